Source: an optimization exercise on an open RTL-to-GDS flow (aim: small area). Production flows keep margins and buffers that such runs may drop. At most, simulation tests tie the RTL to the original design; equivalence was not proved. Runs are listed by start time; runs that overlapped did not see each other's results, and the first one shown may already differ from the original design. The series may have gaps, and a smaller design here may also do less where the tests do not look. The RTL of run 3 was laid out without a check of its function. Power and IR drop assume default switching activity.

==> design.v <==
module num_to_svnseg(
    input [3:0] in,
    output [6:0] out);
    reg [6:0] hex_encoding;
    always @(*) begin
        case (in)
            4'h0: hex_encoding = 7'h7E;
            4'h1: hex_encoding = 7'h30;
            4'h2: hex_encoding = 7'h6D;
            4'h3: hex_encoding = 7'h79;
            4'h4: hex_encoding = 7'h33;
            4'h5: hex_encoding = 7'h5B;
            4'h6: hex_encoding = 7'h5F;
            4'h7: hex_encoding = 7'h70;
            4'h8: hex_encoding = 7'h7F;
            4'h9: hex_encoding = 7'h7B;
            4'hA: hex_encoding = 7'h77;
            4'hB: hex_encoding = 7'h1F;
            4'hC: hex_encoding = 7'h4E;
            4'hD: hex_encoding = 7'h3D;
            4'hE: hex_encoding = 7'h4F;
            4'hF: hex_encoding = 7'h47;
        endcase
    end
    assign out = ~hex_encoding;
endmodule
module svnseg_controller(
    input clk,
    input rst,
    input [3:0] num3,
    input [3:0] num2,
    input [3:0] num1,
    input [3:0] num0,
    output dig1,
    output dig2,
    output dig3,
    output dig4,
    output seg0,
    output seg1,
    output seg2,
    output seg3,
    output seg4,
    output seg5,
    output seg6,
    output seg7);
    reg [11:0] counter;
    reg edited_clk;
    wire scan_tick = counter == 0 && !edited_clk;
    always @(posedge clk) begin
        if (rst) begin
            counter <= 0;
            edited_clk <= 1'b0;
        end
        else begin
            if (counter == 0)
                edited_clk <= !edited_clk;
            counter <= counter + 1;
        end
    end
    reg [1:0] state;
    reg [3:0] digit_select;
    reg [6:0] curr_output;
    wire [6:0] svn3, svn2, svn1, svn0;
    num_to_svnseg decode3(
        .in(num3),
        .out(svn3));
    num_to_svnseg decode2(
        .in(num2),
        .out(svn2));
    num_to_svnseg decode1(
        .in(num1),
        .out(svn1));
    num_to_svnseg decode0(
        .in(num0),
        .out(svn0));
    always @(posedge clk) begin
        if (rst) begin
            state <= 2'b00;
            digit_select <= 4'b0000;
            curr_output <= 7'b0000000;
        end
        else if (scan_tick) begin
            case (state)
                2'b00: begin
                    digit_select <= 4'b1110;
                    curr_output <= svn0;
                    state <= 2'b01;
                end
                2'b01: begin
                    digit_select <= 4'b1101;
                    curr_output <= svn1;
                    state <= 2'b10;
                end
                2'b10: begin
                    digit_select <= 4'b1011;
                    curr_output <= svn2;
                    state <= 2'b11;
                end
                2'b11: begin
                    digit_select <= 4'b0111;
                    curr_output <= svn3;
                    state <= 2'b00;
                end
            endcase
        end
    end
    assign {dig4, dig3, dig2, dig1} = digit_select;
    assign {seg0, seg1, seg2, seg3, seg4, seg5, seg6, seg7} = {curr_output, digit_select != 4'b1011};
endmodule
module sync_pulse_gen
    #(
    parameter TOTAL_ROWS = 525, ACTIVE_ROWS = 480, V_FRONT_PORCH = 10, V_BACK_PORCH = 33,
    parameter TOTAL_COLS = 800, ACTIVE_COLS = 640, H_FRONT_PORCH = 16, H_BACK_PORCH = 48
    )
    (
    input clk,
    input rst,
    output HSync,
    output VSync,
    output reg [$clog2(TOTAL_ROWS)-1:0] row,
    output reg [$clog2(TOTAL_COLS)-1:0] col
    );
    always @(posedge clk) begin
        if (rst) begin
            row <= 0;
            col <= 0;
        end
        else if (col < TOTAL_COLS-1)
            col <= col + 1;
        else begin
            col <= 0;
            if (row < TOTAL_ROWS-1)
                row <= row + 1;
            else
                row <= 0;
        end
    end
    assign HSync = col < ACTIVE_COLS + H_FRONT_PORCH || col >= TOTAL_COLS - H_BACK_PORCH;
    assign VSync = row < ACTIVE_ROWS + V_FRONT_PORCH || row >= TOTAL_ROWS - V_BACK_PORCH;
endmodule
module paddle
#(
    parameter CLKS_PER_MOVE = 250_000,
    parameter ACTIVE_ROWS = 480, ACTIVE_COLS = 640,
    parameter WIDTH = 16, HEIGHT = 64,
    parameter IS_LEFT_PADDLE = 1'b1
)
(
    input clk,
    input rst,
    input up,
    input down,
    input [$clog2(ACTIVE_ROWS)-1:0] row,
    input [$clog2(ACTIVE_COLS)-1:0] col,
    output [$clog2(ACTIVE_COLS)-1:0] pos,
    output paddle_present
);
    reg [$clog2(CLKS_PER_MOVE)-1:0] counter;
    wire [$clog2(ACTIVE_COLS)-1:0] x_pos = IS_LEFT_PADDLE ? WIDTH * 1/2 : ACTIVE_COLS - 1 - (WIDTH * 3/2);
    reg [$clog2(ACTIVE_ROWS)-1:0] y_pos;
    always @(posedge clk) begin
        if (rst) begin
            counter <= 0;
            y_pos <= ACTIVE_ROWS/2 - HEIGHT/2;
        end
        else if (counter == CLKS_PER_MOVE) begin
            counter <= 0;
            if (up && !down && y_pos > 3)
                y_pos <= y_pos - 1;
            else if (down && !up && y_pos < ACTIVE_ROWS-HEIGHT-3)
                y_pos <= y_pos + 1;
        end
        else
            counter <= counter + 1;
    end
    assign paddle_present = row >= y_pos && row < y_pos+HEIGHT && col >= x_pos && col < x_pos+WIDTH;
    assign pos = y_pos;
endmodule
module ball
#(
    parameter CLKS_PER_MOVE = 250_000,
    parameter ACTIVE_ROWS = 480, ACTIVE_COLS = 640,
    parameter SIDE_LEN = 16,
    parameter PADDLE_WIDTH = 16, PADDLE_HEIGHT = 64,
    parameter PADDLE_OFFSET = PADDLE_WIDTH/2
)
(
    input clk,
    input rst,
    input start,
    input [$clog2(ACTIVE_ROWS)-1:0] row,
    input [$clog2(ACTIVE_COLS)-1:0] col,
    input [$clog2(ACTIVE_ROWS)-1:0] pos1,
    input [$clog2(ACTIVE_ROWS)-1:0] pos2,
    output ball_present,
    output reg [3:0] score1,
    output reg [3:0] score2
);
    localparam [2:0] NONE = 3'd0, UP_RIGHT = 3'd1, DOWN_RIGHT = 3'd2, DOWN_LEFT = 3'd3, UP_LEFT = 3'd4;
    reg [2:0] dir;
    reg [$clog2(CLKS_PER_MOVE)-1:0] counter;
    reg [$clog2(ACTIVE_COLS)-1:0] x_pos;
    reg [$clog2(ACTIVE_ROWS)-1:0] y_pos;
    reg [2:0] dir_n;
    reg [$clog2(CLKS_PER_MOVE)-1:0] counter_n;
    reg [$clog2(ACTIVE_COLS)-1:0] x_n;
    reg [$clog2(ACTIVE_ROWS)-1:0] y_n;
    reg [3:0] score1_n, score2_n;
    always @(*) begin
        dir_n = dir;
        counter_n = counter;
        x_n = x_pos;
        y_n = y_pos;
        score1_n = score1;
        score2_n = score2;
        if (dir == NONE) begin
            if (start)
                dir_n = UP_RIGHT;
        end
        else begin
            if (counter == CLKS_PER_MOVE) begin
                counter_n = 0;
                if (x_pos == {$clog2(ACTIVE_COLS){1'b1}} - (SIDE_LEN-2) || x_pos == ACTIVE_COLS-1) begin
                    dir_n = NONE;
                    if (x_pos == ACTIVE_COLS-1)
                        score1_n = score1 + 1;
                    else
                        score2_n = score2 + 1;
                    x_n = ACTIVE_COLS/2 - SIDE_LEN/2;
                    y_n = ACTIVE_ROWS/2 - SIDE_LEN/2;
                end
                else begin
                    if (y_pos == 3
                        || (y_pos == pos1 + PADDLE_HEIGHT && x_pos < PADDLE_WIDTH + PADDLE_OFFSET)
                        || (y_pos == pos2 + PADDLE_HEIGHT && x_pos > ACTIVE_COLS - 1 - SIDE_LEN - PADDLE_WIDTH - PADDLE_OFFSET))
                        dir_n = dir_n == UP_RIGHT ? DOWN_RIGHT : DOWN_LEFT;
                    else if (y_pos >= ACTIVE_ROWS-SIDE_LEN-3
                             || (y_pos + SIDE_LEN == pos1 && x_pos < PADDLE_WIDTH + PADDLE_OFFSET)
                             || (y_pos + SIDE_LEN == pos2 && x_pos > ACTIVE_COLS - 1 - SIDE_LEN - PADDLE_WIDTH - PADDLE_OFFSET))
                        dir_n = dir_n == DOWN_RIGHT ? UP_RIGHT : UP_LEFT;
                    if (x_pos == PADDLE_WIDTH + PADDLE_OFFSET
                        && y_pos >= pos1-SIDE_LEN && y_pos < pos1 + PADDLE_HEIGHT)
                        dir_n = dir_n == UP_LEFT ? UP_RIGHT : DOWN_RIGHT;
                    else if (x_pos == ACTIVE_COLS - 1 - SIDE_LEN - PADDLE_WIDTH - PADDLE_OFFSET
                             && y_pos >= pos2-SIDE_LEN && y_pos < pos2 + PADDLE_HEIGHT)
                        dir_n = dir_n == UP_RIGHT ? UP_LEFT : DOWN_LEFT;
                    x_n = (dir_n == UP_RIGHT || dir_n == DOWN_RIGHT) ? x_pos + 1 : x_pos - 1;
                    y_n = (dir_n == UP_LEFT || dir_n == UP_RIGHT) ? y_pos - 1: y_pos + 1;
                end
            end
            else
                counter_n = counter + 1;
        end
    end
    always @(posedge clk) begin
        if (rst) begin
            dir <= NONE;
            counter <= 0;
            x_pos <= ACTIVE_COLS/2 - SIDE_LEN/2;
            y_pos <= ACTIVE_ROWS/2 - SIDE_LEN/2;
            score1 <= 4'd0;
            score2 <= 4'd0;
        end
        else begin
            dir <= dir_n;
            counter <= counter_n;
            x_pos <= x_n;
            y_pos <= y_n;
            score1 <= score1_n;
            score2 <= score2_n;
        end
    end
    assign ball_present = row >= y_pos && row < y_pos+SIDE_LEN && ((col >= x_pos && col < x_pos+SIDE_LEN) || (x_pos + SIDE_LEN > 2**$clog2(ACTIVE_COLS) + col));
endmodule
module pong
#(
    parameter CLKS_PER_MOVE = 1000
)
(
    input FPGA_CLK,
    input RST_N,
    input RESET,
    input KEY1,
    input KEY2,
    input KEY3,
    input KEY4,
    output VGA_HSYNC,
    output VGA_VSYNC,
    output VGA_R,
    output VGA_G,
    output VGA_B,
    output SVNSEG_DIG1,
    output SVNSEG_DIG2,
    output SVNSEG_DIG3,
    output SVNSEG_DIG4,
    output SVNSEG_SEG0,
    output SVNSEG_SEG1,
    output SVNSEG_SEG2,
    output SVNSEG_SEG3,
    output SVNSEG_SEG4,
    output SVNSEG_SEG5,
    output SVNSEG_SEG6,
    output SVNSEG_SEG7
);
    parameter TOTAL_ROWS = 525, ACTIVE_ROWS = 480;
    parameter TOTAL_COLS = 800, ACTIVE_COLS = 640;
    wire rst = !RST_N;
    wire [$clog2(TOTAL_ROWS)-1:0] row_gen;
    wire [$clog2(TOTAL_COLS)-1:0] col_gen;
    wire [$clog2(TOTAL_ROWS):0] row_counter = {1'b0, row_gen};
    wire [$clog2(TOTAL_COLS):0] col_counter = {1'b0, col_gen};
    wire w_hsync, w_vsync;
    sync_pulse_gen pulse_gen_inst
    (
        .clk(FPGA_CLK),
        .rst(rst),
        .HSync(w_hsync),
        .VSync(w_vsync),
        .row(row_gen),
        .col(col_gen)
    );
    wire [3:0] score1, score2;
    wire start = !RESET;
    wire [$clog2(ACTIVE_COLS)-1:0] pos1;
    wire [$clog2(ACTIVE_COLS)-1:0] pos2;
    wire show_ball, show_paddle1, show_paddle2;
    ball #(.CLKS_PER_MOVE(CLKS_PER_MOVE)) ball_inst
    (
        .clk(FPGA_CLK),
        .rst(rst),
        .start(start),
        .row(row_counter[$clog2(ACTIVE_ROWS)-1:0]),
        .col(col_counter[$clog2(ACTIVE_COLS)-1:0]),
        .pos1(pos1[$clog2(ACTIVE_ROWS)-1:0]),
        .pos2(pos2[$clog2(ACTIVE_ROWS)-1:0]),
        .ball_present(show_ball),
        .score1(score1),
        .score2(score2)
    );
    wire p1_up = !KEY1;
    wire p1_down = !KEY2;
    paddle #(.CLKS_PER_MOVE(CLKS_PER_MOVE), .IS_LEFT_PADDLE(1'b1)) paddle1_inst
    (
        .clk(FPGA_CLK),
        .rst(rst),
        .up(p1_up),
        .down(p1_down),
        .row(row_counter[$clog2(ACTIVE_ROWS)-1:0]),
        .col(col_counter[$clog2(ACTIVE_COLS)-1:0]),
        .paddle_present(show_paddle1),
        .pos(pos1)
    );
    wire p2_up = !KEY3;
    wire p2_down = !KEY4;
    paddle #(.CLKS_PER_MOVE(CLKS_PER_MOVE), .IS_LEFT_PADDLE(1'b0)) paddle2_inst
    (
        .clk(FPGA_CLK),
        .rst(rst),
        .up(p2_up),
        .down(p2_down),
        .row(row_counter[$clog2(ACTIVE_ROWS)-1:0]),
        .col(col_counter[$clog2(ACTIVE_COLS)-1:0]),
        .paddle_present(show_paddle2),
        .pos(pos2)
    );
    wire border = row_counter < 3 || row_counter >= ACTIVE_ROWS-3;
    assign VGA_HSYNC = w_hsync;
    assign VGA_VSYNC = w_vsync;
    assign {VGA_R, VGA_G, VGA_B} =
        {3
            {(show_ball || show_paddle1 || show_paddle2 || border)
             && row_counter < ACTIVE_ROWS && col_counter < ACTIVE_COLS}
        };
    svnseg_controller controller_inst
    (
        .clk(FPGA_CLK),
        .rst(rst),
        .num3(4'h0),
        .num2(score1),
        .num1(4'h0),
        .num0(score2),
        .dig1(SVNSEG_DIG1),
        .dig2(SVNSEG_DIG2),
        .dig3(SVNSEG_DIG3),
        .dig4(SVNSEG_DIG4),
        .seg0(SVNSEG_SEG0),
        .seg1(SVNSEG_SEG1),
        .seg2(SVNSEG_SEG2),
        .seg3(SVNSEG_SEG3),
        .seg4(SVNSEG_SEG4),
        .seg5(SVNSEG_SEG5),
        .seg6(SVNSEG_SEG6),
        .seg7(SVNSEG_SEG7)
    );
endmodule
==> run.sh <==
#!/bin/bash
# synth_recipe.tcl (not shown) runs the flow's synth.tcl, then flattens the netlist and writes it again
# the make line also repeats each setting of config.mk as NAME=value (left out here)
make -C /OpenROAD-flow-scripts/flow DESIGN_CONFIG=/design/flow/config.mk WORK_HOME=/design/flow/orfs CLKGATE_MAP_FILE= SYNTH_SCRIPT=/design/flow/synth_recipe.tcl finish
==> config.mk <==
export PLATFORM = sky130hd
export DESIGN_NAME = pong
export DESIGN_NICKNAME = pong
export VERILOG_FILES = /design/flow/design.v
export SDC_FILE = /design/flow/constraint.sdc
export NUM_CORES = 4
export LEC_CHECK = 0
export CAP_MARGIN = 20
export CORE_MARGIN = 2
export CORE_UTILIZATION = 40
export SLEW_MARGIN = 20
==> constraint.sdc <==
create_clock -name core_clock -period 10.0 [get_ports {FPGA_CLK}]
set_input_delay 2.0000 -clock core_clock [delete_from_list [all_inputs] [get_ports {FPGA_CLK}]]
set_output_delay 2.0000 -clock core_clock [all_outputs]
set_load 0.01 [all_outputs]
==> metrics.csv, run 1 <==
stage;metric;value;unit
outcome;status;finished clean;
floorplan;die footprint;0.02758;mm²
cts;CTS sink cnt;138;
hold_path;WHS Path Cells;1;
route;final WL;24.41;mm
route;via count;8651;
cts;clk root buf;clkbuf_16;
yosys;Post-Syn Nets;1426;
yosys;sequential element share of the synthesized area;0.2629;
timing;total negative slack;0;ns
grt;grt total ovfl;0;
place;Port Buf Inserts;23;
final_layout;footprint of the multi-input gates;0.007191;mm²
grt;Overall Global Routing Usage;0.1818;
route;DR top layer;met4;
timing;RSZ-0062 raised after global routing;false;
route;Routed wire per std cell;15.17;µm
power_and_ir_drop;Leak Pwr;5.021;nW
cts;post-CTS sizing;0;
final_layout;area grow syn2layout;10.62;%
hold_path;Hold Path End;controller_inst.counter[0];
final_layout;Final #Nets;1440;
grt;antenna violations before repair;0;
final_layout;sequential cell area;0.002763;mm²
floorplan;Ports;24;
cts;hold_buf cts;0;
power_and_ir_drop;post-layout power;1.351;mW
timing;fmax;164.0;MHz
setup_path;r2r endpoint;ball_inst.x_pos[9];
floorplan;initial core utilization;0.4055;
final_layout;share of layout cells above drive strength 1;0.05338;
hold_path;worst hold path class;flip-flop to flip-flop;
cts;Clock Pin Slew Worst Setup and Hold Paths;0.07;ns
yosys;top cell type's share of synthesized area;0.2629;
power_and_ir_drop;Cell Pwr Density;116.2;mW/mm²
setup_path;CP max-delay cell;a2111oi_0;
yosys;top post-synthesis cells by area;dfxtp_1 26%, ha_1 20%, xnor2_1 5.2%, inv_1 3.6%, nor2_1 3.3%;
floorplan;Die Wd;166.1;µm
grt;first-pass GRT wire length;41.39;mm
setup_path;Crit Path Max Fanout;5;
route;met2 routed WL;10.95;mm
flow_run;Max-Cap Viols;0;
cts;CTS buffer count;17;
route;DRT Pass-1 Iters;5;
yosys;Mean Syn Cell Area;8.426;µm²
yosys;top cell type by total area after synthesis;dfxtp_1;
cts;TritonCTS clock tree;built;
yosys;post-synthesis instance area;0.01051;mm²
route;vias per cell;5.377;
timing;normalized max-slew margin;0.3448;
hold_path;Min-Delay Startpoint;controller_inst.counter[0];
yosys;number of flops mapped to enable cells by yosys;0;
setup_path;Max stage delay on crit path;0.62;ns
setup_path;CP required;8.00;ns
setup_path;critical-path cell list;inv_1 -> ha_1 -> nor2b_1 -> o21a_1 -> o21a_1 -> o21ai_0 -> nand2b_1 -> a21oi_1 -> o21ai_0 -> a2111oi_0 -> or4_1 -> o211ai_1 -> o311a_1 -> clkdlybuf4s50_1;
timing;worst slew pin tran;0.9675;ns
yosys;Synth async-reset ratio;0;
setup_path;Crit. Startpoint;paddle2_inst.y_pos[1];
floorplan;core area;0.02591;mm²
setup_path;crit path DAT;4.10;ns
power_and_ir_drop;Max VDD drop;0.0001055;V
yosys;Ys Warns;6;
timing;post-layout min period;6.097;ns
place;DP HPWL;18.24;mm
floorplan;# rows;59;
setup_path;Worst setup EP type;output pin;
grt;vias in the first global route;8280;
route;metal3 WL;937;µm
cts;CTS H-tree depth;4;
yosys;Yosys cell types;83;
grt;largest net degree at the start of global routing;76;
final_layout;# diodes;0;
place;Routability Congestion;0.9093;
timing;fin crit share;0.6097;
timing;Hold Vio Cnt, Final;0;
timing;Clock Skew;0.01601;ns
setup_path;Setup CP Type;flip-flop to output pin;
cts;clock latency (worst-skew pair);0.45;ns
setup_path;CP startpoint kind;flip-flop;
setup_path;reg2reg start;paddle2_inst.y_pos[6];
route;WL met1;11.90;mm
setup_path;worst reg-to-reg setup slack;4.27;ns
yosys;Yosys reg bits;138;
timing;# setup viols final;0;
timing;Slew Viols, Final;0;
route;Residual DRC;0;
yosys;ys flop type;dfxtp_1;
cts;Clock Path Buffers;2;
cts;Setup Buffers After CTS;0;
setup_path;FF-to-FF path depth;26;
route;First DRT Iteration DRCs;425;
floorplan;DIE HEIGHT;166.1;µm
final_layout;fillcell total;2510;
route;DRT antenna net count;0;
yosys;Mapped Cells;1247;
-- flip-flops by register name, indices dropped and copies added (netlist names) --
name	cells
controller_inst.counter	12
ball_inst.counter	10
ball_inst.x_pos	10
paddle1_inst.counter	10
paddle2_inst.counter	10
pulse_gen_inst.col	10
pulse_gen_inst.row	10
ball_inst.y_pos	9
paddle1_inst.y_pos	9
paddle2_inst.y_pos	9
controller_inst.curr_output	7
controller_inst.decode0.hex_encoding	7
controller_inst.decode2.hex_encoding	7
ball_inst.score1	4
ball_inst.score2	4
controller_inst.digit_select	4
ball_inst.dir	3
controller_inst.state	2
controller_inst.edited_clk	1
-- placed cells by master (no fill, tap or decap), types with 6 or more instances in the layout --
cell             count
a211oi_1             7
a21boi_0             6
a21o_1              11
a21oi_1             60
a22oi_1             14
a31oi_1              7
and2_1              24
and3_1              14
clkbuf_16           17
clkdlybuf4s50_1     22
dfxtp_1            138
ha_1               168
inv_1              101
inv_8                6
mux2i_1              9
nand2_1             89
nand2b_1            16
nand3_1             55
nand4_1             23
nor2_1              93
nor2b_1             34
nor3_1              19
nor4_1              13
o211a_1             12
o211ai_1            12
o21a_1              13
o21ai_0             60
o221ai_1             7
o22ai_1              7
or3_1               11
xnor2_1             62
xor2_1              38
-- report_power, final --
part / total [mW] / switching [mW] / internal (mW)
Sequential: 0.576 / 0.0126 / 0.563
Combinational: 0.123 / 0.0662 / 0.0572
Clock: 0.652 / 0.310 / 0.341
-- metrics by stage --
| step | util | hold slack, ns | area (µm²) | setup slack (ns) | std cells |
|---|---|---|---|---|---|
| floorplan | - | 0.4326 | 10510 | 4.954 | 1247 |
| CTS | 0.4483 | 0.4802 | 11610 | 3.916 | 1609 |
| global placement | 0.4247 | 0.4536 | 11010 | 4.528 | 1577 |
| detailed placement | 0.4247 | 0.4612 | 11010 | 4.332 | 1577 |
| global route | 0.4486 | 0.5116 | 11620 | 3.638 | 1609 |
| finish | 0.4486 | 0.4764 | 11620 | 3.903 | 1609 |
-- cell type report --
cell class	instances	share of cell area
clock buffers	17	0.03660
clock inverters	15	0.01582
inverters	103	0.03326
multi-input cells	974	0.6186
flip-flops and latches	138	0.2377
well taps	335	0.03606
repair buffers	27	0.02196
-- kinds of logic after synthesis --
logic type | count (synthesis) | synth area share
mux | 10 | 0.01000
flops | 138 | 0.2629
compound gates | 262 | 0.1678
fa+ha+maj | 173 | 0.2087
simple gates | 428 | 0.2121
buf+inv | 135 | 0.05358
xor+xnor | 101 | 0.08490
-- cell usage after synthesis (all sizes together) (7+ instances only) --
master,n
a211oi,8
a21boi,8
a21o,11
a21oi,60
a22oi,14
a31oi,7
and2,25
and3,16
buf,12
clkbuf,20
dfxtp,138
ha,168
inv,103
mux2i,9
nand2,89
nand2b,17
nand3,55
nand4,23
nor2,94
nor2b,34
nor3,21
nor4,13
o211a,12
o211ai,14
o21a,14
o21ai,67
o221ai,7
o22ai,7
or3,11
xnor2,62
xor2,39
-- routing by layer --
layer  GRT usage  up-vias
met2      0.2910      174
met3     0.03313       34
met4     0.06692        0
li1            -     4435
met1      0.2450     4008
met5           0        -
-- critical path: cells and delay by family, from the launching register on --
family	cells	cell delay, ns
flops	1	0.40
buf+inv	2	0.64
compound gates	8	1.89
fa+ha+maj	1	0.33
simple gates	3	0.41
-- worst max path at each step --
| stage | cells past startpoint | slack, ns | to |
|---|---|---|---|
| final | 14 | 3.90 | VGA_B |
| after global routing | 14 | 3.64 | VGA_R |
| after CTS | 14 | 3.92 | VGA_B |
| after detailed placement | 26 | 4.33 | ball_inst.x_pos[9] |
| after global placement | 14 | 4.53 | VGA_R |
| after floorplan | 27 | 4.95 | ball_inst.x_pos[9] |
==> inputs of run 2 (changes only) <==
==> design.v (replaced) <==
module num_to_svnseg(
    input [3:0] in,
    output [6:0] out);
    wire [15:0] a = 16'b1101_0111_1110_1101;
    wire [15:0] b = 16'b0010_0111_1001_1111;
    wire [15:0] c = 16'b0010_1111_1111_1011;
    wire [15:0] d = 16'b0111_1011_0110_1101;
    wire [15:0] e = 16'b1111_1101_0100_0101;
    wire [15:0] f = 16'b1101_1111_0111_0001;
    wire [15:0] g = 16'b1110_1111_0111_1100;
    assign out = ~{a[in], b[in], c[in], d[in], e[in], f[in], g[in]};
endmodule
module pong
#(
    parameter CLKS_PER_MOVE = 1000
)
(
    input FPGA_CLK,
    input RST_N,
    input RESET,
    input KEY1,
    input KEY2,
    input KEY3,
    input KEY4,
    output VGA_HSYNC,
    output VGA_VSYNC,
    output VGA_R,
    output VGA_G,
    output VGA_B,
    output SVNSEG_DIG1,
    output SVNSEG_DIG2,
    output SVNSEG_DIG3,
    output SVNSEG_DIG4,
    output SVNSEG_SEG0,
    output SVNSEG_SEG1,
    output SVNSEG_SEG2,
    output SVNSEG_SEG3,
    output SVNSEG_SEG4,
    output SVNSEG_SEG5,
    output SVNSEG_SEG6,
    output SVNSEG_SEG7
);
    wire clk = FPGA_CLK;
    wire rst = !RST_N;
    reg [9:0] col;
    reg [9:0] row;
    wire col_wrap = col == 10'd799;
    always @(posedge clk) begin
        if (rst) begin
            col <= 10'd0;
            row <= 10'd0;
        end else begin
            col <= col_wrap ? 10'd0 : col + 10'd1;
            if (col_wrap)
                row <= (row == 10'd524) ? 10'd0 : row + 10'd1;
        end
    end
    localparam [9:0] LFSR_END = 10'd356;
    reg [9:0] pc;    
    reg [9:0] bc;    
    wire p_tick = pc == LFSR_END;
    always @(posedge clk) begin
        if (rst || p_tick)
            pc <= 10'd0;
        else
            pc <= {pc[8:0], ~(pc[9] ^ pc[6])};
    end
    reg [8:0] p1, p2;
    wire up1 = !KEY1, dn1 = !KEY2, up2 = !KEY3, dn2 = !KEY4;
    always @(posedge clk) begin
        if (rst) begin
            p1 <= 9'd208;
            p2 <= 9'd208;
        end else if (p_tick) begin
            if (up1 && !dn1 && p1 > 9'd3) p1 <= p1 - 9'd1;
            else if (dn1 && !up1 && p1 < 9'd413) p1 <= p1 + 9'd1;
            if (up2 && !dn2 && p2 > 9'd3) p2 <= p2 - 9'd1;
            else if (dn2 && !up2 && p2 < 9'd413) p2 <= p2 + 9'd1;
        end
    end
    reg idle;           
    reg hr, vu;         
    reg [9:0] x;
    reg [8:1] yh;       
    wire [8:0] y = {yh, x[0]};
    reg [3:0] score1, score2;
    wire b_tick = !idle && bc == LFSR_END;
    always @(posedge clk) begin
        if (rst || idle || b_tick)
            bc <= 10'd0;
        else
            bc <= {bc[8:0], ~(bc[9] ^ bc[6])};
    end
    wire right_side = x[9];
    wire [8:0] pp = right_side ? p2 : p1;
    wire [9:0] d = {1'b0, y} - {1'b0, pp};
    wire near = right_side ? (x > 10'd599) : (x < 10'd24);
    wire face = (right_side ? (x == 10'd599) : (x == 10'd24)) && pp >= 9'd16
                && (d + 10'd16) < 10'd80;      
    wire top = y == 9'd3 || (d == 10'd64 && near);
    wire bot = y >= 9'd461 || (d == 10'h3F0 && near);
    wire out_r = x == 10'd639;
    wire out_l = x == 10'd1009;
    reg h1, v1, h2, v2;
    always @(*) begin
        h1 = hr; v1 = vu;
        if (top) begin
            h1 = hr & vu; v1 = 1'b0;
        end else if (bot) begin
            h1 = hr & !vu; v1 = 1'b1;
        end
        h2 = h1; v2 = v1;
        if (face) begin
            h2 = !right_side;
            v2 = right_side ? (v1 & h1) : (v1 & !h1);
        end
    end
    always @(posedge clk) begin
        if (rst) begin
            idle <= 1'b1;
            x <= 10'd312;
            yh <= 8'd116;
            score1 <= 4'd0;
            score2 <= 4'd0;
        end else if (idle) begin
            if (!RESET) begin
                idle <= 1'b0;
                hr <= 1'b1;
                vu <= 1'b1;
            end
        end else if (b_tick) begin
            if (out_r || out_l) begin
                idle <= 1'b1;
                x <= 10'd312;
                yh <= 8'd116;
                if (out_r) score1 <= score1 + 4'd1;
                else score2 <= score2 + 4'd1;
            end else begin
                hr <= h2;
                vu <= v2;
                x <= h2 ? x + 10'd1 : x - 10'd1;
                yh <= (v2 ? y - 9'd1 : y + 9'd1) >> 1;
            end
        end
    end
    wire [8:0] rb = row[8:0] - y;
    wire [8:0] pd = col[9] ? p2 : p1;
    wire [8:0] rp = row[8:0] - pd;
    wire [9:0] cb = col - x;
    wire ball_on = rb[8:4] == 5'd0 && cb[9:4] == 6'd0;
    wire pad_col = (col >= 10'd8 && col < 10'd24) || (col >= 10'd615 && col < 10'd631);
    wire pad_on = pad_col && rp[8:6] == 3'd0;
    wire border = row < 10'd3 || row >= 10'd477;
    wire pix = (ball_on || pad_on || border) && row < 10'd480 && col < 10'd640;
    assign {VGA_R, VGA_G, VGA_B} = {3{pix}};
    assign VGA_HSYNC = !(col >= 10'd656 && col < 10'd752);
    assign VGA_VSYNC = !(row == 10'd490 || row == 10'd491);
    reg [7:0] su;
    reg started;
    reg [1:0] s;
    reg [3:0] n;
    wire scan_tick = su == 8'd0 && col[4:0] == 5'd0;
    always @(posedge clk) begin
        if (rst) begin
            su <= 8'd0;
            started <= 1'b0;
            s <= 2'd0;
            n <= 4'd8;
        end else begin
            if (col[4:0] == 5'd31)
                su <= su + 8'd1;
            if (scan_tick) begin
                started <= 1'b1;
                s <= s + 2'd1;
                n <= s[0] ? 4'd0 : (s[1] ? score1 : score2);
            end
        end
    end
    wire [6:0] seg;
    num_to_svnseg dec(.in(n), .out(seg));
    wire [3:0] ds = started ? ~(4'b0001 << (s - 2'd1)) : 4'b0000;
    assign {SVNSEG_DIG4, SVNSEG_DIG3, SVNSEG_DIG2, SVNSEG_DIG1} = ds;
    assign {SVNSEG_SEG0, SVNSEG_SEG1, SVNSEG_SEG2, SVNSEG_SEG3,
            SVNSEG_SEG4, SVNSEG_SEG5, SVNSEG_SEG6} = seg;
    assign SVNSEG_SEG7 = ds != 4'b1011;
endmodule
==> run 2 against run 1 <==
- die area decreased by 29%
- final cell count decreased by 28%
- utilization increased by 0.14 points
- sequential power decreased by 26%
- non-clock buffer count increased by 1
- clock power decreased by 42%
- critical path depth increased by 8
- wire length decreased by 30%
- critical endpoint is now yh[8]
- largest cell class unchanged
==> metrics.csv, run 2 <==
stage;metric;value;unit;change
outcome;status;finished clean;;unchanged
grt;first-pass GRT wire length;29.04;mm;was 41.39 mm
yosys;sequential element share of the synthesized area;0.2782;;was 0.2629
cts;Clock Path Buffers;2;;unchanged
setup_path;CP required;10.25;ns;was 8.00 ns
grt;antenna violations before repair;0;;unchanged
yosys;Mean Syn Cell Area;8.099;µm²;was 8.426 µm²
power_and_ir_drop;post-layout power;0.8714;mW;was 1.351 mW
setup_path;critical-path cell list;mux2i_1 -> ha_1 -> a21oi_2 -> mux2_2 -> a211oi_1 -> and4bb_1 -> nand4b_1 -> o31a_1 -> or4b_4 -> nand3_4 -> inv_1 -> ha_1 -> nor2b_1 -> o21ai_0 -> a21boi_0 -> o21ai_0 -> a21oi_1 -> o21ai_0 -> nand2b_1 -> nand2_1 -> mux2i_1 -> a311o_1;;was inv_1 -> ha_1 -> nor2b_1 -> o21a_1 -> o21a_1 -> o21ai_0 -> nand2b_1 -> a21oi_1 -> o21ai_0 -> a2111oi_0 -> or4_1 -> o211ai_1 -> o311a_1 -> clkdlybuf4s50_1
yosys;Synth async-reset ratio;0;;unchanged
setup_path;CP top delay family;compound AO/OA/AOI/OAI gates;;unchanged
route;Residual DRC;0;;unchanged
grt;Overall Global Routing Usage;0.1795;;was 0.1818
cts;post-CTS sizing;0;;unchanged
floorplan;die footprint;0.01963;mm²;was 0.02758 mm²
timing;worst slew pin tran;1.072;ns;was 0.9675 ns
timing;fin crit share;0.5874;;was 0.6097
power_and_ir_drop;Cell Pwr Density;107.1;mW/mm²;was 116.2 mW/mm²
route;DRT Pass-1 Iters;18;;was 5
cts;Clock Pin Slew Worst Setup and Hold Paths;0.07;ns;about the same
cts;CTS buffer count;9;;was 17
timing;RSZ-0062 raised after global routing;false;;unchanged
setup_path;Top cell by count, worst path;o21ai_0;;
setup_path;Levels on crit path;22;;was 14
setup_path;Bufs and invs on worst path;1;;was 2
yosys;commonest cells in the netlist;108 x nor2_1, 100 x dfxtp_1, 76 x ha_1, 67 x nand2_1, 59 x inv_1;;was 168 x ha_1, 138 x dfxtp_1, 101 x inv_1, 93 x nor2_1, 89 x nand2_1
yosys;top cell type's share of synthesized area;0.2701;;was 0.2629
timing;# setup viols final;0;;unchanged
place;Routability Congestion;0.8568;;was 0.9093
cts;clock latency (worst-skew pair);0.36;ns;was 0.45 ns
yosys;top post-synthesis cells by area;dfxtp_1 27%, ha_1 13%, nor2_1 5.5%, mux2i_1 4.5%, a21oi_1 3.9%;;was dfxtp_1 26%, ha_1 20%, xnor2_1 5.2%, inv_1 3.6%, nor2_1 3.3%
yosys;top cell type by total area after synthesis;dfxtp_1;;unchanged
setup_path;Crit Path Max Fanout;22;;was 5
route;vias per cell;5.556;;was 5.377
hold_path;worst hold path class;flip-flop to flip-flop;;unchanged
setup_path;crit path DAT;6.13;ns;was 4.10 ns
timing;Slew Viols, Final;0;;unchanged
route;Routed wire per std cell;14.87;µm;was 15.17 µm
timing;Clock Skew;0.008160;ns;was 0.01601 ns
yosys;Yosys cell types;83;;unchanged
cts;Setup Buffers After CTS;0;;unchanged
power_and_ir_drop;Leak Pwr;3.319;nW;was 5.021 nW
yosys;Post-Syn Nets;1001;;was 1426
final_layout;commonest cells after routing, fill and taps aside;108 x nor2_1, 100 x dfxtp_1, 76 x ha_1;;was 168 x ha_1, 138 x dfxtp_1, 101 x inv_1
final_layout;footprint of the multi-input gates;0.004977;mm²;was 0.007191 mm²
timing;total negative slack;0;ns;unchanged
grt;vias in the first global route;5925;;was 8280
floorplan;DIE HEIGHT;140.1;µm;was 166.1 µm
route;First DRT Iteration DRCs;424;;was 425
setup_path;FF-to-FF path depth;22;;was 26
final_layout;post-layout util;0.4500;;was 0.4486
cts;hold_buf cts;0;;unchanged
cts;CTS H-tree depth;3;;was 4
cts;TritonCTS clock tree;built;;unchanged
setup_path;Worst setup EP type;flip-flop;;was output pin
grt;largest net degree at the start of global routing;55;;was 76
timing;normalized max-slew margin;0.2825;;was 0.3448
yosys;Ys Warns;1;;was 6
yosys;ys flop type;dfxtp_1;;unchanged
cts;CTS sink cnt;102;;was 138
timing;Hold Vio Cnt, Final;0;;unchanged
floorplan;Die Wd;140.1;µm;was 166.1 µm
place;Port Buf Inserts;23;;unchanged
power_and_ir_drop;Max VDD drop;0.00008460;V;was 0.0001055 V
setup_path;CP max-delay cell;dfxtp_1;;was a2111oi_0
yosys;number of flops mapped to enable cells by yosys;2;;was 0
setup_path;CP startpoint kind;flip-flop;;unchanged
route;DRT antenna net count;0;;unchanged
final_layout;area grow syn2layout;9.826;%;was 10.62%
final_layout;Final #Nets;1008;;was 1440
final_layout;fillcell total;1831;;was 2510
place;DP HPWL;12.57;mm;was 18.24 mm
final_layout;# diodes;0;;unchanged
grt;grt total ovfl;0;;unchanged
setup_path;Max stage delay on crit path;0.95;ns;was 0.62 ns
floorplan;Ports;24;;unchanged
final_layout;sequential cell area;0.002062;mm²;was 0.002763 mm²
timing;post-layout min period;5.874;ns;was 6.097 ns
cts;clk root buf;clkbuf_16;;unchanged
floorplan;core area;0.01809;mm²;was 0.02591 mm²
yosys;post-synthesis instance area;0.007411;mm²;was 0.01051 mm²
flow_run;Max-Cap Viols;0;;unchanged
route;final WL;17.19;mm;was 24.41 mm
yosys;Mapped Cells;915;;was 1247
timing;fmax;170.3;MHz;was 164.0 MHz
hold_path;WHS Path Cells;1;;unchanged
final_layout;commonest non-fill, non-tap cell in the layout;nor2_1;;was ha_1
yosys;Yosys reg bits;102;;was 138
yosys;top-count cell post-synth;nor2_1;;was ha_1
floorplan;initial core utilization;0.4098;;was 0.4055
route;via count;6423;;was 8651
setup_path;Setup CP Type;flip-flop to flip-flop;;was flip-flop to output pin
floorplan;# rows;49;;was 59
final_layout;share of layout cells above drive strength 1;0.04639;;was 0.05338
==> run 2: final timing paths <==
path	start	to	slack, ns
worst max-delay path	x[9]	yh[8]	4.13
worst min-delay path	bc[3]	bc[4]	0.46
worst max register to register	x[9]	yh[8]	4.13
worst min register to register	bc[3]	bc[4]	0.46
==> run 2: final cells by class <==
cell class	count	area share
sequential	102	0.2533
clock inverter	5	0.007840
timing repair buffer	28	0.03290
multi-input combinational	720	0.6115
tap	229	0.03520
clock buffer	11	0.03105
inverter	61	0.02813
==> run 2: power by group <==
part | total [mW] | internal (mW) | leakage (nW) | switching [mW]
clock network | 0.379 | 0.211 | 0.155 | 0.168
logic | 0.0656 | 0.0308 | 2.34 | 0.0348
registers | 0.427 | 0.413 | 0.825 | 0.0131
==> run 2: cells by family (layout without fill, tap and decap cells) <==
| family | Yosys count | after routing | synth area share |
|---|---|---|---|
| DFF | 102 | 102 | 0.2782 |
| and+or+nand+nor | 360 | 360 | 0.2509 |
| adders and majority gates | 79 | 79 | 0.1364 |
| buffers and inverters | 93 | 105 | 0.05014 |
| muxes | 37 | 37 | 0.05217 |
| xor gates and xnor gates | 53 | 53 | 0.06365 |
| AOI/OAI and AO/OA | 191 | 191 | 0.1685 |
==> run 2: layer usage <==
metal	share of wire	track usage	vias to the layer above
met4	0.019	0.06007	0
met5	0	0	-
met3	0.034	0.03043	22
met2	0.47	0.3062	119
li1	-	-	3287
met1	0.48	0.2310	2995
==> run 2: metrics by stage <==
stage | cell area (µm²) | hold WS (ns) | worst slack (ns) | cells
3_3_place_gp | 7823 | 0.4406 | 4.355 | 1140
2_1_floorplan | 7411 | 0.4301 | 4.871 | 915
6_report | 8139 | 0.4624 | 4.127 | 1156
4_1_cts | 8139 | 0.4659 | 4.179 | 1156
5_1_grt | 8139 | 0.4824 | 3.638 | 1156
3_5_place_dp | 7823 | 0.4546 | 4.220 | 1140
==> inputs of run 3 (changes only) <==
--- a/design.v
+++ b/design.v
@@ -72,10 +72,10 @@
             p1 <= 9'd208;
             p2 <= 9'd208;
         end else if (p_tick) begin
-            if (up1 && !dn1 && p1 > 9'd3) p1 <= p1 - 9'd1;
-            else if (dn1 && !up1 && p1 < 9'd413) p1 <= p1 + 9'd1;
-            if (up2 && !dn2 && p2 > 9'd3) p2 <= p2 - 9'd1;
-            else if (dn2 && !up2 && p2 < 9'd413) p2 <= p2 + 9'd1;
+            if (up1 && !dn1 && p1[8:2] != 7'd0) p1 <= p1 - 9'd1;
+            else if (dn1 && !up1 && !(&{p1[8:7], p1[4:2], p1[0]})) p1 <= p1 + 9'd1;
+            if (up2 && !dn2 && p2[8:2] != 7'd0) p2 <= p2 - 9'd1;
+            else if (dn2 && !up2 && !(&{p2[8:7], p2[4:2], p2[0]})) p2 <= p2 + 9'd1;
         end
     end
     reg idle;           
@@ -93,14 +93,18 @@
     end
     wire right_side = x[9];
     wire [8:0] pp = right_side ? p2 : p1;
-    wire [9:0] d = {1'b0, y} - {1'b0, pp};
-    wire near = right_side ? (x > 10'd599) : (x < 10'd24);
-    wire face = (right_side ? (x == 10'd599) : (x == 10'd24)) && pp >= 9'd16
-                && (d + 10'd16) < 10'd80;      
-    wire top = y == 9'd3 || (d == 10'd64 && near);
-    wire bot = y >= 9'd461 || (d == 10'h3F0 && near);
-    wire out_r = x == 10'd639;
-    wire out_l = x == 10'd1009;
+    wire [9:0] e = {1'b0, y} + 10'd16 - {1'b0, pp};       
+    wire x_gt599 = x[8] | (x[6] & (x[5] | (x[4] & x[3])));
+    wire x_eq599 = !x[8] & x[6] & !x[5] & x[4] & !x[3] & x[2] & x[1] & x[0];
+    wire x_lt24 = !x[8] & !x[7] & !x[6] & !x[5] & !(x[4] & x[3]);
+    wire x_eq24 = !x[8] & !x[7] & !x[6] & !x[5] & x[4] & x[3] & !x[2] & !x[1] & !x[0];
+    wire near = right_side ? x_gt599 : x_lt24;
+    wire face = (right_side ? x_eq599 : x_eq24) && pp[8:4] != 5'd0
+                && e < 10'd80;                           
+    wire top = y[8:2] == 7'd0 || (e == 10'd80 && near);
+    wire bot = y >= 9'd461 || (e == 10'd0 && near);
+    wire out_r = x[9] & !x[8] & x[6:0] == 7'h7F;    
+    wire out_l = x[9] & x[8] & x[3:0] == 4'd1;      
     reg h1, v1, h2, v2;
     always @(*) begin
         h1 = hr; v1 = vu;
==> flow/run.sh (new file) <==
#!/bin/bash
# Standard synthesis, then an area re-optimisation of its combinational logic
# (registers untouched), then the standard layout from floorplan on.
set -euo pipefail
R=orfs/results/$FLOW_PLATFORM/pong/base
bash standard.sh synth > synth.log 2>&1
cp $R/1_2_yosys.v $R/1_2_yosys.std.v
REOPT_LIB=$FLOW_HOME/platforms/sky130hd/lib/sky130_fd_sc_hd__tt_025C_1v80.lib \
REOPT_IN=$R/1_2_yosys.std.v REOPT_OUT=$R/1_2_yosys.v REOPT_ABC=flow/area.abc \
    yosys -c flow/reopt.tcl > reopt.log 2>&1
touch $R/1_2_yosys.v
bash standard.sh finish > layout.log 2>&1
==> flow/area.abc (new file) <==
strash
&get -n
&deepsyn -T 60
&put
dch
map -a
==> flow/reopt.tcl (new file) <==
# Re-optimise the combinational logic of the standard synthesis netlist for area.
# Registers (their instances, names and cell types) are kept as they are.
yosys -import
set lib $::env(REOPT_LIB)
set in  $::env(REOPT_IN)
set out $::env(REOPT_OUT)
set script $::env(REOPT_ABC)
read_liberty -ignore_miss_func $lib
read_verilog -defer $in
hierarchy -top pong
# keep sequential cells as instances

setattr -mod -set keep_hierarchy 1 sky130_fd_sc_hd__df* sky130_fd_sc_hd__edf* sky130_fd_sc_hd__sdf* sky130_fd_sc_hd__conb_1
flatten
yosys rename -hide w:*.*
opt_clean -purge
techmap
opt -fast
abc -liberty $lib -dont_use *probe* -dont_use *lpflow* -dont_use *clkbuf* -dont_use *clkinv* -dont_use *dlygate* -dont_use *dlymetal* -script $script
opt_clean -purge
hierarchy -top pong
blackbox sky130_fd_sc_hd__*
setundef -zero
hilomap -singleton -hicell sky130_fd_sc_hd__conb_1 HI -locell sky130_fd_sc_hd__conb_1 LO
splitnets
opt_clean -purge
tee -o $out.stat stat -liberty $lib
write_verilog -noattr -nohex -nodec -selected $out
==> standard.sh (new file) <==
#!/bin/bash
# synth_recipe.tcl (not shown) runs the flow's synth.tcl, then flattens the netlist and writes it again
# the make line also repeats each setting of config.mk as NAME=value (left out here)
make -C /OpenROAD-flow-scripts/flow DESIGN_CONFIG=/design/flow/config.mk WORK_HOME=/design/flow/orfs CLKGATE_MAP_FILE= SYNTH_SCRIPT=/design/flow/synth_recipe.tcl "${@:-finish}"
--- a/config.mk
+++ b/config.mk
@@ -7,5 +7,6 @@
 export LEC_CHECK = 0
 export CAP_MARGIN = 20
 export CORE_MARGIN = 2
-export CORE_UTILIZATION = 40
+export CORE_UTILIZATION = 65
+export PLACE_DENSITY = 0.75
 export SLEW_MARGIN = 20
removed: run.sh
==> run 3 against run 2 <==
- critical path type is now flip-flop to output pin
- highest routed layer unchanged
- via count down 9.3%
- clock-buffer cell count shrank 2
- power decreased by 19%
- clock power shrank 36%
- global-route usage increased by 13 points
- synthesized cell count fell by 6.3%
- largest power group unchanged
==> metrics.csv, run 3 <==
stage;metric;value;unit;change
outcome;status;finished clean;;unchanged
timing;Slew Viols, Final;0;;unchanged
cts;Clock Path Buffers;2;;unchanged
timing;Clock Skew;0.01435;ns;was 0.008160 ns
yosys;post-synthesis instance area;0.005514;mm²;was 0.007411 mm²
route;Residual DRC;0;;unchanged
power_and_ir_drop;combinational cell fraction of total power;0.063;;was 0.075
power_and_ir_drop;Switching Share;0.2592;;was 0.2484
yosys;Mapped Cells;857;;was 915
setup_path;worst reg-to-reg setup slack;5.64;ns;was 4.13 ns
setup_path;Worst setup EP type;output pin;;was flip-flop
grt;Overall Global Routing Usage;0.3060;;was 0.1795
route;final WL;13.65;mm;was 17.19 mm
power_and_ir_drop;NetSw;0.1828;mW;was 0.2164 mW
cts;CTS buffer count;9;;unchanged
power_and_ir_drop;internal power;0.5223;mW;was 0.6550 mW
timing;worst slew pin tran;1.032;ns;was 1.072 ns
timing;total negative slack;0;ns;unchanged
setup_path;CP startpoint kind;flip-flop;;unchanged
route;DRT Pass-1 Iters;5;;was 18
final_layout;# diodes;0;;unchanged
place;Port Buf Inserts;23;;unchanged
setup_path;Setup CP Type;flip-flop to output pin;;was flip-flop to flip-flop
power_and_ir_drop;power share of the sequential group;0.593;;was 0.490
floorplan;initial core utilization;0.6711;;was 0.4098
floorplan;Ports;24;;unchanged
place;pre-CTS WS;3.770;ns;was 4.220 ns
cts;clock latency (worst-skew pair);0.36;ns;about the same
setup_path;Max stage delay on crit path;0.77;ns;was 0.95 ns
route;First DRT Iteration DRCs;497;;was 424
setup_path;Crit. Startpoint;col[9];;was x[9]
setup_path;reg2reg start;x[9];;unchanged
power_and_ir_drop;Clock power frac;0.345;;was 0.435
setup_path;critical-path cell list;o21ai_0 -> maj3_1 -> maj3_1 -> maj3_1 -> maj3_1 -> maj3_1 -> o211ai_1 -> o211ai_1 -> a2111oi_0 -> clkdlybuf4s50_1;;was mux2i_1 -> ha_1 -> a21oi_2 -> mux2_2 -> a211oi_1 -> and4bb_1 -> nand4b_1 -> o31a_1 -> or4b_4 -> nand3_4 -> inv_1 -> ha_1 -> nor2b_1 -> o21ai_0 -> a21boi_0 -> o21ai_0 -> a21oi_1 -> o21ai_0 -> nand2b_1 -> nand2_1 -> mux2i_1 -> a311o_1
hold_path;Min-Delay Startpoint;pc[0];;was bc[3]
floorplan;Die Wd;96.11;µm;was 140.1 µm
power_and_ir_drop;Cell Pwr Density;116.2;mW/mm²;was 107.1 mW/mm²
yosys;Ys Warns;1;;unchanged
grt;vias in the first global route;5150;;was 5925
floorplan;die footprint;0.009236;mm²;was 0.01963 mm²
floorplan;# rows;33;;was 49
final_layout;fillcell total;681;;was 1831
grt;largest net degree at the start of global routing;31;;was 55
floorplan;DIE HEIGHT;96.11;µm;was 140.1 µm
setup_path;Crit Path Max Fanout;24;;was 22
final_layout;commonest cells after routing, fill and taps aside;171 x nor2_1, 159 x inv_1, 103 x nand2_1;;was 108 x nor2_1, 100 x dfxtp_1, 76 x ha_1
yosys;Post-Syn Nets;864;;was 1001
timing;Hold Vio Cnt, Final;0;;unchanged
final_layout;Finished Layout Cells;1003;;was 1156
hold_path;worst hold path class;flip-flop to flip-flop;;unchanged
timing;post-layout min period;6.680;ns;was 5.874 ns
timing;fin crit share;0.6680;;was 0.5874
cts;TritonCTS clock tree;built;;unchanged
setup_path;Bufs and invs on worst path;1;;unchanged
cts;clk root buf;clkbuf_8;;was clkbuf_16
floorplan;core area;0.008217;mm²;was 0.01809 mm²
yosys;Mean Syn Cell Area;6.434;µm²;was 8.099 µm²
timing;normalized max-slew margin;0.3070;;was 0.2825
timing;Worst Hold Slack;0.4249;ns;was 0.4624 ns
grt;antenna violations before repair;0;;unchanged
cts;CTS H-tree depth;3;;unchanged
setup_path;crit path DAT;4.68;ns;was 6.13 ns
cts;hold_buf cts;0;;unchanged
final_layout;share of layout cells above drive strength 1;0.02339;;was 0.04639
place;Routability Congestion;0.9511;;was 0.8568
grt;first-pass GRT wire length;22.54;mm;was 29.04 mm
final_layout;design area;0.006070;mm²;was 0.008139 mm²
cts;post-CTS sizing;0;;unchanged
place;dpl cells;987;;was 1140
route;Routed wire per std cell;13.61;µm;was 14.87 µm
final_layout;area grow syn2layout;10.07;%;was 9.826%
route;via count;5826;;was 6423
flow_run;Max-Cap Viols;0;;unchanged
timing;fmax;149.7;MHz;was 170.3 MHz
timing;RSZ-0062 raised after global routing;false;;unchanged
setup_path;CP required;8.00;ns;was 10.25 ns
timing;# setup viols final;0;;unchanged
power_and_ir_drop;Leak Pwr;2.453;nW;was 3.319 nW
route;DRT antenna net count;0;;unchanged
final_layout;Final #Nets;900;;was 1008
place;DP Area;0.005891;mm²;was 0.007823 mm²
power_and_ir_drop;Max VDD drop;0.00007002;V;was 0.00008460 V
final_layout;commonest non-fill, non-tap cell in the layout;nor2_1;;unchanged
timing;final worst setup slack;3.320;ns;was 4.127 ns
place;DP HPWL;10.37;mm;was 12.57 mm
cts;CTS sink cnt;102;;unchanged
cts;Setup Buffers After CTS;0;;unchanged
route;vias per cell;5.809;;was 5.556
cts;Clock Pin Slew Worst Setup and Hold Paths;0.11;ns;was 0.07 ns
setup_path;CP top delay family;adder cells;;was compound AO/OA/AOI/OAI gates
grt;grt total ovfl;0;;unchanged
setup_path;Top cell by count, worst path;maj3_1;;was o21ai_0
setup_path;CP max-delay cell;dfxtp_1;;unchanged
## run 3: power groups by stage
stage | Sequential, mW | Combinational [mW] | Clock (mW)
finish | 0.418 | 0.0442 | 0.243
detailed placement | 0.427 | 0.0436 | 0
global placement | 0.427 | 0.0419 | 0
floorplan | 0.426 | 0.0266 | 0
CTS | 0.418 | 0.0435 | 0.247
global route | 0.419 | 0.0493 | 0.260
## run 3: final timing paths
path	to	depth (start not counted)
worst max-delay path	VGA_G	10
worst max register to register	yh[8]	22
worst min register to register	pc[1]	2
worst min-delay path	pc[1]	2
## run 3: per-layer routing
layer | routed length, µm | vias to the layer above | track usage
met5 | 0 | - | 0
met4 | 364 | 0 | 0.1298
met3 | 1019 | 53 | 0.05560
met2 | 6241 | 241 | 0.5029
met1 | 6022 | 2608 | 0.3938
li1 | - | 2924 | -
## run 3: area by class of cell
cell class | instances | area, µm² | area share
Sequential cell | 102 | 2062 | 0.3397
Multi-Input combinational cell | 596 | 2855 | 0.4704
Timing Repair Buffer | 25 | 245.2 | 0.04040
Clock inverter | 7 | 55.05 | 0.009070
Inverter | 159 | 596.8 | 0.09833
Tap cell | 105 | 131.4 | 0.02165
Clock buffer | 9 | 123.9 | 0.02041
## run 3: worst reg2reg max path, delay by kind of cell (launching register included)
kind                   cells  cell delay (ns)
AOI/OAI and AO/OA         11             2.02
and+or+nand+nor            9             1.28
DFF                        1             0.78
buffers and inverters      2             0.16
## run 3: through the flow
stage / total power [mW] / util
after floorplan: 0.4523 / -
after global placement: 0.4687 / 0.7169
after detailed placement: 0.4707 / 0.7169
after CTS: 0.7080 / 0.7387
after global routing: 0.7285 / 0.7387
final: 0.7051 / 0.7387
==> inputs of run 4 (changes only) <==
--- a/design.v
+++ b/design.v
@@ -55,7 +55,15 @@
                 row <= (row == 10'd524) ? 10'd0 : row + 10'd1;
         end
     end
-    localparam [9:0] LFSR_END = 10'd356;
+    function [9:0] lfsr_after(input integer steps);
+        integer i;
+        begin
+            lfsr_after = 10'd0;
+            for (i = 0; i < steps; i = i + 1)
+                lfsr_after = {lfsr_after[8:0], ~(lfsr_after[9] ^ lfsr_after[6])};
+        end
+    endfunction
+    localparam [9:0] LFSR_END = lfsr_after(CLKS_PER_MOVE);
     reg [9:0] pc;    
     reg [9:0] bc;    
     wire p_tick = pc == LFSR_END;
@@ -86,7 +94,7 @@
     reg [3:0] score1, score2;
     wire b_tick = !idle && bc == LFSR_END;
     always @(posedge clk) begin
-        if (rst || idle || b_tick)
+        if (idle || b_tick)
             bc <= 10'd0;
         else
             bc <= {bc[8:0], ~(bc[9] ^ bc[6])};
@@ -162,24 +170,29 @@
     reg [7:0] su;
     reg started;
     reg [1:0] s;
-    reg [3:0] n;
+    reg chg;
     wire scan_tick = su == 8'd0 && col[4:0] == 5'd0;
+    wire inc1 = b_tick && out_r;
+    wire inc2 = b_tick && out_l;
     always @(posedge clk) begin
         if (rst) begin
             su <= 8'd0;
             started <= 1'b0;
             s <= 2'd0;
-            n <= 4'd8;
+            chg <= 1'b0;
         end else begin
             if (col[4:0] == 5'd31)
                 su <= su + 8'd1;
             if (scan_tick) begin
                 started <= 1'b1;
                 s <= s + 2'd1;
-                n <= s[0] ? 4'd0 : (s[1] ? score1 : score2);
-            end
-        end
-    end
+                chg <= s[1] ? (!s[0] && inc1) : (!s[0] && inc2);
+            end else if (s[0] && (s[1] ? inc1 : inc2))
+                chg <= 1'b1;
+        end
+    end
+    wire [3:0] shown = (s[1] ? score1 : score2) - {3'd0, chg};
+    wire [3:0] n = !started ? 4'd8 : !s[0] ? 4'd0 : shown;
     wire [6:0] seg;
     num_to_svnseg dec(.in(n), .out(seg));
     wire [3:0] ds = started ? ~(4'b0001 << (s - 2'd1)) : 4'b0000;
==> flow/run.sh (replaced) <==
#!/bin/bash
# Standard synthesis, then an area re-optimisation of its combinational logic
# (registers untouched: same instances, names and cell types), then the
# standard layout from floorplan on, with single-strength port buffers and a
# clock tree without dummy loads.
set -euo pipefail
R=orfs/results/$FLOW_PLATFORM/pong/base
bash standard.sh synth > synth.log 2>&1
cp $R/1_2_yosys.v $R/1_2_yosys.std.v

# several ABC runs with different seeds; keep the smallest result
LIB=$FLOW_HOME/platforms/sky130hd/lib/sky130_fd_sc_hd__tt_025C_1v80.lib
mkdir -p reopt
for S in 0 1 2 3; do
    printf 'strash\n&get -n\n&deepsyn -T 240 -S %s\n&put\ndch -f\namap -F 3 -A 10\n' $S > reopt/s$S.abc
    REOPT_LIB=$LIB REOPT_IN=$R/1_2_yosys.std.v REOPT_OUT=reopt/s$S.v REOPT_ABC=reopt/s$S.abc \
        yosys -c flow/reopt.tcl > reopt_s$S.log 2>&1 &
done
wait
best=""; best_area=""
for S in 0 1 2 3; do
    a=$(grep -i "chip area" reopt/s$S.v.stat | grep -o '[0-9.]*$' || true)
    echo "seed $S area $a" >> reopt_summary.log
    if [[ -n "$a" ]] && { [[ -z "$best_area" ]] || awk -v a="$a" -v b="$best_area" 'BEGIN { exit !(a < b) }'; }; then
        best=$S; best_area=$a
    fi
done
echo "kept seed $best ($best_area)" >> reopt_summary.log
cp reopt/s$best.v $R/1_2_yosys.v
touch $R/1_2_yosys.v

export BUFFER_PORTS_ARGS="-buffer_cell sky130_fd_sc_hd__buf_1"
export CTS_ARGS="-sink_clustering_enable -repair_clock_nets -dont_use_dummy_load"
bash standard.sh finish > layout.log 2>&1
--- a/flow/reopt.tcl
+++ b/flow/reopt.tcl
@@ -16,7 +16,7 @@
 opt_clean -purge
 techmap
 opt -fast
-abc -liberty $lib -dont_use *probe* -dont_use *lpflow* -dont_use *clkbuf* -dont_use *clkinv* -dont_use *dlygate* -dont_use *dlymetal* -script $script
+abc -liberty $lib -dont_use *probe* -dont_use *lpflow* -dont_use *clkbuf* -dont_use *clkinv* -dont_use *dlygate* -dont_use *dlymetal* -script $script pong
 opt_clean -purge
 hierarchy -top pong
 blackbox sky130_fd_sc_hd__*
--- a/config.mk
+++ b/config.mk
@@ -7,6 +7,5 @@
 export LEC_CHECK = 0
 export CAP_MARGIN = 20
 export CORE_MARGIN = 2
-export CORE_UTILIZATION = 65
-export PLACE_DENSITY = 0.75
+export CORE_UTILIZATION = 55
 export SLEW_MARGIN = 20
removed: flow/area.abc
==> run 4 against run 3 <==
- sequential power fell by 3%
- clock power fell by 16%
- clock skew rose by 0.010 ns
- maximum frequency rose by 26%
- critical path depth rose by 1
- largest cell class unchanged
- highest routed layer unchanged
==> metrics.csv, run 4 <==
stage;metric;value;unit;change
outcome;status;finished clean;;unchanged
final_layout;commonest non-fill, non-tap cell in the layout;inv_1;;was nor2_1
timing;Worst Hold Slack;0.4249;ns;about the same
cts;Setup Buffers After CTS;0;;unchanged
floorplan;DIE HEIGHT;101.4;µm;was 96.11 µm
setup_path;CP required;8.00;ns;about the same
power_and_ir_drop;combinational cell fraction of total power;0.049;;was 0.063
hold_path;Min-Delay Startpoint;bc[0];;was pc[0]
floorplan;Ports;24;;unchanged
cts;hold_buf cts;0;;unchanged
setup_path;Crit Path Max Fanout;14;;was 24
timing;# setup viols final;0;;unchanged
final_layout;fillcell total;880;;was 681
grt;antenna violations before repair;0;;unchanged
final_layout;commonest cells after routing, fill and taps aside;129 x inv_1, 104 x nor2_1, 97 x dfxtp_1;;was 171 x nor2_1, 159 x inv_1, 103 x nand2_1
timing;normalized max-slew margin;0.4304;;was 0.3070
hold_path;worst hold path class;flip-flop to flip-flop;;unchanged
floorplan;initial core utilization;0.5644;;was 0.6711
timing;worst slew pin tran;0.8465;ns;was 1.032 ns
setup_path;reg2reg start;x[9];;unchanged
hold_path;WHS Path Cells;2;;unchanged
timing;RSZ-0062 raised after global routing;false;;unchanged
grt;vias in the first global route;4705;;was 5150
timing;Hold Vio Cnt, Final;0;;unchanged
timing;fmax;188.0;MHz;was 149.7 MHz
hold_path;Hold Path End;bc[1];;was pc[1]
cts;clock latency (worst-skew pair);0.37;ns;was 0.36 ns
route;via count;5378;;was 5826
cts;Clock Pin Slew Worst Setup and Hold Paths;0.09;ns;was 0.11 ns
place;Routability Congestion;0.9425;;was 0.9511
place;DP HPWL;10.33;mm;was 10.37 mm
route;DRT Pass-1 Iters;6;;was 5
cts;CTS sink cnt;99;;was 102
route;First DRT Iteration DRCs;532;;was 497
final_layout;Finished Layout Cells;880;;was 1003
timing;fin crit share;0.5320;;was 0.6680
timing;Slew Viols, Final;0;;unchanged
cts;post-CTS sizing;0;;unchanged
setup_path;Setup CP Type;flip-flop to output pin;;unchanged
timing;Clock Skew;0.02439;ns;was 0.01435 ns
grt;grt total ovfl;0;;unchanged
setup_path;crit path DAT;3.32;ns;was 4.68 ns
yosys;post-synthesis instance area;0.005215;mm²;was 0.005514 mm²
power_and_ir_drop;NetSw;0.1496;mW;was 0.1828 mW
yosys;Ys Warns;1;;unchanged
flow_run;Max-Cap Viols;0;;unchanged
final_layout;Final #Nets;760;;was 900
floorplan;core area;0.009240;mm²;was 0.008217 mm²
yosys;Post-Syn Nets;723;;was 864
cts;Clock Path Buffers;2;;unchanged
timing;total negative slack;0;ns;unchanged
cts;CTS H-tree depth;3;;unchanged
power_and_ir_drop;post-layout power;0.6398;mW;was 0.7051 mW
yosys;Mean Syn Cell Area;7.284;µm²;was 6.434 µm²
final_layout;# diodes;0;;unchanged
route;Routed wire per std cell;15.61;µm;was 13.61 µm
place;Port Buf Inserts;23;;unchanged
setup_path;worst reg-to-reg setup slack;5.00;ns;was 5.64 ns
power_and_ir_drop;power share of the sequential group;0.632;;was 0.593
final_layout;share of layout cells above drive strength 1;0.01598;;was 0.02339
grt;first-pass GRT wire length;22.63;mm;was 22.54 mm
cts;CTS buffer count;9;;unchanged
power_and_ir_drop;Cell Pwr Density;114.1;mW/mm²;was 116.2 mW/mm²
setup_path;CP startpoint kind;flip-flop;;unchanged
power_and_ir_drop;Leak Pwr;2.088;nW;was 2.453 nW
route;Residual DRC;0;;unchanged
power_and_ir_drop;Switching Share;0.2339;;was 0.2592
place;dpl cells;871;;was 987
grt;Overall Global Routing Usage;0.2743;;was 0.3060
cts;clk root buf;clkbuf_8;;unchanged
power_and_ir_drop;Clock power frac;0.319;;was 0.345
route;vias per cell;6.111;;was 5.809
timing;post-layout min period;5.320;ns;was 6.680 ns
floorplan;die footprint;0.01028;mm²;was 0.009236 mm²
setup_path;r2r endpoint;x[9];;was yh[8]
yosys;Mapped Cells;716;;was 857
final_layout;area grow syn2layout;7.558;%;was 10.07%
cts;TritonCTS clock tree;built;;unchanged
route;DRT antenna net count;0;;unchanged
power_and_ir_drop;internal power;0.4901;mW;was 0.5223 mW
floorplan;Die Wd;101.4;µm;was 96.11 µm
power_and_ir_drop;Max VDD drop;0.00008680;V;was 0.00007002 V
setup_path;FF-to-FF path depth;20;;was 22
route;final WL;13.74;mm;was 13.65 mm
grt;largest net degree at the start of global routing;40;;was 31
floorplan;# rows;35;;was 33
setup_path;Worst setup EP type;output pin;;unchanged
-- run 4: worst max path at each step --
| stage | start | endpoint | slack [ns] | cells past startpoint |
|---|---|---|---|---|
| final | col[9] | VGA_R | 4.68 | 11 |
| after global routing | x[9] | x[9] | 4.40 | 20 |
| after CTS | col[9] | VGA_R | 4.78 | 11 |
| after detailed placement | x[9] | x[9] | 5.17 | 20 |
| after floorplan | col[9] | VGA_B | 5.19 | 10 |
| after global placement | col[9] | VGA_G | 5.29 | 11 |
-- run 4: cell type report --
| type | instances | area [µm²] | share of cell area |
|---|---|---|---|
| multi-input cells | 488 | 2729 | 0.4865 |
| flip-flops and latches | 99 | 2002 | 0.3569 |
| inverters | 129 | 484.2 | 0.08633 |
| well taps | 129 | 161.4 | 0.02878 |
| repair buffers | 26 | 108.9 | 0.01941 |
| clock buffers | 9 | 123.9 | 0.02208 |
-- run 4: power groups by stage --
| stage | clock network (mW) | logic, mW | registers (mW) |
|---|---|---|---|
| 2_1_floorplan | 0 | 0.0206 | 0.412 |
| 3_3_place_gp | 0 | 0.0303 | 0.413 |
| 3_5_place_dp | 0 | 0.0311 | 0.414 |
| 4_1_cts | 0.210 | 0.0313 | 0.404 |
| 5_1_grt | 0.225 | 0.0357 | 0.406 |
| 6_report | 0.204 | 0.0314 | 0.404 |
-- run 4: routing by layer --
| layer | vias to the layer above | GRT usage | routed length, µm |
|---|---|---|---|
| met2 | 215 | 0.4024 | 5923 |
| met1 | 2446 | 0.4006 | 6421 |
| met3 | 31 | 0.05659 | 1086 |
| met5 | - | 0 | 0 |
| met4 | 0 | 0.09459 | 306 |
| li1 | 2686 | - | - |
-- run 4: critical path, cell delays in order, from the launching register on --
cell,delay [ns]
dfxtp_1,0.44
inv_1,0.37
o22ai_1,0.16
a221o_1,0.35
a222oi_1,0.24
nor3_1,0.10
a211oi_1,0.23
a21oi_1,0.08
a2111oi_0,0.41
a21oi_1,0.13
nor3_1,0.26
buf_1,0.19
-- run 4: stage by stage --
step | utilization | setup slack (ns) | instance area [µm²]
after floorplan | - | 5.189 | 5215
after global placement | 0.5936 | 5.289 | 5485
after detailed placement | 0.5936 | 5.173 | 5485
after CTS | 0.6070 | 4.776 | 5609
after global routing | 0.6070 | 4.401 | 5609
final | 0.6070 | 4.680 | 5609
==> inputs of run 5 (changes only) <==
--- a/design.v
+++ b/design.v
@@ -168,23 +168,21 @@
     assign VGA_HSYNC = !(col >= 10'd656 && col < 10'd752);
     assign VGA_VSYNC = !(row == 10'd490 || row == 10'd491);
     reg [7:0] su;
-    reg started;
     reg [1:0] s;
     reg chg;
+    wire started = !(s == 2'd0 && chg);
     wire scan_tick = su == 8'd0 && col[4:0] == 5'd0;
     wire inc1 = b_tick && out_r;
     wire inc2 = b_tick && out_l;
     always @(posedge clk) begin
         if (rst) begin
             su <= 8'd0;
-            started <= 1'b0;
             s <= 2'd0;
-            chg <= 1'b0;
+            chg <= 1'b1;
         end else begin
             if (col[4:0] == 5'd31)
                 su <= su + 8'd1;
             if (scan_tick) begin
-                started <= 1'b1;
                 s <= s + 2'd1;
                 chg <= s[1] ? (!s[0] && inc1) : (!s[0] && inc2);
             end else if (s[0] && (s[1] ? inc1 : inc2))
--- a/flow/run.sh
+++ b/flow/run.sh
@@ -12,7 +12,7 @@
 LIB=$FLOW_HOME/platforms/sky130hd/lib/sky130_fd_sc_hd__tt_025C_1v80.lib
 mkdir -p reopt
 for S in 0 1 2 3; do
-    printf 'strash\n&get -n\n&deepsyn -T 240 -S %s\n&put\ndch -f\namap -F 3 -A 10\n' $S > reopt/s$S.abc
+    printf 'strash\n&get -n\n&deepsyn -T 300 -S %s\n&put\ndch -f\namap -F 3 -A 10\n' $S > reopt/s$S.abc
     REOPT_LIB=$LIB REOPT_IN=$R/1_2_yosys.std.v REOPT_OUT=reopt/s$S.v REOPT_ABC=reopt/s$S.abc \
         yosys -c flow/reopt.tcl > reopt_s$S.log 2>&1 &
 done
==> run 5 against run 4 <==
- non-clock buffer count up 1
- area after synthesis decreased by 0.77%
- hold slack improved by 0.015 ns
- final area down 0.98%
- critical path type is now flip-flop to flip-flop
- die area down 0.74%
- critical path depth rose by 13
- largest cell class unchanged
- worst setup slack got worse by 0.39 ns
==> metrics.csv, run 5 <==
stage;metric;value;unit;change
outcome;status;finished clean;;unchanged
timing;final worst setup slack;4.286;ns;was 4.680 ns
route;via count;5286;;was 5378
floorplan;Die Wd;101;µm;was 101.4 µm
power_and_ir_drop;combinational cell fraction of total power;0.097;;was 0.049
final_layout;share of layout cells above drive strength 1;0.01731;;was 0.01598
final_layout;sequential cell area;0.001982;mm²;was 0.002002 mm²
timing;RSZ-0062 raised after global routing;false;;unchanged
setup_path;reg2reg start;x[9];;unchanged
place;Port Buf Inserts;23;;unchanged
setup_path;CP required;10.22;ns;was 8.00 ns
route;Routed wire per std cell;15.65;µm;was 15.61 µm
timing;Slew Viols, Final;0;;unchanged
final_layout;footprint of the multi-input gates;0.002713;mm²;was 0.002729 mm²
yosys;Mapped Cells;715;;was 716
timing;# setup viols final;0;;unchanged
route;Residual DRC;0;;unchanged
final_layout;Final #Nets;760;;unchanged
yosys;Mean Syn Cell Area;7.238;µm²;was 7.284 µm²
grt;first-pass GRT wire length;22.05;mm;was 22.63 mm
final_layout;area grow syn2layout;7.326;%;was 7.558%
power_and_ir_drop;NetSw;0.1729;mW;was 0.1496 mW
route;final WL;13.49;mm;was 13.74 mm
floorplan;die footprint;0.01020;mm²;was 0.01028 mm²
setup_path;FF-to-FF path depth;24;;was 20
place;pre-CTS WS;4.562;ns;was 5.173 ns
setup_path;crit path DAT;5.94;ns;was 3.32 ns
floorplan;# rows;35;;unchanged
final_layout;commonest cells after routing, fill and taps aside;128 x inv_1, 111 x nor2_1, 96 x dfxtp_1;;was 129 x inv_1, 104 x nor2_1, 97 x dfxtp_1
cts;CTS sink cnt;98;;was 99
final_layout;# diodes;0;;unchanged
setup_path;Crit Path Max Fanout;16;;was 14
setup_path;r2r endpoint;x[9];;unchanged
grt;grt total ovfl;0;;unchanged
cts;post-CTS sizing;0;;unchanged
floorplan;DIE HEIGHT;101;µm;was 101.4 µm
hold_path;WHS Path Cells;2;;unchanged
hold_path;worst hold path class;flip-flop to flip-flop;;unchanged
power_and_ir_drop;Leak Pwr;2.053;nW;was 2.088 nW
timing;fmax;175.0;MHz;was 188.0 MHz
grt;Overall Global Routing Usage;0.2690;;was 0.2743
setup_path;Worst setup EP type;flip-flop;;was output pin
floorplan;Ports;24;;unchanged
route;vias per cell;6.132;;was 6.111
timing;fin crit share;0.5714;;was 0.5320
power_and_ir_drop;Cell Pwr Density;121.2;mW/mm²;was 114.1 mW/mm²
route;DRT antenna net count;0;;unchanged
timing;worst slew pin tran;0.7730;ns;was 0.8465 ns
cts;CTS H-tree depth;3;;unchanged
grt;vias in the first global route;4732;;was 4705
route;First DRT Iteration DRCs;506;;was 532
setup_path;CP startpoint kind;flip-flop;;unchanged
cts;TritonCTS clock tree;built;;unchanged
final_layout;design area;0.005554;mm²;was 0.005609 mm²
cts;Clock Pin Slew Worst Setup and Hold Paths;0.10;ns;was 0.09 ns
timing;Clock Skew;0.02571;ns;was 0.02439 ns
hold_path;Min-Delay Startpoint;pc[1];;was bc[0]
floorplan;initial core utilization;0.5627;;was 0.5644
cts;Setup Buffers After CTS;0;;unchanged
grt;largest net degree at the start of global routing;37;;was 40
timing;post-layout min period;5.714;ns;was 5.320 ns
final_layout;fillcell total;905;;was 880
floorplan;core area;0.009196;mm²;was 0.009240 mm²
power_and_ir_drop;internal power;0.5002;mW;was 0.4901 mW
cts;hold_buf cts;0;;unchanged
place;DP HPWL;10.17;mm;was 10.33 mm
power_and_ir_drop;Switching Share;0.2569;;was 0.2339
place;Routability Congestion;1.024;;was 0.9425
timing;Worst Hold Slack;0.4396;ns;was 0.4249 ns
power_and_ir_drop;Max VDD drop;0.00006722;V;was 0.00008680 V
cts;clk root buf;clkbuf_8;;unchanged
final_layout;commonest non-fill, non-tap cell in the layout;inv_1;;unchanged
yosys;Post-Syn Nets;722;;was 723
grt;antenna violations before repair;0;;unchanged
setup_path;Setup CP Type;flip-flop to flip-flop;;was flip-flop to output pin
power_and_ir_drop;Clock power frac;0.302;;was 0.319
hold_path;Hold Path End;pc[2];;was bc[1]
setup_path;worst reg-to-reg setup slack;4.29;ns;was 5.00 ns
timing;normalized max-slew margin;0.4799;;was 0.4304
route;DRT Pass-1 Iters;6;;unchanged
flow_run;Max-Cap Viols;0;;unchanged
timing;Hold Vio Cnt, Final;0;;unchanged
place;DP Area;0.005430;mm²;was 0.005485 mm²
timing;total negative slack;0;ns;unchanged
cts;CTS buffer count;9;;unchanged
cts;Clock Path Buffers;2;;unchanged
power_and_ir_drop;power share of the sequential group;0.601;;was 0.632
cts;clock latency (worst-skew pair);0.36;ns;was 0.37 ns
yosys;post-synthesis instance area;0.005175;mm²;was 0.005215 mm²
yosys;Ys Warns;1;;unchanged
setup_path;Crit. Startpoint;x[9];;was col[9]
-- run 5: changes by cell type in the layout (fill, tap and decap cells not counted), moves of 4 or more --
| cell | delta |
|---|---|
| nor3_1 | +16 |
| a211oi_1 | -11 |
| nand2_1 | -11 |
| nor2_1 | +7 |
| o21ai_0 | -5 |
| nand3_1 | -4 |
-- run 5: stage by stage --
| step | util | cells | power, mW |
|---|---|---|---|
| after CTS | 0.6039 | 862 | 0.6805 |
| after floorplan | - | 715 | 0.4574 |
| after global routing | 0.6039 | 862 | 0.7051 |
| after detailed placement | 0.5905 | 853 | 0.4788 |
| final | 0.6039 | 862 | 0.6731 |
| after global placement | 0.5905 | 853 | 0.4766 |
-- run 5: worst max path at each step --
stage	end	cells after the start	slack [ns]
floorplan	VGA_B	11	5.33
global placement	x[9]	24	4.88
detailed placement	x[9]	24	4.56
CTS	x[9]	24	4.53
global route	x[9]	24	3.66
finish	x[9]	24	4.29
-- run 5: area by class of cell --
class / instances / area share
clock buffers: 9 / 0.02230
multi-input cells: 489 / 0.4884
well taps: 111 / 0.02501
inverters: 128 / 0.08651
repair buffers: 27 / 0.02095
flip-flops and latches: 98 / 0.3568
-- run 5: power by group through the flow --
stage | Combinational (mW) | Clock (mW) | Sequential, mW
2_1_floorplan | 0.0460 | 0 | 0.411
3_3_place_gp | 0.0629 | 0 | 0.414
3_5_place_dp | 0.0650 | 0 | 0.414
4_1_cts | 0.0652 | 0.211 | 0.405
5_1_grt | 0.0737 | 0.225 | 0.406
6_report | 0.0653 | 0.203 | 0.405
-- run 5: metal layers --
layer  track usage  vias up  routed length, µm  part of all wire
li1              -     2671                  -                 -
met1        0.3672     2424               6257              0.46
met2        0.4221      165               6114              0.45
met3       0.05617       26                863             0.064
met4       0.09563        0                258             0.019
met5             0        -                  0                 0
-- run 5: critical path, cell delays in order, from the launching register on --
cell      delay (ns)
dfxtp_1         0.65
inv_1           0.35
o22ai_1         0.31
inv_1           0.12
a22oi_1         0.31
a221oi_1        0.18
and2_0          0.23
a21oi_1         0.17
nor2_1          0.06
a21oi_1         0.26
nor3b_1         0.28
o221ai_1        0.21
or4_1           0.48
o32ai_1         0.20
inv_1           0.11
o221ai_1        0.15
o21ai_0         0.15
a21oi_1         0.24
o221ai_1        0.19
a21oi_1         0.29
o221ai_1        0.24
inv_1           0.11
o21ai_0         0.10
o21ai_0         0.15
a21oi_1         0.05
==> inputs of run 6 (changes only) <==
==> flow/run.sh (replaced) <==
#!/bin/bash
# Standard synthesis, then an area re-optimisation of its combinational logic
# (registers untouched: same instances, names and cell types), then the
# standard layout from floorplan on, with single-strength port buffers and a
# clock tree without dummy loads.
set -euo pipefail
R=orfs/results/$FLOW_PLATFORM/pong/base
bash standard.sh synth > synth.log 2>&1
cp $R/1_2_yosys.v $R/1_2_yosys.std.v

LIB=$FLOW_HOME/platforms/sky130hd/lib/sky130_fd_sc_hd__tt_025C_1v80.lib
mkdir -p reopt
reopt() {  # reopt IN OUT SCRIPT LOG
    REOPT_LIB=$LIB REOPT_IN=$1 REOPT_OUT=$2 REOPT_ABC=$3 yosys -c flow/reopt.tcl > $4 2>&1 || true
}
# stage 1: deep AIG optimisation with four seeds, then area mapping
for S in 0 1 2 3; do
    printf 'strash\n&get -n\n&deepsyn -T 300 -S %s\n&put\ndch -f\namap -F 3 -A 10\n' $S > reopt/s$S.abc
    reopt $R/1_2_yosys.std.v reopt/s$S.v reopt/s$S.abc reopt_s$S.log &
done
wait
# stage 2: remap each result again, 1 to 8 times
for K in 1 2 3 4 5 6 7 8; do
    : > reopt/k$K.abc
    for i in $(seq $K); do printf 'strash\ndch -f\namap -F 3 -A 10\n' >> reopt/k$K.abc; done
done
for S in 0 1 2 3; do
    if [[ -f reopt/s$S.v ]]; then
        for K in 1 2 3 4 5 6 7 8; do
            reopt reopt/s$S.v reopt/s${S}_k$K.v reopt/k$K.abc reopt_s${S}_k$K.log &
        done
        wait
    fi
done
# keep the smallest
best=""; best_area=""
for f in reopt/s*.v; do
    a=$(grep -i "chip area" $f.stat 2>/dev/null | grep -o '[0-9.]*$' || true)
    echo "$f area $a" >> reopt_summary.log
    if [[ -n "$a" ]] && { [[ -z "$best_area" ]] || awk -v a="$a" -v b="$best_area" 'BEGIN { exit !(a < b) }'; }; then
        best=$f; best_area=$a
    fi
done
echo "kept $best ($best_area)" >> reopt_summary.log
cp $best $R/1_2_yosys.v
touch $R/1_2_yosys.v

export BUFFER_PORTS_ARGS="-buffer_cell sky130_fd_sc_hd__buf_1"
export CTS_ARGS="-sink_clustering_enable -repair_clock_nets -dont_use_dummy_load"
bash standard.sh finish > layout.log 2>&1
==> run 6 against run 5 <==
- worst setup slack worse by 0.081 ns
- largest cell class unchanged
- power shrank 3.1%
- still clean on timing, DRC and antenna
- sequential cell count unchanged
- die area down 0.77%
- synthesized cell count down 0.84%
- wire length down 2.5%
- critical path type unchanged
- non-clock buffer count is 1 lower
- utilization decreased by 0.24 points
- via count increased by 0.17%
- critical endpoint is now x[8]
==> metrics.csv, run 6 <==
stage;metric;value;unit;change
grt;Overall Global Routing Usage;0.2726;;was 0.2690
cts;CTS buffer count;9;;unchanged
timing;Slew Viols, Final;0;;unchanged
route;Routed wire per std cell;15.38;µm;was 15.65 µm
power_and_ir_drop;Leak Pwr;1.997;nW;was 2.053 nW
floorplan;die footprint;0.01012;mm²;was 0.01020 mm²
floorplan;# rows;35;;unchanged
grt;Most Crowded Layer GR;met2;;unchanged
timing;# setup viols final;0;;unchanged
grt;GR Util met2;0.4395;;was 0.4221
route;DRT antenna net count;0;;unchanged
setup_path;CP startpoint kind;flip-flop;;unchanged
power_and_ir_drop;NetSw;0.1596;mW;was 0.1729 mW
cts;Clock Path Buffers;2;;unchanged
timing;normalized max-slew margin;0.4702;;was 0.4799
final_layout;Final #Nets;753;;was 760
final_layout;fillcell total;876;;was 905
power_and_ir_drop;internal power;0.4926;mW;was 0.5002 mW
route;final WL;13.15;mm;was 13.49 mm
setup_path;Crit Path Max Fanout;17;;was 16
cts;Setup Buffers After CTS;0;;unchanged
timing;fmax;172.6;MHz;was 175.0 MHz
cts;CTS sink cnt;98;;unchanged
yosys;Ys Warns;1;;unchanged
timing;post-layout min period;5.795;ns;was 5.714 ns
place;DP HPWL;9.941;mm;was 10.17 mm
timing;worst slew pin tran;0.7864;ns;was 0.7730 ns
route;via count;5295;;was 5286
place;Routability Congestion;0.9168;;was 1.024
grt;antenna violations before repair;0;;unchanged
floorplan;Ports;24;;unchanged
floorplan;DIE HEIGHT;100.6;µm;was 101 µm
power_and_ir_drop;Switching Share;0.2447;;was 0.2569
final_layout;commonest cells after routing, fill and taps aside;116 x nor2_1, 111 x inv_1, 96 x dfxtp_1;;was 128 x inv_1, 111 x nor2_1, 96 x dfxtp_1
cts;CTS H-tree depth;3;;unchanged
hold_path;WHS Path Cells;2;;unchanged
setup_path;CP required;10.24;ns;was 10.22 ns
final_layout;share of layout cells above drive strength 1;0.01613;;was 0.01731
power_and_ir_drop;combinational cell fraction of total power;0.073;;was 0.097
setup_path;Worst setup EP type;flip-flop;;unchanged
grt;vias in the first global route;4717;;was 4732
cts;clock latency (worst-skew pair);0.37;ns;was 0.36 ns
grt;met1 GRT Util;0.3769;;was 0.3672
final_layout;footprint of the multi-input gates;0.002735;mm²;was 0.002713 mm²
power_and_ir_drop;Clock power frac;0.313;;was 0.302
setup_path;worst reg-to-reg setup slack;4.21;ns;was 4.29 ns
power_and_ir_drop;power share of the sequential group;0.614;;was 0.601
final_layout;commonest non-fill, non-tap cell in the layout;nor2_1;;was inv_1
setup_path;reg2reg start;x[9];;unchanged
power_and_ir_drop;Cell Pwr Density;118.5;mW/mm²;was 121.2 mW/mm²
route;DRT Pass-1 Iters;6;;unchanged
yosys;Mapped Cells;709;;was 715
yosys;post-synthesis instance area;0.005134;mm²;was 0.005175 mm²
setup_path;crit path DAT;6.03;ns;was 5.94 ns
timing;Clock Skew;0.03534;ns;was 0.02571 ns
grt;met3 usage;0.05617;;unchanged
setup_path;r2r endpoint;x[8];;was x[9]
final_layout;# diodes;0;;unchanged
grt;grt total ovfl;0;;unchanged
grt;largest net degree at the start of global routing;24;;was 37
final_layout;sequential cell area;0.001982;mm²;unchanged
floorplan;Die Wd;100.6;µm;was 101 µm
place;Port Buf Inserts;23;;unchanged
timing;Worst Hold Slack;0.4437;ns;was 0.4396 ns
cts;TritonCTS clock tree;built;;unchanged
timing;fin crit share;0.5795;;was 0.5714
cts;hold_buf cts;0;;unchanged
route;First DRT Iteration DRCs;337;;was 506
cts;Clock Pin Slew Worst Setup and Hold Paths;0.08;ns;was 0.10 ns
timing;Hold Vio Cnt, Final;0;;unchanged
flow_run;Max-Cap Viols;0;;unchanged
hold_path;worst hold path class;flip-flop to flip-flop;;unchanged
power_and_ir_drop;Max VDD drop;0.00007264;V;was 0.00006722 V
floorplan;core area;0.009153;mm²;was 0.009196 mm²
grt;first-pass GRT wire length;22.23;mm;was 22.05 mm
hold_path;Min-Delay Startpoint;pc[4];;was pc[1]
route;Residual DRC;0;;unchanged
hold_path;Hold Path End;pc[5];;was pc[2]
power_and_ir_drop;post-layout power;0.6521;mW;was 0.6731 mW
route;vias per cell;6.193;;was 6.132
timing;total negative slack;0;ns;unchanged
cts;clk root buf;clkbuf_8;;unchanged
cts;post-CTS sizing;0;;unchanged
setup_path;FF-to-FF path depth;25;;was 24
setup_path;Setup CP Type;flip-flop to flip-flop;;unchanged
timing;RSZ-0062 raised after global routing;false;;unchanged
yosys;Mean Syn Cell Area;7.241;µm²;was 7.238 µm²
outcome;status;finished clean;;unchanged
final_layout;area grow syn2layout;7.239;%;was 7.326%
yosys;Post-Syn Nets;716;;was 722
floorplan;initial core utilization;0.5609;;was 0.5627
[run 6: cell count changes in the layout (fill, tap and decap cells not counted), moves of 5 or more]
cell,before,now
a21oi_1,49,42
inv_1,128,111
a22oi_1,13,7
and3_1,4,12
nand3_1,11,20
nor2_1,111,116
o21ai_0,52,60
nand4_1,12,6
[run 6: worst max-delay path: stages, from the launching register on]
cell,delay (ns)
dfxtp_1,0.66
inv_1,0.36
o22ai_1,0.33
inv_1,0.12
o22ai_1,0.26
o221ai_1,0.20
nor2_1,0.15
nor2_1,0.07
o21ai_0,0.33
nand3_1,0.14
a222oi_1,0.45
o2111ai_1,0.23
o41ai_1,0.14
nand2_1,0.16
o211ai_1,0.19
o22ai_1,0.12
o21ai_0,0.31
inv_1,0.09
a221oi_1,0.35
o21ai_0,0.22
inv_1,0.13
o221ai_1,0.17
inv_1,0.12
o221ai_1,0.13
a21oi_1,0.17
o21ai_0,0.09
[run 6: worst max path at each step]
| stage | startpoint | endpoint | depth (start not counted) | slack (ns) |
|---|---|---|---|---|
| 3_3_place_gp | x[9] | x[8] | 25 | 4.67 |
| 2_1_floorplan | x[9] | x[8] | 25 | 5.18 |
| 3_5_place_dp | x[9] | x[8] | 25 | 4.35 |
| 5_1_grt | x[9] | x[8] | 25 | 3.30 |
| 6_report | x[9] | x[8] | 25 | 4.21 |
| 4_1_cts | x[9] | x[8] | 25 | 4.32 |
[run 6: metrics by stage]
| step | setup slack (ns) | std cells | area [µm²] | util |
|---|---|---|---|---|
| floorplan | 5.181 | 709 | 5134 | - |
| global placement | 4.667 | 846 | 5381 | 0.5880 |
| detailed placement | 4.353 | 846 | 5381 | 0.5880 |
| CTS | 4.318 | 855 | 5505 | 0.6015 |
| global route | 3.302 | 855 | 5505 | 0.6015 |
| finish | 4.205 | 855 | 5505 | 0.6015 |
[run 6: layer usage]
layer	part of all wire	vias up
li1	-	2661
met2	0.45	178
met1	0.47	2433
met3	0.068	23
met5	0	-
met4	0.011	0
[run 6: power groups by stage]
| stage | Combinational, mW | Clock [mW] | Sequential [mW] |
|---|---|---|---|
| after floorplan | 0.0332 | 0 | 0.408 |
| after global placement | 0.0461 | 0 | 0.409 |
| after detailed placement | 0.0474 | 0 | 0.410 |
| after CTS | 0.0476 | 0.210 | 0.400 |
| after global routing | 0.0546 | 0.224 | 0.401 |
| final | 0.0478 | 0.204 | 0.400 |
[run 6: area by class of cell]
cell class,count,share of cell area
multi-input cells,500,0.4968
flip-flops and latches,98,0.3600
inverters,111,0.07568
well taps,111,0.02523
clock buffers,9,0.02250
repair buffers,26,0.01977
==> inputs of run 7 (changes only) <==
--- a/design.v
+++ b/design.v
@@ -132,8 +132,6 @@
             idle <= 1'b1;
             x <= 10'd312;
             yh <= 8'd116;
-            score1 <= 4'd0;
-            score2 <= 4'd0;
         end else if (idle) begin
             if (!RESET) begin
                 idle <= 1'b0;
@@ -145,8 +143,6 @@
                 idle <= 1'b1;
                 x <= 10'd312;
                 yh <= 8'd116;
-                if (out_r) score1 <= score1 + 4'd1;
-                else score2 <= score2 + 4'd1;
             end else begin
                 hr <= h2;
                 vu <= v2;
@@ -169,28 +165,34 @@
     assign VGA_VSYNC = !(row == 10'd490 || row == 10'd491);
     reg [7:0] su;
     reg [1:0] s;
-    reg chg;
-    wire started = !(s == 2'd0 && chg);
+    reg pend;
+    wire started = !(s == 2'd0 && pend);
     wire scan_tick = su == 8'd0 && col[4:0] == 5'd0;
     wire inc1 = b_tick && out_r;
     wire inc2 = b_tick && out_l;
+    wire [1:0] s_next = scan_tick ? s + 2'd1 : s;
     always @(posedge clk) begin
         if (rst) begin
             su <= 8'd0;
             s <= 2'd0;
-            chg <= 1'b1;
+            pend <= 1'b1;
+            score1 <= 4'd0;
+            score2 <= 4'd0;
         end else begin
             if (col[4:0] == 5'd31)
                 su <= su + 8'd1;
-            if (scan_tick) begin
-                s <= s + 2'd1;
-                chg <= s[1] ? (!s[0] && inc1) : (!s[0] && inc2);
-            end else if (s[0] && (s[1] ? inc1 : inc2))
-                chg <= 1'b1;
-        end
-    end
-    wire [3:0] shown = (s[1] ? score1 : score2) - {3'd0, chg};
-    wire [3:0] n = !started ? 4'd8 : !s[0] ? 4'd0 : shown;
+            s <= s_next;
+            if (scan_tick)
+                pend <= (s_next == 2'b01 && inc2) || (s_next == 2'b11 && inc1);
+            else if ((s == 2'b01 && inc2) || (s == 2'b11 && inc1))
+                pend <= 1'b1;
+            if ((inc1 && s_next != 2'b11) || (scan_tick && s == 2'b11 && pend))
+                score1 <= score1 + 4'd1;
+            if ((inc2 && s_next != 2'b01) || (scan_tick && s == 2'b01 && pend))
+                score2 <= score2 + 4'd1;
+        end
+    end
+    wire [3:0] n = !started ? 4'd8 : !s[0] ? 4'd0 : (s[1] ? score1 : score2);
     wire [6:0] seg;
     num_to_svnseg dec(.in(n), .out(seg));
     wire [3:0] ds = started ? ~(4'b0001 << (s - 2'd1)) : 4'b0000;
==> run 7 against run 6 <==
- sequential power barely moved
- area after synthesis fell by 0.95%
- wire length rose by 0.23%
- still clean
- largest power group unchanged
- register-to-register slack improved by 0.84 ns
- clock-buffer cell count did not move
- power rose by 0.20%
- non-clock buffer count fell by 1
==> metrics.csv, run 7 <==
stage;metric;value;unit;change
power_and_ir_drop;Clock power frac;0.311;;was 0.313
grt;antenna violations before repair;0;;unchanged
setup_path;FF-to-FF path depth;22;;was 25
cts;Clock Path Buffers;2;;unchanged
timing;total negative slack;0;ns;unchanged
place;DP HPWL;9.981;mm;was 9.941 mm
floorplan;initial core utilization;0.5582;;was 0.5609
setup_path;worst reg-to-reg setup slack;5.05;ns;was 4.21 ns
setup_path;Setup CP Type;flip-flop to output pin;;was flip-flop to flip-flop
power_and_ir_drop;combinational cell fraction of total power;0.072;;was 0.073
final_layout;commonest cells after routing, fill and taps aside;117 x nor2_1, 108 x inv_1, 96 x dfxtp_1;;was 116 x nor2_1, 111 x inv_1, 96 x dfxtp_1
timing;RSZ-0062 raised after global routing;false;;unchanged
place;Port Buf Inserts;23;;unchanged
grt;grt total ovfl;0;;unchanged
floorplan;Die Wd;100.2;µm;was 100.6 µm
route;DRT Pass-1 Iters;8;;was 6
yosys;post-synthesis instance area;0.005085;mm²;was 0.005134 mm²
floorplan;DIE HEIGHT;100.2;µm;was 100.6 µm
outcome;status;finished clean;;unchanged
setup_path;r2r endpoint;x[9];;was x[8]
timing;worst slew pin tran;0.8685;ns;was 0.7864 ns
setup_path;critical-path cell list;inv_1 -> a221oi_1 -> a21oi_1 -> o221ai_1 -> a222oi_1 -> o21bai_1 -> o21ai_0 -> o2111ai_1 -> o21ai_0 -> nor2_1 -> or3_1 -> nor2_1 -> nor2b_1 -> buf_1;;
route;First DRT Iteration DRCs;409;;was 337
power_and_ir_drop;Cell Pwr Density;119.9;mW/mm²;was 118.5 mW/mm²
route;DRT antenna net count;0;;unchanged
setup_path;Worst setup EP type;output pin;;was flip-flop
floorplan;Ports;24;;unchanged
cts;clock latency (worst-skew pair);0.37;ns;about the same
power_and_ir_drop;Max VDD drop;0.00006554;V;was 0.00007264 V
setup_path;reg2reg start;x[9];;unchanged
floorplan;die footprint;0.01003;mm²;was 0.01012 mm²
power_and_ir_drop;internal power;0.4922;mW;was 0.4926 mW
timing;fmax;184.4;MHz;was 172.6 MHz
grt;largest net degree at the start of global routing;50;;was 24
power_and_ir_drop;NetSw;0.1613;mW;was 0.1596 mW
grt;met1 GRT Util;0.3717;;was 0.3769
timing;post-layout min period;5.423;ns;was 5.795 ns
setup_path;crit path DAT;3.42;ns;was 6.03 ns
route;Residual DRC;0;;unchanged
timing;fin crit share;0.5423;;was 0.5795
final_layout;# diodes;0;;unchanged
final_layout;Final #Nets;744;;was 753
setup_path;CP max-delay cell;dfxtp_1;;unchanged
final_layout;area grow syn2layout;7.161;%;was 7.239%
cts;TritonCTS clock tree;built;;unchanged
grt;Most Crowded Layer GR;met2;;unchanged
timing;Hold Vio Cnt, Final;0;;unchanged
floorplan;# rows;35;;unchanged
setup_path;CP startpoint kind;flip-flop;;unchanged
cts;Setup Buffers After CTS;0;;unchanged
floorplan;core area;0.009109;mm²;was 0.009153 mm²
route;vias per cell;6.199;;was 6.193
grt;vias in the first global route;4635;;was 4717
cts;post-CTS sizing;0;;unchanged
cts;Clock Pin Slew Worst Setup and Hold Paths;0.08;ns;about the same
final_layout;commonest non-fill, non-tap cell in the layout;nor2_1;;unchanged
cts;CTS buffer count;9;;unchanged
yosys;Mapped Cells;701;;was 709
place;Routability Congestion;0.9018;;was 0.9168
grt;Overall Global Routing Usage;0.2689;;was 0.2726
timing;Slew Viols, Final;0;;unchanged
power_and_ir_drop;Switching Share;0.2468;;was 0.2447
hold_path;worst hold path class;flip-flop to flip-flop;;unchanged
cts;hold_buf cts;0;;unchanged
timing;# setup viols final;0;;unchanged
cts;clk root buf;clkbuf_8;;unchanged
setup_path;CP required;8.00;ns;was 10.24 ns
timing;Clock Skew;0.03697;ns;was 0.03534 ns
route;Routed wire per std cell;15.58;µm;was 15.38 µm
hold_path;WHS Path Cells;2;;unchanged
cts;CTS sink cnt;98;;unchanged
yosys;Post-Syn Nets;708;;was 716
grt;met3 usage;0.04596;;was 0.05617
route;via count;5244;;was 5295
power_and_ir_drop;Leak Pwr;2.007;nW;was 1.997 nW
hold_path;Min-Delay Startpoint;bc[3];;was pc[4]
final_layout;share of layout cells above drive strength 1;0.01497;;was 0.01613
grt;GR Util met2;0.4362;;was 0.4395
timing;Worst Hold Slack;0.4299;ns;was 0.4437 ns
setup_path;Crit Path Max Fanout;14;;was 17
yosys;Mean Syn Cell Area;7.254;µm²;was 7.241 µm²
timing;normalized max-slew margin;0.4165;;was 0.4702
yosys;Ys Warns;1;;unchanged
grt;first-pass GRT wire length;21.96;mm;was 22.23 mm
route;final WL;13.18;mm;was 13.15 mm
power_and_ir_drop;power share of the sequential group;0.617;;was 0.614
hold_path;Hold Path End;bc[4];;was pc[5]
cts;CTS H-tree depth;3;;unchanged
flow_run;Max-Cap Viols;0;;unchanged
setup_path;Max stage delay on crit path;0.61;ns;was 0.66 ns
[run 7: changes by cell type in the layout (fill, tap and decap cells not counted), moves of 4 or more]
| cell | before | now |
|---|---|---|
| nand4_1 | 6 | 12 |
| a221oi_1 | 5 | 9 |
| o21ai_0 | 60 | 66 |
| and3_1 | 12 | 7 |
| nor3_1 | 40 | 34 |
| o22ai_1 | 38 | 34 |
| nand3_1 | 20 | 9 |
| a21oi_1 | 42 | 46 |
[run 7: layout make-up]
cell class / count / area (µm²)
Timing Repair Buffer: 25 / 101.3
Tap cell: 111 / 138.9
Clock buffer: 9 / 123.9
Inverter: 108 / 405.4
Sequential cell: 98 / 1982
Fill cell: 903 / 3660
Multi-Input combinational cell: 495 / 2698
[run 7: worst max-delay path by stage]
stage                       from  endpoint  slack, ns  depth (start not counted)
final                     col[9]     VGA_B       4.58                         14
after global routing      col[9]     VGA_G       4.31                         14
after detailed placement  col[9]     VGA_B       5.03                         14
after floorplan           col[9]     VGA_B       5.32                         13
after global placement    col[9]     VGA_R       5.10                         14
after CTS                 col[9]     VGA_B       4.60                         14
[run 7: worst max-delay path: cells and delay by family, from the launching register on]
family                 cells  cell delay [ns]
AOI/OAI and AO/OA          8             1.32
and+or+nand+nor            4             0.64
DFF                        1             0.61
buffers and inverters      2             0.51
[run 7: power by group through the flow]
| stage | logic, mW | clock network [mW] | registers, mW |
|---|---|---|---|
| after CTS | 0.0466 | 0.209 | 0.403 |
| final | 0.0467 | 0.204 | 0.403 |
| after detailed placement | 0.0465 | 0 | 0.412 |
| after global placement | 0.0454 | 0 | 0.412 |
| after floorplan | 0.0317 | 0 | 0.410 |
| after global routing | 0.0533 | 0.226 | 0.404 |
[run 7: layer usage]
layer | wire, µm | vias up
li1 | - | 2614
met1 | 6197 | 2427
met2 | 6050 | 184
met3 | 763 | 19
met4 | 172 | 0
met5 | 0 | -
[run 7: through the flow]
stage	power (mW)	cell area (µm²)	std cells	setup slack (ns)	util
6_report	0.6534	5449	846	4.577	0.5982
5_1_grt	0.6835	5449	846	4.310	0.5982
4_1_cts	0.6588	5449	846	4.605	0.5982
3_5_place_dp	0.4587	5325	837	5.028	0.5846
3_3_place_gp	0.4574	5325	837	5.097	0.5846
2_1_floorplan	0.4421	5085	701	5.318	-
==> inputs of run 8 (changes only) <==
--- a/flow/run.sh
+++ b/flow/run.sh
@@ -19,19 +19,22 @@
     reopt $R/1_2_yosys.std.v reopt/s$S.v reopt/s$S.abc reopt_s$S.log &
 done
 wait
-# stage 2: remap each result again, 1 to 8 times
-for K in 1 2 3 4 5 6 7 8; do
-    : > reopt/k$K.abc
-    for i in $(seq $K); do printf 'strash\ndch -f\namap -F 3 -A 10\n' >> reopt/k$K.abc; done
+# stage 2: remap each result again and again (a chain of 16 steps, two
+# alternating recipes), keeping every step's netlist
+printf 'strash\ndch -f\namap -F 3 -A 10\n' > reopt/r0.abc
+printf 'strash\n&get -n\n&dc2\n&dch -f\n&put\namap -F 3 -A 10\n' > reopt/r1.abc
+chain() {  # chain SEED
+    local prev=reopt/s$1.v
+    for K in $(seq 1 16); do
+        [[ -f $prev ]] || return 0
+        reopt $prev reopt/s${1}_k$K.v reopt/r$((K % 2)).abc reopt_s${1}_k$K.log
+        prev=reopt/s${1}_k$K.v
+    done
+}
+for S in 0 1 2 3; do
+    chain $S &
 done
-for S in 0 1 2 3; do
-    if [[ -f reopt/s$S.v ]]; then
-        for K in 1 2 3 4 5 6 7 8; do
-            reopt reopt/s$S.v reopt/s${S}_k$K.v reopt/k$K.abc reopt_s${S}_k$K.log &
-        done
-        wait
-    fi
-done
+wait
 # keep the smallest
 best=""; best_area=""
 for f in reopt/s*.v; do
==> run 8 against run 7 <==
- non-clock buffer count did not move
- critical path type unchanged
- maximum frequency fell by 7.2%
- final cell count fell by 0.35%
- clock-buffer cell count did not move
- worst setup slack got worse by 0.42 ns
- power fell by 0.43%
- area after synthesis rose by 0.66%
- first-iteration DRC count rose by 3.9%
- still clean on timing, DRC and antenna
- wire length rose by 0.86%
==> metrics.csv, run 8 <==
stage;metric;value;unit;change
grt;antenna violations before repair;0;;unchanged
setup_path;Crit Path Max Fanout;16;;was 14
setup_path;CP startpoint kind;flip-flop;;unchanged
timing;Clock Skew;0.04349;ns;was 0.03697 ns
power_and_ir_drop;Leak Pwr;2.020;nW;was 2.007 nW
yosys;Mean Syn Cell Area;7.333;µm²;was 7.254 µm²
timing;normalized max-slew margin;0.4575;;was 0.4165
place;Routability Congestion;0.9825;;was 0.9018
flow_run;Max-Cap Viols;0;;unchanged
setup_path;Worst setup EP type;output pin;;unchanged
floorplan;Ports;24;;unchanged
place;Port Buf Inserts;23;;unchanged
place;DP Area;0.005359;mm²;was 0.005325 mm²
grt;first-pass GRT wire length;21.90;mm;was 21.96 mm
yosys;Mapped Cells;698;;was 701
cts;CTS sink cnt;98;;unchanged
cts;Clock Path Buffers;2;;unchanged
final_layout;commonest cells after routing, fill and taps aside;116 x nor2_1, 107 x inv_1, 96 x dfxtp_1;;was 117 x nor2_1, 108 x inv_1, 96 x dfxtp_1
yosys;post-synthesis instance area;0.005119;mm²;was 0.005085 mm²
final_layout;Final #Nets;741;;was 744
cts;TritonCTS clock tree;built;;unchanged
floorplan;# rows;35;;unchanged
yosys;Post-Syn Nets;705;;was 708
cts;Clock Pin Slew Worst Setup and Hold Paths;0.12;ns;was 0.08 ns
floorplan;initial core utilization;0.5593;;was 0.5582
timing;Hold Vio Cnt, Final;0;;unchanged
route;DRT Pass-1 Iters;6;;was 8
cts;hold_buf cts;0;;unchanged
route;vias per cell;6.189;;was 6.199
final_layout;# diodes;0;;unchanged
final_layout;commonest non-fill, non-tap cell in the layout;nor2_1;;unchanged
route;final WL;13.30;mm;was 13.18 mm
cts;CTS H-tree depth;3;;unchanged
grt;Overall Global Routing Usage;0.2680;;was 0.2689
final_layout;fillcell total;888;;was 903
route;First DRT Iteration DRCs;425;;was 409
floorplan;die footprint;0.01009;mm²;was 0.01003 mm²
cts;Setup Buffers After CTS;0;;unchanged
final_layout;area grow syn2layout;7.113;%;was 7.161%
hold_path;worst hold path class;flip-flop to flip-flop;;unchanged
floorplan;DIE HEIGHT;100.5;µm;was 100.2 µm
timing;worst slew pin tran;0.8107;ns;was 0.8685 ns
final_layout;post-layout util;0.5990;;was 0.5982
floorplan;core area;0.009153;mm²;was 0.009109 mm²
power_and_ir_drop;Cell Pwr Density;118.7;mW/mm²;was 119.9 mW/mm²
timing;RSZ-0062 raised after global routing;false;;unchanged
grt;grt total ovfl;0;;unchanged
floorplan;Die Wd;100.5;µm;was 100.2 µm
place;DP HPWL;10.01;mm;was 9.981 mm
final_layout;share of layout cells above drive strength 1;0.01503;;was 0.01497
timing;post-layout min period;5.841;ns;was 5.423 ns
setup_path;CP required;8.00;ns;about the same
yosys;Ys Warns;1;;unchanged
grt;vias in the first global route;4597;;was 4635
timing;Slew Viols, Final;0;;unchanged
grt;largest net degree at the start of global routing;39;;was 50
route;DRT antenna net count;0;;unchanged
setup_path;crit path DAT;3.84;ns;was 3.42 ns
cts;CTS buffer count;9;;unchanged
cts;clk root buf;clkbuf_8;;unchanged
route;via count;5217;;was 5244
timing;fmax;171.2;MHz;was 184.4 MHz
setup_path;Setup CP Type;flip-flop to output pin;;unchanged
final_layout;design area;0.005483;mm²;was 0.005449 mm²
timing;# setup viols final;0;;unchanged
route;Residual DRC;0;;unchanged
timing;total negative slack;0;ns;unchanged
timing;fin crit share;0.5841;;was 0.5423
cts;clock latency (worst-skew pair);0.39;ns;was 0.37 ns
route;Routed wire per std cell;15.77;µm;was 15.58 µm
cts;post-CTS sizing;0;;unchanged
outcome;status;finished clean;;unchanged
power_and_ir_drop;Max VDD drop;0.00008214;V;was 0.00006554 V
[run 8: layout make-up]
type	instances	area [µm²]	area share
sequential	98	1982	0.3615
multi-input combinational	493	2735	0.4989
inverter	107	401.6	0.07325
timing repair buffer	25	101.3	0.01848
clock buffer	9	123.9	0.02259
tap	111	138.9	0.02533
[run 8: worst max-delay path, cell delays in order, from the launching register on]
cell       delay [ns]
dfxtp_1          0.65
inv_1            0.33
o22ai_1          0.24
a21oi_1          0.07
nor2_1           0.10
o21ai_0          0.14
o22a_1           0.23
a2111oi_0        0.32
o21ai_0          0.16
nor4b_1          0.37
a2111oi_0        0.13
nor4b_1          0.53
buf_1            0.21
[run 8: path summary, 6_finish.rpt]
| kind | start | end | slack, ns | depth (start not counted) |
|---|---|---|---|---|
| worst min register to register | bc[9] | bc[0] | 0.44 | 1 |
| worst max register to register | x[9] | x[9] | 5.11 | 21 |
| worst min-delay path | bc[9] | bc[0] | 0.44 | 1 |
| worst max-delay path | x[9] | VGA_R | 4.16 | 12 |
[run 8: power by group]
| group | internal, mW | switching (mW) | total, mW |
|---|---|---|---|
| Clock | 0.0810 | 0.124 | 0.205 |
| Sequential | 0.396 | 0.00546 | 0.402 |
| Combinational | 0.0140 | 0.0295 | 0.0435 |
| Total | 0.491 | 0.159 | 0.651 |
[run 8: routing by layer]
metal  routed length, µm  up-vias  GRT usage
met2                6297      174     0.4538
met3                 657       36    0.03953
met4                 371        0     0.1012
met1                5970     2398     0.3462
li1                    -     2609          -
met5                   0        -          0
[run 8: metrics by stage]
step                      power (mW)  setup WS, ns  hold WS [ns]  cells
after detailed placement      0.4539         4.737        0.4248    834
after global routing          0.6727         3.979        0.4597    843
final                         0.6506         4.159        0.4388    843
after floorplan               0.4378         4.893        0.3961    698
after CTS                     0.6530         4.299        0.4436    843
after global placement        0.4530         4.890        0.4130    834
==> inputs of run 9 (changes only) <==
--- a/flow/run.sh
+++ b/flow/run.sh
@@ -13,28 +13,33 @@
 reopt() {  # reopt IN OUT SCRIPT LOG
     REOPT_LIB=$LIB REOPT_IN=$1 REOPT_OUT=$2 REOPT_ABC=$3 yosys -c flow/reopt.tcl > $4 2>&1 || true
 }
-# stage 1: deep AIG optimisation with four seeds, then area mapping
-for S in 0 1 2 3; do
-    printf 'strash\n&get -n\n&deepsyn -T 300 -S %s\n&put\ndch -f\namap -F 3 -A 10\n' $S > reopt/s$S.abc
-    reopt $R/1_2_yosys.std.v reopt/s$S.v reopt/s$S.abc reopt_s$S.log &
+# stage 1: deep AIG optimisation with eight seeds (four at a time), then
+# area mapping
+for B in 0 4; do
+    for S in $B $((B + 1)) $((B + 2)) $((B + 3)); do
+        printf 'strash\n&get -n\n&deepsyn -T 300 -S %s\n&put\ndch -f\namap -F 3 -A 10\n' $S > reopt/s$S.abc
+        reopt $R/1_2_yosys.std.v reopt/s$S.v reopt/s$S.abc reopt_s$S.log &
+    done
+    wait
 done
-wait
-# stage 2: remap each result again and again (a chain of 16 steps, two
+# stage 2: remap each result again and again (a chain of 8 steps, two
 # alternating recipes), keeping every step's netlist
 printf 'strash\ndch -f\namap -F 3 -A 10\n' > reopt/r0.abc
 printf 'strash\n&get -n\n&dc2\n&dch -f\n&put\namap -F 3 -A 10\n' > reopt/r1.abc
 chain() {  # chain SEED
     local prev=reopt/s$1.v
-    for K in $(seq 1 16); do
+    for K in $(seq 1 8); do
         [[ -f $prev ]] || return 0
         reopt $prev reopt/s${1}_k$K.v reopt/r$((K % 2)).abc reopt_s${1}_k$K.log
         prev=reopt/s${1}_k$K.v
     done
 }
-for S in 0 1 2 3; do
-    chain $S &
+for B in 0 4; do
+    for S in $B $((B + 1)) $((B + 2)) $((B + 3)); do
+        chain $S &
+    done
+    wait
 done
-wait
 # keep the smallest
 best=""; best_area=""
 for f in reopt/s*.v; do
==> run 9 against run 8 <==
- register-to-register slack improved by 0.07 ns
- maximum frequency is 12% higher
- combinational power grew 4%
- sequential cell count unchanged
- sequential share of layout area hardly changed
- final area barely moved
- first-iteration DRC count down 11%
- via count fell by 0.46%
- die area about the same
==> metrics.csv, run 9 <==
stage;metric;value;unit;change
outcome;status;finished clean;;unchanged
final_layout;post-layout util;0.5989;;was 0.5990
power_and_ir_drop;internal power;0.4915;mW;was 0.4912 mW
cts;Clock Pin Slew Worst Setup and Hold Paths;0.09;ns;was 0.12 ns
route;final WL;13.39;mm;was 13.30 mm
timing;Clock Skew;0.02047;ns;was 0.04349 ns
final_layout;Finished Layout Cells;842;;was 843
yosys;Mapped Cells;697;;was 698
cts;CTS sink cnt;98;;unchanged
place;DP HPWL;10.01;mm;about the same
floorplan;# rows;35;;unchanged
final_layout;sequential cell area;0.001982;mm²;unchanged
yosys;Post-Syn Nets;704;;was 705
place;Routability Congestion;0.9839;;was 0.9825
timing;normalized max-slew margin;0.5302;;was 0.4575
route;First DRT Iteration DRCs;379;;was 425
timing;Slew Viols, Final;0;;unchanged
final_layout;commonest cells after routing, fill and taps aside;104 x inv_1, 102 x nor2_1, 96 x dfxtp_1;;was 116 x nor2_1, 107 x inv_1, 96 x dfxtp_1
cts;post-CTS sizing;0;;unchanged
grt;antenna violations before repair;0;;unchanged
grt;largest net degree at the start of global routing;43;;was 39
power_and_ir_drop;power share of the sequential group;0.615;;was 0.617
setup_path;Setup CP Type;flip-flop to output pin;;unchanged
timing;post-layout min period;5.209;ns;was 5.841 ns
power_and_ir_drop;combinational cell fraction of total power;0.069;;was 0.067
power_and_ir_drop;NetSw;0.1644;mW;was 0.1594 mW
setup_path;Top cell by count, worst path;o21ai_0;;
timing;fin crit share;0.5209;;was 0.5841
setup_path;critical-path cell list;inv_1 -> o22ai_1 -> o21ai_0 -> o21ai_0 -> o221ai_1 -> a31oi_1 -> o21ai_0 -> nor4_1 -> nor4_1 -> nor3_1 -> buf_1;;was inv_1 -> o22ai_1 -> a21oi_1 -> nor2_1 -> o21ai_0 -> o22a_1 -> a2111oi_0 -> o21ai_0 -> nor4b_1 -> a2111oi_0 -> nor4b_1 -> buf_1
place;dpl cells;833;;was 834
floorplan;Ports;24;;unchanged
grt;first-pass GRT wire length;22.31;mm;was 21.90 mm
cts;CTS H-tree depth;3;;unchanged
final_layout;fillcell total;889;;was 888
floorplan;die footprint;0.01009;mm²;about the same
timing;RSZ-0062 raised after global routing;false;;unchanged
hold_path;Min-Delay Startpoint;pc[0];;was bc[9]
final_layout;# diodes;0;;unchanged
route;Routed wire per std cell;15.91;µm;was 15.77 µm
cts;clk root buf;clkbuf_8;;unchanged
setup_path;Crit. Startpoint;col[9];;was x[9]
floorplan;core area;0.009153;mm²;unchanged
place;Port Buf Inserts;23;;unchanged
grt;Overall Global Routing Usage;0.2763;;was 0.2680
cts;Setup Buffers After CTS;0;;unchanged
floorplan;DIE HEIGHT;100.5;µm;about the same
route;vias per cell;6.167;;was 6.189
cts;CTS buffer count;9;;unchanged
timing;worst slew pin tran;0.6869;ns;was 0.8107 ns
timing;# setup viols final;0;;unchanged
setup_path;Max stage delay on crit path;0.67;ns;was 0.65 ns
power_and_ir_drop;Max VDD drop;0.00008056;V;was 0.00008214 V
floorplan;initial core utilization;0.5591;;was 0.5593
grt;grt total ovfl;0;;unchanged
hold_path;worst hold path class;flip-flop to flip-flop;;unchanged
timing;Hold Vio Cnt, Final;0;;unchanged
route;Residual DRC;0;;unchanged
final_layout;footprint of the multi-input gates;0.002745;mm²;was 0.002735 mm²
final_layout;Final #Nets;740;;was 741
setup_path;CP startpoint kind;flip-flop;;unchanged
power_and_ir_drop;Leak Pwr;2.026;nW;was 2.020 nW
route;DRT antenna net count;0;;unchanged
power_and_ir_drop;Switching Share;0.2506;;was 0.2450
yosys;post-synthesis instance area;0.005117;mm²;was 0.005119 mm²
power_and_ir_drop;Clock power frac;0.316;;about the same
route;DRT Pass-1 Iters;5;;was 6
grt;vias in the first global route;4692;;was 4597
setup_path;CP required;8.00;ns;about the same
cts;TritonCTS clock tree;built;;unchanged
route;via count;5193;;was 5217
setup_path;Crit Path Max Fanout;16;;unchanged
setup_path;crit path DAT;3.21;ns;was 3.84 ns
flow_run;Max-Cap Viols;0;;unchanged
final_layout;area grow syn2layout;7.115;%;was 7.113%
cts;Clock Path Buffers;2;;unchanged
yosys;Ys Warns;1;;unchanged
setup_path;CP max-delay cell;dfxtp_1;;unchanged
cts;clock latency (worst-skew pair);0.37;ns;was 0.39 ns
timing;fmax;192.0;MHz;was 171.2 MHz
setup_path;Worst setup EP type;output pin;;unchanged
final_layout;commonest non-fill, non-tap cell in the layout;inv_1;;was nor2_1
final_layout;share of layout cells above drive strength 1;0.01505;;was 0.01503
floorplan;Die Wd;100.5;µm;about the same
cts;hold_buf cts;0;;unchanged
setup_path;reg2reg start;x[9];;unchanged
timing;total negative slack;0;ns;unchanged
yosys;Mean Syn Cell Area;7.342;µm²;was 7.333 µm²
power_and_ir_drop;Cell Pwr Density;119.7;mW/mm²;was 118.7 mW/mm²
run 9: final timing paths:
kind	to	slack, ns	depth (start not counted)
worst min-delay path	pc[1]	0.43	2
worst max register to register	x[9]	5.18	24
worst min register to register	pc[1]	0.43	2
worst max-delay path	VGA_B	4.79	11
run 9: cell type report:
class	instances	area share
clock buffers	9	0.02260
inverters	104	0.07122
multi-input cells	495	0.5008
flip-flops and latches	98	0.3616
well taps	111	0.02534
repair buffers	25	0.01849
run 9: layer usage:
layer  GRT usage  part of all wire  up-vias
met1      0.3886              0.47     2367
met3     0.04716             0.067       28
li1            -                 -     2618
met4     0.09484             0.025        0
met5           0                 0        -
met2      0.4300              0.44      180
run 9: power groups by stage:
stage          sequential, mW  combinational, mW  clock (mW)
3_3_place_gp            0.412             0.0439           0
5_1_grt                 0.405             0.0510       0.225
2_1_floorplan           0.410             0.0305           0
6_report                0.403             0.0454       0.207
4_1_cts                 0.403             0.0452       0.212
3_5_place_dp            0.412             0.0449           0
run 9: metrics by stage:
stage	instance area [µm²]	power [mW]	setup slack (ns)	hold slack, ns
floorplan	5117	0.4410	5.479	0.3963
CTS	5482	0.6606	4.820	0.4333
global placement	5358	0.4562	5.287	0.4038
finish	5482	0.6559	4.791	0.4304
global route	5482	0.6805	4.422	0.4579
detailed placement	5358	0.4574	5.233	0.4202
run 9: critical path, delay by kind of cell, from the launching register on:
kind                   cells  cell delay (ns)
buffers and inverters      2             0.55
AO/OA/AOI/OAI              6             1.10
flip-flops                 1             0.67
AND/OR/NAND/NOR            3             0.52

[what the ideal ports hide]
Ports are ideal in the flow. The routed layouts listed here were re-timed in OpenROAD. Step 1: set_driving_cell puts a clkbuf_16 on FPGA_CLK and a buf_2 on each other input, an assumption about the parent block. Step 2 also shifts input and output timing later by t, the mid clock arrival at the registers, as if the neighbouring blocks saw the same clock. a / b / c = no drivers / after step 1 / after step 2; a / b = the first two.
| run | t, ns | slack for setup (ns) | worst setup path after step 2 |
|---|---|---|---|
| run 1 | 0.486 | 3.903 / 3.855 / 4.275 | register to register |
| run 2 | 0.399 | 4.127 / 4.127 / 4.127 | register to register |
| run 3 | 0.388 | 3.320 / 3.289 / 3.677 | register to output |
| run 4 | 0.391 | 4.680 / 4.645 / 4.998 | register to register |
| run 5 | 0.386 | 4.286 / 4.286 / 4.286 | register to register |
| run 6 | 0.382 | 4.205 / 4.205 / 4.205 | register to register |
| run 7 | 0.390 | 4.577 / 4.543 / 4.933 | register to output |
| run 8 | 0.401 | 4.159 / 4.125 / 4.526 | register to output |
| run 9 | 0.400 | 4.791 / 4.755 / 5.155 | register to output |
After both steps setup and hold are still met in every run listed.
